From an optimization exercise on the open Yosys and OpenROAD flow, aimed at small area; shortcuts taken in it are not production practice.
Where RTL was checked, it was by simulation tests only, not by an equivalence proof against the original.
Runs are listed by start time; runs that overlapped did not see each other's results, and the first one shown may already differ from the original design.
Not every run is shown, and edits may drop behaviour that the tests do not exercise.
Only the layout flow was run in runs 3 and 4; the RTL was not checked for function there.
No activity file was given, so power comes from the tool's default toggle rates.

File: config.mk
export PLATFORM = sky130hd
export DESIGN_NAME = conv3x3_engine
export DESIGN_NICKNAME = conv3x3_engine
export VERILOG_FILES = /design/flow/design.v
export SDC_FILE = /design/flow/constraint.sdc
export NUM_CORES = 4
export LEC_CHECK = 0
export CAP_MARGIN = 20
export CORE_MARGIN = 2
export CORE_UTILIZATION = 40
export SLEW_MARGIN = 20
File: constraint.sdc
create_clock -name core_clock -period 10.0 [get_ports {clk}]
set_input_delay 2.0000 -clock core_clock [delete_from_list [all_inputs] [get_ports {clk}]]
set_output_delay 2.0000 -clock core_clock [all_outputs]
set_load 0.01 [all_outputs]
File: design.v
`timescale 1ns / 1ps
module line_buffer #(
    parameter DATA_WIDTH = 16,
    parameter IMG_WIDTH  = 64
)(
    input  wire                     clk,
    input  wire                     rst_n,
    input  wire [DATA_WIDTH-1:0]    pixel_in,
    input  wire                     valid_in,
    output reg  [DATA_WIDTH-1:0]    row0,   
    output reg  [DATA_WIDTH-1:0]    row1,   
    output reg  [DATA_WIDTH-1:0]    row2,   
    output reg                      valid_out,
    output reg new_row  
);
    (* ram_style = "block" *)
    reg [DATA_WIDTH-1:0] linebuf1 [0:IMG_WIDTH-1];
    (* ram_style = "block" *)
    reg [DATA_WIDTH-1:0] linebuf2 [0:IMG_WIDTH-1];
    reg [$clog2(IMG_WIDTH)-1:0] col;
    reg [1:0] row_cnt;
    always @(posedge clk or negedge rst_n) begin
        if (!rst_n) begin
            col       <= 0;
            row_cnt   <= 0;
            valid_out <= 0;
            new_row   <= 0;    
            row0 <= 0;
            row1 <= 0;
            row2 <= 0;
        end
        else if (valid_in) begin
            row0 <= linebuf2[col];
            row1 <= linebuf1[col];
            row2 <= pixel_in;
            linebuf2[col] <= linebuf1[col];
            linebuf1[col] <= pixel_in;
            new_row <= 0;    
            if (col == IMG_WIDTH-1) begin
                col <= 0;
                new_row <= 1;  
                if (row_cnt < 2)
                    row_cnt <= row_cnt + 1;
            end
            else begin
                col <= col + 1;
            end
            if (row_cnt >= 2)
                valid_out <= 1;
            else
                valid_out <= 0;
        end
    end
endmodule
`timescale 1ns / 1ps
module sliding_window #(
    parameter DATA_WIDTH = 16
)(
    input  wire clk,
    input  wire rst_n,
    input  wire [DATA_WIDTH-1:0] row0,
    input  wire [DATA_WIDTH-1:0] row1,
    input  wire [DATA_WIDTH-1:0] row2,
    input  wire valid_in,
    input  wire new_row,
    output reg [DATA_WIDTH-1:0] w00, w01, w02,
    output reg [DATA_WIDTH-1:0] w10, w11, w12,
    output reg [DATA_WIDTH-1:0] w20, w21, w22,
    output reg valid_out
);
reg [1:0] col_cnt;
reg [DATA_WIDTH-1:0] s0_0, s0_1, s0_2;
reg [DATA_WIDTH-1:0] s1_0, s1_1, s1_2;
reg [DATA_WIDTH-1:0] s2_0, s2_1, s2_2;
always @(posedge clk or negedge rst_n)
begin
    if(!rst_n)
    begin
        col_cnt <= 0;
        valid_out <= 0;
        s0_0<=0; s0_1<=0; s0_2<=0;
        s1_0<=0; s1_1<=0; s1_2<=0;
        s2_0<=0; s2_1<=0; s2_2<=0;
    end
    else if(valid_in)
    begin
        w00 <= s0_0;
        w01 <= s0_1;
        w02 <= s0_2;
        w10 <= s1_0;
        w11 <= s1_1;
        w12 <= s1_2;
        w20 <= s2_0;
        w21 <= s2_1;
        w22 <= s2_2;
        s0_0 <= s0_1;
        s0_1 <= s0_2;
        s0_2 <= row0;
        s1_0 <= s1_1;
        s1_1 <= s1_2;
        s1_2 <= row1;
        s2_0 <= s2_1;
        s2_1 <= s2_2;
        s2_2 <= row2;
        if(col_cnt < 2)
            col_cnt <= col_cnt + 1;
        valid_out <= (col_cnt >= 2);
    end
    else
        valid_out <= 0;
end
endmodule
`timescale 1ns / 1ps
module weight_buffer #(
    parameter WR_DATA_W = 64,
    parameter DATA_W    = 16,
    parameter PAR       = 9,
    parameter ADDR_W    = 10,
    parameter DEPTH     = 1024
)(
    input  wire clk,
    input  wire rst_n,
    input  wire [WR_DATA_W-1:0] wr_data,
    input  wire                 wr_en,
    input  wire [ADDR_W-1:0]    wr_addr,
    input  wire [ADDR_W-1:0]    rd_addr,
    output reg  [PAR*DATA_W-1:0] weight_vec
);
reg [PAR*DATA_W-1:0] mem0;
always @(posedge clk)
begin
    if(wr_en)
    begin
        case(wr_addr)
        0: mem0[63:0]     <= wr_data;
        1: mem0[127:64]   <= wr_data;
        2: mem0[143:128]  <= wr_data[15:0];
        default: ;
        endcase
    end
end
always @(posedge clk or negedge rst_n)
begin
    if(!rst_n)
        weight_vec <= 0;
    else
        weight_vec <= (rd_addr == 0) ? mem0 : {PAR*DATA_W{1'b0}};
end
endmodule
`timescale 1ns / 1ps
module mac_unit #(
    parameter DATA_W = 16,
    parameter ACC_W  = 48
)(
    input  wire clk,
    input  wire rst_n,
    input  wire valid_in,
    input  wire signed [DATA_W-1:0] data_in,
    input  wire signed [DATA_W-1:0] weight_in,
    output reg  signed [ACC_W-1:0]  mac_out,
    output reg                      valid_out
);
    reg signed [DATA_W-1:0] data_reg;
    reg signed [DATA_W-1:0] weight_reg;
    reg                     valid_reg1;
    always @(posedge clk or negedge rst_n) begin
        if (!rst_n) begin
            data_reg   <= 0;
            weight_reg <= 0;
            valid_reg1 <= 0;
        end else begin
            data_reg   <= data_in;
            weight_reg <= weight_in;
            valid_reg1 <= valid_in;
        end
    end
    wire signed [2*DATA_W-1:0] mult_wire;
    assign mult_wire = data_reg * weight_reg;
    reg signed [2*DATA_W-1:0] mult_reg;
    reg                       valid_reg2;
    always @(posedge clk or negedge rst_n) begin
        if (!rst_n) begin
            mult_reg   <= 0;
            valid_reg2 <= 0;
        end else begin
            mult_reg   <= mult_wire;
            valid_reg2 <= valid_reg1;
        end
    end
    always @(posedge clk or negedge rst_n) begin
        if (!rst_n) begin
            mac_out   <= 0;
            valid_out <= 0;
        end else begin
            mac_out   <= {{(ACC_W-2*DATA_W){mult_reg[2*DATA_W-1]}}, mult_reg};
            valid_out <= valid_reg2;
        end
    end
endmodule
`timescale 1ns / 1ps
module mac_array #(
    parameter PAR     = 9,
    parameter DATA_W  = 16,
    parameter ACC_W   = 48
)(
    input  wire clk,
    input  wire rst_n,
    input  wire valid_in,
    input  wire signed [PAR*DATA_W-1:0] data_vec,
    input  wire signed [PAR*DATA_W-1:0] weight_vec,
    output wire signed [PAR*ACC_W-1:0]  mac_out,
    output wire                         valid_out
);
    genvar i;
    wire [PAR-1:0] valid_lane;
    generate
        for (i = 0; i < PAR; i = i + 1) begin : MAC_LANES
            mac_unit #(
                .DATA_W(DATA_W),
                .ACC_W (ACC_W)
            ) mac_inst (
                .clk       (clk),
                .rst_n     (rst_n),
                .valid_in  (valid_in),
                .data_in   (data_vec [i*DATA_W +: DATA_W]),
                .weight_in (weight_vec[i*DATA_W +: DATA_W]),
                .mac_out  (mac_out[i*ACC_W +: ACC_W]),
                .valid_out (valid_lane[i])
            );
        end
    endgenerate
    assign valid_out = valid_lane[PAR-1];
endmodule
`timescale 1ns / 1ps
module adder_tree_16 #(
    parameter PAR   = 9,
    parameter ACC_W = 48
)(
    input  wire clk,
    input  wire rst_n,
    input  wire valid_in,
    input  wire signed [PAR*ACC_W-1:0] in_vec,
    output reg  signed [ACC_W-1:0] sum_out,
    output reg                     valid_out
);
    reg signed [PAR*ACC_W-1:0] in_reg;
    reg valid_s0;
    always @(posedge clk or negedge rst_n) begin
        if (!rst_n) begin
            in_reg   <= 0;
            valid_s0 <= 0;
        end
        else begin
            in_reg   <= in_vec;
            valid_s0 <= valid_in;
        end
    end
    wire signed [ACC_W-1:0] s0 [0:PAR-1];
    genvar i;
    generate
        for (i = 0; i < PAR; i = i + 1) begin : UNPACK
            assign s0[i] = in_reg[i*ACC_W +: ACC_W];
        end
    endgenerate
    reg signed [ACC_W-1:0] s1 [0:4];
    reg valid_s1;
    always @(posedge clk or negedge rst_n) begin
        if (!rst_n) begin
            s1[0]<=0; s1[1]<=0; s1[2]<=0; s1[3]<=0; s1[4]<=0;
            valid_s1 <= 0;
        end
        else begin
            s1[0] <= s0[0] + s0[1];
            s1[1] <= s0[2] + s0[3];
            s1[2] <= s0[4] + s0[5];
            s1[3] <= s0[6] + s0[7];
            s1[4] <= s0[8];
            valid_s1 <= valid_s0;
        end
    end
    reg signed [ACC_W-1:0] s2 [0:2];
    reg valid_s2;
    always @(posedge clk or negedge rst_n) begin
        if (!rst_n) begin
            s2[0]<=0; s2[1]<=0; s2[2]<=0;
            valid_s2 <= 0;
        end
        else begin
            s2[0] <= s1[0] + s1[1];
            s2[1] <= s1[2] + s1[3];
            s2[2] <= s1[4];
            valid_s2 <= valid_s1;
        end
    end
    reg signed [ACC_W-1:0] s3 [0:1];
    reg valid_s3;
    always @(posedge clk or negedge rst_n) begin
        if (!rst_n) begin
            s3[0]<=0; s3[1]<=0;
            valid_s3 <= 0;
        end
        else begin
            s3[0] <= s2[0] + s2[1];
            s3[1] <= s2[2];
            valid_s3 <= valid_s2;
        end
    end
    always @(posedge clk or negedge rst_n) begin
        if (!rst_n) begin
            sum_out   <= 0;
            valid_out <= 0;
        end
        else begin
            sum_out   <= s3[0] + s3[1];
            valid_out <= valid_s3;
        end
    end
endmodule
`timescale 1ns / 1ps
module relu6 #(
    parameter DATA_W = 16,
    parameter FRAC_W = 8
)(
    input  wire signed [DATA_W-1:0] data_in,
    output wire signed [DATA_W-1:0] data_out
);
    localparam signed [DATA_W-1:0] SIX_QUANTIZED = 6 <<< FRAC_W;
    assign data_out = (data_in < 0)               ? 0 :
                      (data_in > SIX_QUANTIZED)   ? SIX_QUANTIZED :
                                                    data_in;
endmodule
`timescale 1ns / 1ps
module requantizer #(
    parameter ACC_W  = 48,
    parameter DATA_W = 16,
    parameter FRAC_W = 8
)(
    input  wire clk,
    input  wire rst_n,
    input  wire signed [ACC_W-1:0] sum_in,
    input  wire                    valid_in,
    input  wire signed [ACC_W-1:0] bias,
    output reg  signed [DATA_W-1:0] data_out,
    output reg                      valid_out
);
    reg signed [ACC_W-1:0] acc_reg;
    reg                    valid_acc;
    always @(posedge clk or negedge rst_n) begin
        if (!rst_n) begin
            acc_reg   <= 0;
            valid_acc <= 0;
        end else begin
            acc_reg   <= sum_in + bias;
            valid_acc <= valid_in;
        end
    end
    wire signed [ACC_W-1:0] shifted = acc_reg >>> FRAC_W;
    reg signed [DATA_W-1:0] sat;
    always @(*) begin
        if (shifted > $signed({1'b0, {(DATA_W-1){1'b1}}}))
            sat = {1'b0, {(DATA_W-1){1'b1}}};
        else if (shifted < $signed({1'b1, {(DATA_W-1){1'b0}}}))
            sat = {1'b1, {(DATA_W-1){1'b0}}};
        else
            sat = shifted[DATA_W-1:0];
    end
    wire signed [DATA_W-1:0] act;
    relu6 #(
        .DATA_W(DATA_W),
        .FRAC_W(FRAC_W)
    ) relu_inst (
        .data_in (sat),
        .data_out(act)
    );
    always @(posedge clk or negedge rst_n) begin
        if (!rst_n) begin
            data_out  <= 0;
            valid_out <= 0;
        end else begin
            data_out  <= act;
            valid_out <= valid_acc;
        end
    end
endmodule
`timescale 1ns / 1ps
module conv3x3_engine #(
    parameter DATA_W = 16,
    parameter ACC_W  = 48,
    parameter IMG_W  = 5,
    parameter PAR    = 9
)(
    input  wire clk,
    input  wire rst_n,
    input  wire [DATA_W-1:0] pixel_in,
    input  wire              valid_in,
    input  wire [63:0] wr_data,
    input  wire        wr_en,
    input  wire [9:0]  wr_addr,
    input  wire [9:0]  rd_addr,
    input  wire signed [ACC_W-1:0] bias,
    output wire signed [DATA_W-1:0] pixel_out,
    output wire                     valid_out
);
    wire [DATA_W-1:0] row0, row1, row2;
    wire lb_valid, lb_new_row;
    line_buffer #(
        .DATA_WIDTH(DATA_W),
        .IMG_WIDTH (IMG_W)
    ) lb_inst (
        .clk      (clk),
        .rst_n    (rst_n),
        .pixel_in (pixel_in),
        .valid_in (valid_in),
        .row0     (row0),
        .row1     (row1),
        .row2     (row2),
        .valid_out(lb_valid),
        .new_row  (lb_new_row)
    );
    reg lb_fire;
    always @(posedge clk or negedge rst_n) begin
        if (!rst_n)
            lb_fire <= 1'b0;
        else
            lb_fire <= valid_in;
    end
    wire [DATA_W-1:0] w00, w01, w02, w10, w11, w12, w20, w21, w22;
    wire sw_valid;
    sliding_window #(
        .DATA_WIDTH(DATA_W)
    ) sw_inst (
        .clk      (clk),
        .rst_n    (rst_n),
        .row0     (row0),
        .row1     (row1),
        .row2     (row2),
        .valid_in (lb_fire & lb_valid),
        .new_row  (lb_new_row),
        .w00(w00), .w01(w01), .w02(w02),
        .w10(w10), .w11(w11), .w12(w12),
        .w20(w20), .w21(w21), .w22(w22),
        .valid_out(sw_valid)
    );
    wire [PAR*DATA_W-1:0] weight_vec;
    weight_buffer #(
        .WR_DATA_W(64),
        .DATA_W   (DATA_W),
        .PAR      (PAR),
        .ADDR_W   (10),
        .DEPTH    (1024)
    ) wb_inst (
        .clk       (clk),
        .rst_n     (rst_n),
        .wr_data   (wr_data),
        .wr_en     (wr_en),
        .wr_addr   (wr_addr),
        .rd_addr   (rd_addr),
        .weight_vec(weight_vec)
    );
    wire [PAR*DATA_W-1:0] data_vec = {w22, w21, w20, w12, w11, w10, w02, w01, w00};
    wire [PAR*ACC_W-1:0]  mac_out;
    wire                  mac_valid;
    mac_array #(
        .PAR   (PAR),
        .DATA_W(DATA_W),
        .ACC_W (ACC_W)
    ) mac_inst (
        .clk       (clk),
        .rst_n     (rst_n),
        .valid_in  (sw_valid),
        .data_vec  (data_vec),
        .weight_vec(weight_vec),
        .mac_out   (mac_out),
        .valid_out (mac_valid)
    );
    wire signed [ACC_W-1:0] sum_out;
    wire                    sum_valid;
    adder_tree_16 #(
        .PAR  (PAR),
        .ACC_W(ACC_W)
    ) tree_inst (
        .clk      (clk),
        .rst_n    (rst_n),
        .valid_in (mac_valid),
        .in_vec   (mac_out),
        .sum_out  (sum_out),
        .valid_out(sum_valid)
    );
    requantizer #(
        .ACC_W (ACC_W),
        .DATA_W(DATA_W),
        .FRAC_W(8)
    ) rq_inst (
        .clk      (clk),
        .rst_n    (rst_n),
        .sum_in   (sum_out),
        .valid_in (sum_valid),
        .bias     (bias),
        .data_out (pixel_out),
        .valid_out(valid_out)
    );
endmodule
File: run.sh
#!/bin/bash
# synth_recipe.tcl (not shown) runs the flow's synth.tcl, then flattens the netlist and writes it again
# the make line also repeats each setting of config.mk as NAME=value (left out here)
make -C /OpenROAD-flow-scripts/flow DESIGN_CONFIG=/design/flow/config.mk WORK_HOME=/design/flow/orfs CLKGATE_MAP_FILE= SYNTH_SCRIPT=/design/flow/synth_recipe.tcl finish
==> impl_metrics.yaml, run 1 <==
detailed_routing:
  met1_length_mm: 196
  drc: 0
  vias: 106469
  topRoutingLayerUsed: "met5"
  drtPass1Iterations: 6
  wl_per_cell_um: 20.5
  met2WireLength_mm: 203
  route.antenna.remaining_nets: 0
  drt_wl_total_mm: 439
  drt_iter0_drc: 7510
  via_per_inst: 4.96
  wl_met3_mm: 26.9
setup_path:
  start_kind: "flip-flop"
  cpMaxStageDelayCell: "dfrtp_1"
  cp_cell_sequence: "and2_1, fa_1, inv_1, fa_1, fa_1, inv_1, fa_1, fa_1, inv_1, fa_1, inv_1, ha_1, a21o_1, a21oi_1, or2_2, o311ai_1, o41ai_2, o21ai_1, o41a_1, a211oi_1, a21oi_1, xnor2_1"
  r2r_end: "mac_inst.MAC_LANES[2].mac_inst.mult_reg[31]"
  critical_path_class: "reg -> reg"
  crit_path_end_kind: "flip-flop"
  rr_worst_depth: 22
  reg2reg_from: "mac_inst.MAC_LANES[2].mac_inst.data_reg[7]"
  cp_max_fo: 16
  cp_slowest_stage_delay_ps: 820
  crit_path_frequent_cell: "fa_1"
  cp.arrival_ps: 7840
  crit_required_ps: 10770
  worstSetupStartpoint: "mac_inst.MAC_LANES[2].mac_inst.data_reg[7]"
  endpoint: "mac_inst.MAC_LANES[2].mac_inst.mult_reg[31]"
  reg2reg_setup_slack_ps: 2940
final_layout:
  fin_nets: 19096
  drive_gt1_share_pct: 4.69
  fillers: 40402
  seq_area_um2: 64600
  syn_to_final_growth_pct: 9.93
  multi_input_area_um2: 98700
sta:
  drv_slew: 0
  fmaxAchievable_mhz: 142
  min_period_ps: 7060
  grt_setup_unrepaired: "false"
  fin_skew_ps: 53.6
  finalCritPeriodShare_pct: 70.6
  setup-violations-final: 0
  fin_setup_tns_ps: 0
  relSlewSlack_pct: 25.1
  finalHoldViolCount: 0
  worstMarginPinSlew_ps: 1120
floorplanning:
  rows: 243
  dieArea_um2: 443000
  coreArea_um2: 437000
  die_y_um: 666
  fp.dieW_um: 666
  ios: 169
  initial_core_util_pct: 40.1
power_and_ir_drop:
  p_per_area_nw_per_um2: 128
  power_mw: 24.6
  peakVddDrop_mv: 0.135
  p_leak_nw: 99.3
global_routing:
  grt_pass1_wl_mm: 686
  antenna_found_initial: 48
  overflow: 0
  grt_usage_pct: 20.2
  grt_max_degree: 179
  grt_pass1_vias: 112704
placement:
  port-buffer-count: 167
  hpwl_mm: 345
  place.gp.congestion: 0.884
yosys:
  netlist_instances: 15370
  yosysSeqAreaShare_pct: 36.9
  syn_area_um2: 175000
  ys.flop_type: "dfrtp_1"
  synth_edf_count: 448
  synthArstFlopShare_pct: 82.0
  synth_warnings: 12
  synth-seq-cells: 2491
  synth_area_leaders: "dfrtp_1 29%, fa_1 27%, ha_1 7.9%"
  synth_cell_types: 98
  yosys.area.top_type: "dfrtp_1"
  synth.top_cell.area_share_pct: 29.2
  syn_area_per_cell_um2: 11.4
clock_tree:
  cts_buffers: 276
  insertion_delay_ps: 950
  cts_tree: "built"
  ctsResizeCount: 0
  cts_hold_buf: 0
  cts_buffer_depth: 4
  cts.clk_slew.worst_paths_ps: 70
  cts_root_buffer: "clkbuf_16"
  cts_setup_buffers: 0
  cts_sinks: 2491
  htreeDepth: 5
flow_run:
  drv_cap: 0
worst_hold_path:
  min_path_type: "reg -> reg"
outcome:
  outcome: "finished clean"
-- synthesized netlist by cell type (all sizes together) (10+ instances only) --
master   count
edfxtp     448
nand2b      89
o21ai      292
nor2b       59
fa        2366
nand3      124
or3         30
buf         18
xor2       157
a211oi      52
o211ai      48
a21oi      517
o31ai       26
o21a        76
a21boi      10
or4         10
nor4        22
a31oi       94
a31o        10
nor3        85
a21o       322
o2111ai     12
mux2       160
inv       2765
clkbuf     389
o41ai       11
nand2     1322
a221oi      15
a211o       23
a221o       14
nand4       43
nor2       434
a2111oi     16
dfrtp     2043
or2         24
and3        70
o21bai      96
o311ai      10
a41oi       12
xnor2      478
o31a        10
a22oi       68
and2      1282
ha        1107
and4        12
-- power by group --
part | switching [mW] | leakage [nW] | total (mW) | internal, mW
clock network | 4.40 | 4.56 | 10.4 | 5.98
registers | 1.19 | 31.8 | 12.4 | 11.2
logic | 1.10 | 62.9 | 1.75 | 0.647
total | 6.68 | 99.3 | 24.6 | 17.9
-- stage by stage --
stage                     instances  hold WS [ps]  setup WS (ps)  utilization [%]  instance area [um2]
after global placement        20950           331           2980             41.9               183000
after detailed placement      20950           334           3010             41.9               183000
after CTS                     21450           318           2980             44.0               192000
after global routing          21451           331           2500             44.1               192000
after floorplan               15374           331           2260                -               175000
final                         21472           319           2940             44.1               193000
-- cell usage in the layout (no fill, tap or decap), types with 89 or more instances in the layout --
| master | n |
|---|---|
| dfrtp_1 | 2043 |
| nand2_1 | 1321 |
| clkdlybuf4s50_1 | 165 |
| nand2b_1 | 89 |
| and2_1 | 1280 |
| edfxtp_1 | 448 |
| o21ai_0 | 232 |
| o21bai_1 | 95 |
| a21oi_1 | 511 |
| inv_1 | 2765 |
| nand3_1 | 124 |
| nor2_1 | 433 |
| a31oi_1 | 93 |
| a21o_1 | 322 |
| xor2_1 | 157 |
| mux2_2 | 160 |
| xnor2_1 | 478 |
| ha_1 | 1106 |
| fa_1 | 2366 |
| clkbuf_16 | 284 |
-- cell type report --
cell class              count  share of cell area [%]
flip-flops and latches   2491                    33.5
well taps                5757                    3.74
repair buffers            226                    1.16
inverters                2766                    5.39
clock inverters           119                   0.751
multi-input cells        9710                    51.3
diodes                     22                  0.0286
clock buffers             381                    4.10
-- worst max-delay path, delay by kind of cell, from the launching register on --
kind / cells / cell delay [ps]
AOI/OAI and AO/OA: 8 / 2160
and+or+nand+nor: 2 / 380
adders and majority gates: 7 / 3190
DFF: 1 / 820
xor gates and xnor gates: 1 / 140
buffers and inverters: 4 / 230
-- worst min path at each step --
stage,start,endpoint,depth (start not counted)
6_report,tree_inst.valid_s1,tree_inst.valid_s2,0
5_1_grt,mac_inst.MAC_LANES[4].mac_inst.mult_reg[22],mac_inst.MAC_LANES[4].mac_inst.mac_out[22],0
4_1_cts,mac_inst.MAC_LANES[4].mac_inst.mac_out[13],tree_inst.in_reg[205],0
3_5_place_dp,sw_inst.w00[4],mac_inst.MAC_LANES[0].mac_inst.data_reg[4],0
3_3_place_gp,sw_inst.w00[14],mac_inst.MAC_LANES[0].mac_inst.data_reg[14],0
2_1_floorplan,sw_inst.w00[0],mac_inst.MAC_LANES[0].mac_inst.data_reg[0],0
-- logic make-up after synthesis --
| kind of cell | Yosys count | synth area share [%] |
|---|---|---|
| xor gates and xnor gates | 635 | 3.18 |
| muxes | 163 | 1.05 |
| and+or+nand+nor | 3636 | 10.4 |
| other | 1 | 0.00214 |
| adders and majority gates | 3473 | 35.0 |
| buffers and inverters | 3173 | 6.80 |
| DFF | 2491 | 36.9 |
| AOI/OAI and AO/OA | 1798 | 6.75 |
-- per-layer routing --
metal,vias up,GRT usage [%]
met5,-,0
met4,26,5.59
met3,552,3.62
met2,2473,32.4
met1,54996,28.3
li1,48422,-
==> run 2, diff against run 1 <==
==> design.v (replaced) <==
`timescale 1ns / 1ps
module conv3x3_engine (
    input  wire clk,
    input  wire rst_n,
    input  wire [15:0] pixel_in,
    input  wire        valid_in,
    input  wire [63:0] wr_data,
    input  wire        wr_en,
    input  wire [9:0]  wr_addr,
    input  wire [9:0]  rd_addr,
    input  wire signed [47:0] bias,
    output reg  signed [15:0] pixel_out,
    output reg                valid_out
);
    reg [3:0] cnt;
    always @(posedge clk or negedge rst_n)
        if (!rst_n) cnt <= 4'd0;
        else if (valid_in && cnt != 4'd13) cnt <= cnt + 4'd1;
    reg [15:0] h [0:12];
    integer i;
    always @(posedge clk)
        if (valid_in) begin
            h[0] <= pixel_in;
            for (i = 1; i < 13; i = i + 1) h[i] <= h[i-1];
        end
    reg [143:0] W;
    always @(posedge clk)
        if (wr_en) begin
            if (wr_addr == 10'd0) W[63:0]    <= wr_data;
            if (wr_addr == 10'd1) W[127:64]  <= wr_data;
            if (wr_addr == 10'd2) W[143:128] <= wr_data[15:0];
        end
    wire rd0 = (rd_addr == 10'd0);
    wire first = (cnt == 4'd12);
    wire [15:0] x0 = first ? 16'd0 : h[12];
    wire [15:0] x3 = first ? 16'd0 : h[7];
    wire [15:0] x6 = first ? 16'd0 : h[2];
    wire [143:0] xv = {h[0], h[1], x6, h[5], h[6], x3, h[10], h[11], x0};
    reg signed [47:0] acc;
    integer k;
    always @(*) begin
        acc = bias;
        for (k = 0; k < 9; k = k + 1)
            acc = acc + (rd0 ? $signed(xv[16*k +: 16]) * $signed(W[16*k +: 16]) : 48'sd0);
    end
    wire signed [47:0] q = acc >>> 8;
    wire [15:0] res = q < 0 ? 16'd0 : (q > 48'sd1536 ? 16'd1536 : q[15:0]);
    always @(posedge clk) pixel_out <= res;
    always @(posedge clk or negedge rst_n)
        if (!rst_n) valid_out <= 1'b0;
        else valid_out <= valid_in && cnt >= 4'd12;
endmodule
==> run 2 against run 1 <==
  * The layout now fails its checks (setup timing)
  * Via count shrank 23%
  * Sequential share of layout area shrank 25 points
  * Register-to-register slack got worse by 5800 ps
  * Worst setup slack worse by 5800 ps
  * Wire length shrank 24%
  * Die area down 37%
  * Global-route usage up 4.6 points
  * Critical path type unchanged
  * Critical endpoint is now pixel_out[4]
  * Highest routed layer unchanged
==> impl_metrics.yaml, run 2 <==
detailed_routing:
  drt_wl_total_mm: 333
  drtPass1Iterations: 8
  vias: 82411
  via_per_inst: 4.83
  drt_iter0_drc: 5452
  drc: 0
  wl_per_cell_um: 19.5
  route.antenna.remaining_nets: 0
setup_path:
  crit_path_end_kind: "flip-flop"
  cp_max_fo: 8
  rr_worst_depth: 49
  cp_slowest_stage_delay_ps: 740
  cp.arrival_ps: 13570
  start_kind: "flip-flop"
  crit_required_ps: 10690
  crit_path_frequent_cell: "fa_1"
  critical_path_class: "reg -> reg"
  cpMaxStageDelayCell: "fa_2"
outcome:
  outcome: "finished with violations"
  violations: "setup timing"
final_layout:
  top_register: "h"
  drive_gt1_share_pct: 17.7
  syn_to_final_growth_pct: 22.1
  final_cell_mix: "2,967 x inv_1, 2,665 x fa_1, 1,924 x buf_4, 1,362 x nand2_1, 761 x ha_1"
  instances_no_fill: 17052
  fin_nets: 16935
  layout_commonest_cell: "inv_1"
  largest_register_ffs: 208
placement:
  pre_cts_slack_ps: -3310
  port-buffer-count: 168
  hpwl_mm: 294
  post-place-cells: 16875
  place.gp.congestion: 0.988
yosys:
  yosysSeqAreaShare_pct: 9.98
  synthArstFlopShare_pct: 1.34
  synth.most_common_cell: "inv_1"
  synth_edf_count: 352
  netlist_instances: 11420
  syn_area_per_cell_um2: 9.67
  ys.flop_type: "edfxtp_1"
  synth_cell_types: 88
  synth.top_cell.area_share_pct: 48.7
  yosys.area.top_type: "fa_1"
  synth-seq-cells: 373
  synthTopCellsByCount: "2,989 x inv_1, 2,683 x fa_1, 1,375 x nand2_1"
  synth_warnings: 2
  syn_area_um2: 110000
  synth_area_leaders: "fa_1 49%, inv_1 10%, edfxtp_1 9.6%"
worst_hold_path:
  hold_depth: 0
  min_path_type: "reg -> reg"
sta:
  worstMarginPinSlew_ps: 939
  finalCritPeriodShare_pct: 129
  setup-violations-final: 11
  fin_skew_ps: 59.9
  setup_ws_ps: -2880
  grt_setup_unrepaired: "true"
  finalHoldViolCount: 0
  fmaxAchievable_mhz: 77.6
  relSlewSlack_pct: 37.4
  drv_slew: 0
  min_period_ps: 12880
  fin_setup_tns_ps: -31270
floorplanning:
  dieArea_um2: 280000
  fp.dieW_um: 529
  rows: 192
  initial_core_util_pct: 40.3
  die_y_um: 529
  coreArea_um2: 274000
  ios: 169
clock_tree:
  cts_sinks: 373
  cts_tree: "built"
  cts.clk_slew.worst_paths_ps: 60
  cts_buffer_depth: 3
  cts_buffers: 58
  cts_hold_buf: 0
  cts_root_buffer: "clkbuf_16"
  htreeDepth: 2
  insertion_delay_ps: 770
global_routing:
  grt_pass1_wl_mm: 528
  overflow: 0
  antenna_found_initial: 17
  grt_usage_pct: 24.8
  grt_pass1_vias: 89603
  grt_max_degree: 99
flow_run:
  drv_cap: 0
==> run 2: cell types whose count changed after synthesis, sizes merged, moves of 224 or more <==
cell / delta
xnor2: -245
dfrtp: -2038
a21oi: -317
a21o: -235
ha: -317
inv: +224
and3: +284
and2: -507
fa: +317
==> run 2: stage by stage <==
step / hold slack [ps] / util (%) / instance area (um2)
global route: 423 / 49.2 / 135000
global placement: 400 / 47.9 / 131000
floorplan: 400 / - / 111000
detailed placement: 405 / 47.9 / 131000
CTS: 418 / 49.0 / 134000
finish: 417 / 49.2 / 135000
==> run 2: layer usage <==
metal	share of wire, %	GRT usage, %
met1	43	34.0
met3	6.4	3.13
met4	5.0	10.3
met2	46	39.7
met5	0.0054	0
==> run 2: cell type report <==
cell class / instances / area [um2]
Antenna cell: 6 / 15.0
Clock buffer: 63 / 1470
Clock inverter: 47 / 529
Fill cell: 25750 / 139000
Inverter: 2990 / 11200
Multi-Input combinational cell: 7687 / 87800
Sequential cell: 373 / 11000
Tap cell: 3686 / 4610
Timing Repair Buffer: 2200 / 18200
==> run 2: path summary, 6_finish.rpt <==
check                      slack, ps     start      endpoint
max                            -2880   h[5][6]  pixel_out[4]
min                              420  h[9][14]     h[10][14]
max reg2reg                    -2880   h[5][6]  pixel_out[4]
min reg2reg                      420  h[9][14]     h[10][14]
max in group asynchronous       8290     rst_n        cnt[1]
min in group asynchronous       1460     rst_n        cnt[3]
==> run 2: logic make-up (layout without fill, tap and decap cells) <==
logic type / Yosys count / count (layout) / share of synthesized area (%)
buf+inv: 3364 / 5300 / 11.5
simple gates: 3190 / 3190 / 14.3
flops: 373 / 373 / 9.98
other cells: 1 / 11 / 0.00340
mux: 5 / 5 / 0.0465
compound gates: 683 / 683 / 3.99
xor+xnor: 331 / 331 / 2.63
fa+ha+maj: 3473 / 3473 / 57.6
==> run 2: worst max-delay path, delay by kind of cell, from the launching register on <==
kind                     cells  cell delay [ps]
AO/OA/AOI/OAI               12             2210
XOR/XNOR                     2              340
multiplexers                 1               80
adder cells (fa/ha/maj)     13             6360
AND/OR/NAND/NOR              9             2260
flip-flops                   1              380
buffers and inverters       12             1160
==> run 2: repair_timing <==
action	in CTS	in global routing
pin swaps	84	63
setup buffers	42	18
cloned	2	3
resized for setup	114	115
setup endpoints to repair	11	11
Power of run 2 is left out: the tool's default activity adds up to more than one toggle a clock period on the data nets, which glitch-free logic cannot reach.
## Run 3: large edit since run 2, in outline
design.v: 52 -> 4331 lines; modules unchanged: 0
  csa_fa: new, 10 lines
  csa_ha: new, 9 lines
  conv3x3_engine: edited, 51 -> 4310 lines, shown in part
  code outside the modules changed too, not shown
==> module csa_fa as of run 3 <==
module csa_fa (
    input  wire a,
    input  wire b,
    input  wire c,
    output wire s,
    output wire co
);
    assign s  = a ^ b ^ c;
    assign co = (a & b) | (c & (a ^ b));
endmodule
==> module csa_ha as of run 3 <==
module csa_ha (
    input  wire a,
    input  wire b,
    output wire s,
    output wire co
);
    assign s  = a ^ b;
    assign co = a & b;
endmodule
==> module conv3x3_engine, changes in run 3, first 51 of 4329 lines <==
@@ -1,4 +1,4 @@
 module conv3x3_engine (
-    input  wire clk,
-    input  wire rst_n,
+    input  wire        clk,
+    input  wire        rst_n,
     input  wire [15:0] pixel_in,
@@ -10,15 +10,21 @@
     input  wire signed [47:0] bias,
-    output reg  signed [15:0] pixel_out,
-    output reg                valid_out
+    output wire signed [15:0] pixel_out,
+    output reg         valid_out
 );
     reg [3:0] cnt;
+    reg       first;
     always @(posedge clk or negedge rst_n)
-        if (!rst_n) cnt <= 4'd0;
-        else if (valid_in && cnt != 4'd13) cnt <= cnt + 4'd1;
-    reg [15:0] h [0:12];
-    integer i;
+        if (!rst_n) begin
+            cnt   <= 4'd0;
+            first <= 1'b0;
+        end else if (valid_in) begin
+            if (cnt != 4'd13) cnt <= cnt + 4'd1;
+            first <= (cnt == 4'd11);
+        end
+    reg [15:0] h0, h1, h2, h3, h4, h5, h6, h7, h8, h9, h10, h11, h12;
     always @(posedge clk)
         if (valid_in) begin
-            h[0] <= pixel_in;
-            for (i = 1; i < 13; i = i + 1) h[i] <= h[i-1];
+            h0 <= pixel_in; h1 <= h0; h2 <= h1; h3 <= h2; h4 <= h3;
+            h5 <= h4; h6 <= h5; h7 <= h6; h8 <= h7; h9 <= h8;
+            h10 <= h9; h11 <= h10; h12 <= h11;
         end
@@ -31,21 +37,4274 @@
         end
-    wire rd0 = (rd_addr == 10'd0);
-    wire first = (cnt == 4'd12);
-    wire [15:0] x0 = first ? 16'd0 : h[12];
-    wire [15:0] x3 = first ? 16'd0 : h[7];
-    wire [15:0] x6 = first ? 16'd0 : h[2];
-    wire [143:0] xv = {h[0], h[1], x6, h[5], h[6], x3, h[10], h[11], x0};
-    reg signed [47:0] acc;
-    integer k;
-    always @(*) begin
-        acc = bias;
-        for (k = 0; k < 9; k = k + 1)
-            acc = acc + (rd0 ? $signed(xv[16*k +: 16]) * $signed(W[16*k +: 16]) : 48'sd0);
--- a/config.mk
+++ b/config.mk
@@ -11 +11,3 @@
 export SLEW_MARGIN = 20
+export SYNTH_HIERARCHICAL = 1
+export SYNTH_MINIMUM_KEEP_SIZE = 0
==> run 3 against run 2 <==
  * Now clean on timing, DRC and antenna
  * Register-to-register slack improved by 3000 ps
  * Hold slack got worse by 15 ps
  * Worst setup slack improved by 3000 ps
  * Design area fell by 40%
  * Clock skew fell by 10 ps
  * Cell count fell by 48%
  * Critical path type unchanged
==> impl_metrics.yaml, run 3 <==
yosys:
  yosys.area.top_type: "fa_1"
  synth_cell_types: 89
  synth-seq-cells: 370
  yosysSeqAreaShare_pct: 16.2
  syn_area_per_cell_um2: 11.0
  synth.most_common_cell: "fa_1"
  synthArstFlopShare_pct: 1.62
  syn_area_um2: 67800
  synth.top_cell.area_share_pct: 39.4
  netlist_instances: 6153
  synth_edf_count: 352
  ys.flop_type: "edfxtp_1"
  synth_warnings: 7
  synthTopCellsByCount: "1,335 x fa_1, 1,044 x xnor2_1, 1,016 x a22oi_1"
  synth_area_leaders: "fa_1 39%, edfxtp_1 16%, xnor2_1 13%"
power_and_ir_drop:
  p_leak_nw: 33.2
  comb_power_share_pct: 35.7
  power.share.clock_pct: 33.5
  swShare_pct: 37.0
  internal-power_mw: 3.90
  peakVddDrop_mv: 0.134
  power_mw: 6.19
  p_seq_share_pct: 30.8
  p_sw_mw: 2.29
  p_per_area_nw_per_um2: 76.1
placement:
  port-buffer-count: 163
  hpwl_mm: 289
  place.gp.congestion: 1.11
global_routing:
  overflow: 0
  grt_usage_pct: 38.3
  grt_pass1_wl_mm: 456
  grt_pass1_vias: 56938
  grt_max_degree: 86
  antenna_found_initial: 17
final_layout:
  syn_to_final_growth_pct: 19.9
  final_cell_mix: "1,229 x fa_1, 1,028 x xnor2_1, 988 x a22oi_1, 831 x buf_4, 352 x edfxtp_1"
  layout_commonest_cell: "fa_1"
  top_register: "W"
  drive_gt1_share_pct: 21.0
  largest_register_ffs: 144
  fin_nets: 8271
  fin_util_pct: 48.2
  fillers: 15490
sta:
  min_period_ps: 9830
  fin_skew_ps: 49.6
  worstMarginPinSlew_ps: 1150
  setup-violations-final: 0
  finalCritPeriodShare_pct: 98.3
  grt_setup_unrepaired: "true"
  relSlewSlack_pct: 23.3
  fmaxAchievable_mhz: 102
  drv_slew: 0
  finalHoldViolCount: 0
detailed_routing:
  vias: 55811
  via_per_inst: 6.25
  drt_iter0_drc: 7398
  wl_per_cell_um: 37.5
  route.antenna.remaining_nets: 0
  drt_wl_total_mm: 335
  drtPass1Iterations: 6
  drc: 0
floorplanning:
  ios: 169
  dieArea_um2: 173000
  initial_core_util_pct: 40.2
  fp.dieW_um: 416
  rows: 151
  die_y_um: 416
  coreArea_um2: 169000
clock_tree:
  cts_tree: "built"
  cts_buffer_depth: 3
  htreeDepth: 2
  insertion_delay_ps: 720
  cts_sinks: 370
  cts_hold_buf: 0
  cts_buffers: 51
  cts.clk_slew.worst_paths_ps: 70
  cts_root_buffer: "clkbuf_16"
setup_path:
  cp_max_fo: 13
  cp_slowest_stage_delay_ps: 620
  crit_path_frequent_cell: "fa_1"
  cpMaxStageDelayCell: "fa_1"
  crit_path_end_kind: "flip-flop"
  critical_path_class: "reg -> reg"
  start_kind: "flip-flop"
  crit_required_ps: 10560
  cp.arrival_ps: 10390
outcome:
  outcome: "finished clean"
worst_hold_path:
  min_path_type: "reg -> reg"
flow_run:
  drv_cap: 0
[run 3: final timing paths]
kind | startpoint | to | slack [ps] | cells after the start
max | rd0 | q[10] | 170 | 28
min | h8[8] | h9[8] | 400 | 0
max reg2reg | rd0 | q[10] | 170 | 28
min reg2reg | h8[8] | h9[8] | 400 | 0
max in group asynchronous | rst_n | cnt[0] | 8220 | 1
min in group asynchronous | rst_n | valid_out | 1550 | 1
[run 3: through the flow]
| step | worst slack, ps | std cells | cell area [um2] | TNS (ps) | hold WS [ps] |
|---|---|---|---|---|---|
| detailed placement | -592 | 8804 | 78100 | -5920 | 405 |
| global route | -67.3 | 8919 | 81300 | -192 | 412 |
| finish | 168 | 8924 | 81300 | 0 | 402 |
| global placement | -650 | 8804 | 78100 | -6320 | 400 |
| floorplan | 117 | 6159 | 67900 | 0 | 400 |
| CTS | 1.12 | 8904 | 80100 | 0 | 410 |
[run 3: logic make-up after synthesis]
family / count (synthesis) / share of synthesized area (%)
other: 2 / 0.0111
adders and majority gates: 1461 / 41.7
muxes: 123 / 1.82
AOI/OAI and AO/OA: 1345 / 14.1
and+or+nand+nor: 940 / 7.35
xor gates and xnor gates: 1097 / 14.2
buffers and inverters: 815 / 4.65
DFF: 370 / 16.2
[run 3: worst max-delay path, delay by kind of cell (launching register included)]
kind,cells,cell delay [ps]
adders and majority gates,11,5620
xor gates and xnor gates,1,170
buffers and inverters,5,870
DFF,1,380
and+or+nand+nor,7,1590
AOI/OAI and AO/OA,4,1020
[run 3: metal layers]
layer	vias to the layer above	wire (um)	track usage [%]	part of all wire (%)
li1	22052	-	-	-
met1	28986	125000	48.5	37
met2	4021	143000	57.0	43
met3	740	46500	15.0	14
met4	12	20300	18.3	6.1
met5	-	57	0	0.017
[run 3: area by class of cell]
class                           instances  area, um2  area share [%]
Clock inverter                         40        504           0.620
Sequential cell                       370      11000            13.5
Timing Repair Buffer                 1135      10500            12.9
Antenna cell                            5       12.5          0.0154
Tap cell                             2218       2780            3.41
Clock buffer                           56       1360            1.67
Inverter                              126        475           0.584
Multi-Input combinational cell       4974      54800            67.4
[run 3: per-module statistics from Yosys, one instance, submodules excluded]
module,cells inside,flip-flops and latches
csa_fa,1,0
conv3x3_engine,4791,370
csa_ha,1,0
[run 3: repair_timing]
action                                 CTS  global route
resized for setup                       13           282
buffers inserted                         4            12
endpoints found under the hold margin    0             0
cloned                                   0             3
setup endpoints to repair               11            11
pin swaps                                0            69
[run 3: power groups by stage]
stage / sequential (mW) / clock, mW / combinational (mW)
2_1_floorplan: 1.83 / 0 / 1.03
3_3_place_gp: 1.93 / 0 / 2.05
3_5_place_dp: 1.93 / 0 / 2.05
4_1_cts: 1.90 / 2.09 / 2.06
5_1_grt: 1.90 / 2.14 / 2.33
6_report: 1.90 / 2.08 / 2.21
==> run 4, diff against run 3 <==
--- a/design.v
+++ b/design.v
@@ -4309,4 +4309,6 @@
     csa_fa u_s2723 (.a(bias[34]), .b(c2586), .c(c2654), .s(s2723), .co(c2724));
-    wire [36:0] ra = {1'b1, c2724, c2722, c2720, c2718, c2716, c2714, c2712, c2710, c2708, c2706, c2704, c2702, c2700, c2698, c2696, c2694, c2692, c2690, c2688, c2686, c2684, c2682, c2680, c2678, c2676, c2674, c2672, c2670, c2668, c2666, c2664, c2662, c2660, c2658, c2656, s2655};
-    wire [36:0] rb = {1'b0, 1'b1, s2723, s2721, s2719, s2717, s2715, s2713, s2711, s2709, s2707, s2705, s2703, s2701, s2699, s2697, s2695, s2693, s2691, s2689, s2687, s2685, s2683, s2681, s2679, s2677, s2675, s2673, s2671, s2669, s2667, s2665, s2663, s2661, s2659, s2657, s2455};
+    wire [36:0] ra_d = {1'b1, c2724, c2722, c2720, c2718, c2716, c2714, c2712, c2710, c2708, c2706, c2704, c2702, c2700, c2698, c2696, c2694, c2692, c2690, c2688, c2686, c2684, c2682, c2680, c2678, c2676, c2674, c2672, c2670, c2668, c2666, c2664, c2662, c2660, c2658, c2656, s2655};
+    wire [36:0] rb_d = {1'b0, 1'b1, s2723, s2721, s2719, s2717, s2715, s2713, s2711, s2709, s2707, s2705, s2703, s2701, s2699, s2697, s2695, s2693, s2691, s2689, s2687, s2685, s2683, s2681, s2679, s2677, s2675, s2673, s2671, s2669, s2667, s2665, s2663, s2661, s2659, s2657, s2455};
+    reg  [36:0] ra, rb;
+    always @(posedge clk) begin ra <= ra_d; rb <= rb_d; end
     wire [36:0] V = ra + rb;
@@ -4327,5 +4329,11 @@
     assign pixel_out = {5'd0, q};
+    reg v1;
     always @(posedge clk or negedge rst_n)
-        if (!rst_n) valid_out <= 1'b0;
-        else        valid_out <= valid_in && cnt >= 4'd12;
+        if (!rst_n) begin
+            v1 <= 1'b0;
+            valid_out <= 1'b0;
+        end else begin
+            v1 <= valid_in && cnt >= 4'd12;
+            valid_out <= v1;
+        end
 endmodule
==> run 4 against run 3 <==
  * Global-route usage down 0.71 points
  * Largest cell class unchanged
  * Count of clock-buffer cells in the layout up 10
  * Clock skew up 71 ps
  * Core utilization down 4.7 points
  * First-iteration DRC count up 4.4%
==> impl_metrics.yaml, run 4 <==
outcome:
  outcome: "finished clean"
power_and_ir_drop:
  swShare_pct: 36.2
  peakVddDrop_mv: 0.162
  comb_power_share_pct: 24.0
  power.share.clock_pct: 36.7
  internal-power_mw: 3.78
  p_per_area_nw_per_um2: 79.3
  p_leak_nw: 29.5
  p_sw_mw: 2.14
  p_seq_share_pct: 39.4
detailed_routing:
  wl_per_cell_um: 39.8
  drtPass1Iterations: 8
  route.antenna.remaining_nets: 0
  drt_wl_total_mm: 332
  via_per_inst: 6.43
  drc: 0
  vias: 53589
  drt_iter0_drc: 7720
sta:
  finalCritPeriodShare_pct: 82.9
  fin_skew_ps: 121
  worstMarginPinSlew_ps: 1230
  fmaxAchievable_mhz: 121
  relSlewSlack_pct: 18.3
  grt_setup_unrepaired: "false"
  drv_slew: 0
  finalHoldViolCount: 0
  min_period_ps: 8290
  setup-violations-final: 0
  fin_setup_tns_ps: 0
yosys:
  synth_area_leaders: "fa_1 39%, edfxtp_1 15%, xnor2_1 13%"
  synthTopCellsByCount: "1,335 x fa_1, 1,048 x xnor2_1, 1,016 x a22oi_1"
  synth.most_common_cell: "fa_1"
  yosysSeqAreaShare_pct: 17.9
  synthArstFlopShare_pct: 1.58
  syn_area_per_cell_um2: 11.1
  synth.top_cell.area_share_pct: 38.7
  syn_area_um2: 69100
  synth_cell_types: 75
  ys.flop_type: "edfxtp_1"
  synth_warnings: 7
  synth-seq-cells: 442
  netlist_instances: 6229
  yosys.area.top_type: "fa_1"
  synth_edf_count: 352
setup_path:
  cpMaxStageDelayCell: "dfxtp_4"
  critical_path_class: "reg -> reg"
  crit_required_ps: 10550
  crit_path_end_kind: "flip-flop"
  cp_slowest_stage_delay_ps: 780
  reg2reg_from: "rd0"
  worstSetupStartpoint: "rd0"
  start_kind: "flip-flop"
  timing.critical_path.buf_inv: 3
  crit_path_frequent_cell: "fa_1"
  cp_cell_sequence: "buf_4, and2_1, ha_1, nand2b_1, inv_2, xnor2_1, inv_1, fa_1, fa_1, fa_1, fa_1, fa_1, fa_1, fa_1, fa_1, fa_1"
  cp_max_fo: 64
  cp.arrival_ps: 8840
  crit_family: "adder cells"
final_layout:
  drive_gt1_share_pct: 6.93
  fillers: 16122
  layout_commonest_cell: "fa_1"
  fin_nets: 7582
  top_register: "W"
  syn_to_final_growth_pct: 8.02
  stdcell_area_um2: 74700
  multi_input_area_um2: 53800
  largest_register_ffs: 144
  final_cell_mix: "1,335 x fa_1, 1,046 x xnor2_1, 1,016 x a22oi_1, 352 x edfxtp_1, 254 x nand2_1"
  seq_area_um2: 12400
clock_tree:
  cts_buffer_depth: 3
  cts_tree: "built"
  insertion_delay_ps: 780
  cts_sinks: 442
  cts_root_buffer: "clkbuf_16"
  cts.clk_slew.worst_paths_ps: 70
  cts_setup_buffers: 0
  htreeDepth: 2
  ctsResizeCount: 0
  cts_buffers: 58
  cts_hold_buf: 0
global_routing:
  overflow: 0
  grt_pass1_vias: 53195
  grt_usage_pct: 37.5
  antenna_found_initial: 11
  grt_max_degree: 65
  grt_pass1_wl_mm: 452
floorplanning:
  initial_core_util_pct: 40.3
  fp.dieW_um: 420
  coreArea_um2: 172000
  die_y_um: 420
  ios: 169
  rows: 152
  dieArea_um2: 176000
placement:
  hpwl_mm: 268
  place.gp.congestion: 1.07
  dpl_cell_area_um2: 72700
  port-buffer-count: 163
worst_hold_path:
  min_path_type: "reg -> reg"
  min-delay-start: "v1"
flow_run:
  drv_cap: 0
[run 4: cell types whose count changed after synthesis, sizes merged, moves of 11 or more]
cell    before  now
nand3       34   23
buf        131  120
clkbuf     557  573
dfxtp       12   83
[run 4: Yosys stat by module (local to each module, per instance)]
| module | cell area (um2) | cells inside |
|---|---|---|
| conv3x3_engine | 42100 | 4867 |
| csa_fa | 20.0 | 1 |
| csa_ha | 12.5 | 1 |
[run 4: final timing paths]
check	endpoint	slack, ps	depth (start not counted)
worst max register to register	rb[20]	1710	16
worst min register to register	valid_out	350	0
max in group asynchronous	valid_out	8260	1
min in group asynchronous	cnt[0]	1490	1
worst min-delay path	valid_out	350	0
worst max-delay path	rb[20]	1710	16
[run 4: area by class of cell]
type / count / share of cell area [%]
multi-input cells: 4974 / 72.0
flip-flops and latches: 442 / 16.6
repair buffers: 367 / 4.28
well taps: 2310 / 3.87
clock buffers: 66 / 2.03
inverters: 126 / 0.633
clock inverters: 42 / 0.563
diodes: 3 / 0.0101
[run 4: power by group through the flow]
stage	combinational, mW	sequential [mW]	clock (mW)
2_1_floorplan	0.885	2.20	0
3_3_place_gp	1.37	2.36	0
3_5_place_dp	1.38	2.36	0
6_report	1.42	2.33	2.17
5_1_grt	1.52	2.34	2.27
4_1_cts	1.39	2.32	2.21
[run 4: cell families (layout without fill, tap and decap cells)]
logic type / after synthesis / count (layout) / synth area share, %
and+or+nand+nor: 920 / 920 / 6.95
buffers and inverters: 819 / 601 / 4.50
muxes: 125 / 125 / 1.82
xor gates and xnor gates: 1097 / 1097 / 13.9
adders and majority gates: 1461 / 1461 / 40.9
DFF: 442 / 442 / 17.9
AOI/OAI and AO/OA: 1363 / 1363 / 13.9
other: 2 / 11 / 0.0109
[run 4: worst register-to-register path, delay by kind of cell, from the launching register on]
family	cells	cell delay (ps)
xor+xnor	1	490
buf+inv	3	1160
fa+ha+maj	10	4790
simple gates	2	850
flops	1	780
[run 4: through the flow]
stage	utilization [%]	instances	hold slack, ps	worst slack [ps]	total power, mW
after floorplan	-	6235	331	2260	3.09
after global placement	42.3	8217	334	1870	3.73
after detailed placement	42.3	8217	342	1860	3.74
after CTS	43.4	8325	353	1740	5.92
after global routing	43.5	8327	365	1500	6.12
final	43.5	8330	353	1710	5.92
[run 4: per-layer routing]
layer  GRT usage (%)  vias up  part of all wire [%]
met5               0        -                 0.011
met1            49.3    27970                    39
met3            17.6      689                    15
li1                -    20722                     -
met4            15.1        6                   5.0
met2            53.1     4202                    41
--- run 5: outline of the changes from run 4 ---
design.v: 4339 -> 5486 lines; modules unchanged: 2
  pp_sel3: new, 11 lines
  conv3x3_engine: edited, 4318 -> 5453 lines, shown in part
  code outside the modules changed too, not shown
==> module pp_sel3 as of run 5 <==
module pp_sel3 (
    input  wire a,
    input  wire p,
    input  wire b,
    input  wire q,
    input  wire c,
    input  wire r,
    output wire y
);
    assign y = ~((a & p) | (b & q) | (c & r));
endmodule
==> module conv3x3_engine as of run 5, first 47 of 5453 lines <==
module conv3x3_engine (
    input  wire        clk,
    input  wire        rst_n,
    input  wire [15:0] pixel_in,
    input  wire        valid_in,
    input  wire [63:0] wr_data,
    input  wire        wr_en,
    input  wire [9:0]  wr_addr,
    input  wire [9:0]  rd_addr,
    input  wire signed [47:0] bias,
    output wire signed [15:0] pixel_out,
    output reg         valid_out
);
    reg [3:0] cnt;
    reg       first;
    always @(posedge clk or negedge rst_n)
        if (!rst_n) begin
            cnt   <= 4'd0;
            first <= 1'b0;
        end else if (valid_in) begin
            if (cnt != 4'd13) cnt <= cnt + 4'd1;
            first <= (cnt == 4'd11);
        end
    reg [15:0] h0, h1, h2, h3, h4, h5, h6, h7, h8, h9, h10, h11, h12;
    always @(posedge clk)
        if (valid_in) begin
            h0 <= pixel_in; h1 <= h0; h2 <= h1; h3 <= h2; h4 <= h3;
            h5 <= h4; h6 <= h5; h7 <= h6; h8 <= h7; h9 <= h8;
            h10 <= h9; h11 <= h10; h12 <= h11;
        end
    reg [143:0] W;
    always @(posedge clk)
        if (wr_en) begin
            if (wr_addr == 10'd0) W[63:0]    <= wr_data;
            if (wr_addr == 10'd1) W[127:64]  <= wr_data;
            if (wr_addr == 10'd2) W[143:128] <= wr_data[15:0];
        end
    reg rd0;
    always @(posedge clk) rd0 <= (rd_addr == 10'd0);
    wire col0 = rd0 & ~first;
    wire [15:0] w0 = W[15:0],    w1 = W[31:16],   w2 = W[47:32];
    wire [15:0] w3 = W[63:48],   w4 = W[79:64],   w5 = W[95:80];
    wire [15:0] w6 = W[111:96],  w7 = W[127:112], w8 = W[143:128];
    wire [15:0] x0 = h12 & {16{~first}}, x1 = h11, x2 = h10;
    wire [15:0] x3 = h7  & {16{~first}}, x4 = h6,  x5 = h5;
    wire [15:0] x6 = h2  & {16{~first}}, x7 = h1,  x8 = h0;
    wire [17:0] w3_0 = {{2{w0[15]}}, w0} + {w0[15], w0, 1'b0};
==> run 5 against run 4 <==
  * Hold slack better by 1.0 ps
  * Count of clock-buffer cells in the layout is 5 higher
  * Fmax is 9.1% lower
  * Critical endpoint is now rb[23]
  * Flip-flop and latch count stayed put
  * Register-to-register slack worse by 830 ps
  * Worst setup slack worse by 830 ps
  * Sequential share of layout area is 0.97 points higher
  * Die area is 11% lower
  * Design area is 5.5% lower
  * Synthesized cell count is 25% lower
  * Cell count is 12% lower
==> impl_metrics.yaml, run 5 <==
sta:
  worstMarginPinSlew_ps: 1290
  relSlewSlack_pct: 13.3
  setup-violations-final: 0
  grt_setup_unrepaired: "false"
  fin_setup_tns_ps: 0
  finalCritPeriodShare_pct: 91.2
  fin_skew_ps: 32.3
  min_period_ps: 9120
  finalHoldViolCount: 0
  drv_slew: 0
  fmaxAchievable_mhz: 110
setup_path:
  crit_path_end_kind: "flip-flop"
  crit_path_frequent_cell: "fa_1"
  critical_path_class: "reg -> reg"
  r2r_end: "rb[23]"
  cpMaxStageDelayCell: "edfxtp_1"
  reg2reg_from: "W[1]"
  cp.arrival_ps: 9700
  rr_worst_depth: 24
  reg2reg_setup_slack_ps: 880
  start_kind: "flip-flop"
  crit_required_ps: 10580
  cp_max_fo: 18
  cp_cell_sequence: "ha_1, inv_1, fa_1, nor2b_1, o21ai_0, a21boi_0, o21ai_0, a21boi_0, o2111ai_1, nand3_1, or4_1, nand2_1, xnor2_1, a222oi_1, fa_1, fa_1, fa_1, fa_1, fa_1, fa_1, fa_1, fa_1, fa_1, fa_1"
  crit_family: "adder cells"
  timing.critical_path.buf_inv: 1
  cp_slowest_stage_delay_ps: 760
clock_tree:
  htreeDepth: 2
  cts_setup_buffers: 0
  cts_tree: "built"
  insertion_delay_ps: 730
  cts_root_buffer: "clkbuf_16"
  cts_buffers: 59
  cts_sinks: 442
  ctsResizeCount: 0
  cts.clk_slew.worst_paths_ps: 60
  cts_hold_buf: 0
  cts_buffer_depth: 3
floorplanning:
  die_y_um: 396
  ios: 169
  dieArea_um2: 157000
  fp.dieW_um: 396
  rows: 143
  coreArea_um2: 152000
  initial_core_util_pct: 40.4
final_layout:
  final_cell_mix: "1,295 x fa_1, 1,224 x a222oi_1, 352 x edfxtp_1, 266 x buf_4, 248 x nor2_1"
  syn_to_final_growth_pct: 14.6
  fillers: 14004
  drive_gt1_share_pct: 8.90
  largest_register_ffs: 144
  top_register: "W"
  fin_nets: 6907
  layout_commonest_cell: "fa_1"
global_routing:
  antenna_found_initial: 18
  grt_pass1_wl_mm: 492
  grt_max_degree: 141
  overflow: 0
  grt_usage_pct: 45.9
  grt_pass1_vias: 57019
detailed_routing:
  drt_iter0_drc: 17348
  drtPass1Iterations: 29
  drc: 0
  wl_per_cell_um: 49.8
  via_per_inst: 7.86
  route.antenna.remaining_nets: 0
  vias: 57804
  drt_wl_total_mm: 366
yosys:
  synth.top_cell.area_share_pct: 42.1
  synthArstFlopShare_pct: 1.58
  synthTopCellsByCount: "1,295 x fa_1, 1,224 x a222oi_1, 352 x edfxtp_1"
  synth_cell_types: 75
  yosys.area.top_type: "fa_1"
  synth.most_common_cell: "fa_1"
  synth_area_leaders: "fa_1 42%, a222oi_1 20%, edfxtp_1 17%"
  yosysSeqAreaShare_pct: 20.2
  synth_edf_count: 352
  syn_area_um2: 61600
  netlist_instances: 4701
  ys.flop_type: "edfxtp_1"
  synth_warnings: 7
  syn_area_per_cell_um2: 13.1
  synth-seq-cells: 442
flow_run:
  drv_cap: 0
placement:
  hpwl_mm: 295
  place.gp.congestion: 1.08
  port-buffer-count: 163
worst_hold_path:
  min-delay-start: "v1"
  hold_depth: 0
  min_path_type: "reg -> reg"
  hold-path-endpoint: "valid_out"
outcome:
  outcome: "finished clean"
## run 5: cell types whose count changed after synthesis, moves of 47 or more
cell / previous run / this run
and2_1: 189 / 54
mux2i_1: 121 / 6
xnor2_1: 1048 / 74
o21ai_0: 149 / 80
buf_1: 105 / 0
nor2_1: 164 / 248
nor3b_1: 8 / 55
inv_1: 84 / 234
ha_1: 126 / 195
nand2_1: 255 / 115
clkbuf_1: 572 / 21
a22oi_1: 1016 / 3
a222oi_1: 0 / 1224
## run 5: worst register-to-register path: cells and delay by family (launching register included)
kind | cells | cell delay (ps)
XOR/XNOR | 1 | 730
AO/OA/AOI/OAI | 6 | 1240
adder cells (fa/ha/maj) | 12 | 5750
flip-flops | 1 | 760
AND/OR/NAND/NOR | 4 | 450
buffers and inverters | 1 | 60
## run 5: logic make-up after synthesis
group / synth area share, %
compound gates: 23.7
xor+xnor: 1.48
fa+ha+maj: 46.1
buf+inv: 1.66
flops: 20.2
mux: 0.140
other cells: 0.0122
simple gates: 6.83
## run 5: area by class of cell
type                    count  area (um2)  share of cell area [%]
diodes                      9        22.5                  0.0319
clock buffers              71        1630                    2.30
clock inverters            40         428                   0.607
inverters                 240         901                    1.28
multi-input cells        4084       48900                    69.3
flip-flops and latches    442       12400                    17.6
well taps                2030        2540                    3.60
repair buffers            438        3700                    5.25
## run 5: worst max path at each step
stage | startpoint | to | slack (ps) | cells past startpoint
2_1_floorplan | W[0] | rb[18] | 2060 | 24
3_3_place_gp | W[2] | rb[23] | 1150 | 23
3_5_place_dp | W[1] | rb[23] | 1080 | 24
4_1_cts | W[1] | rb[23] | 1050 | 24
5_1_grt | W[48] | rb[18] | 560 | 25
6_report | W[1] | rb[23] | 880 | 24
## run 5: Yosys stat by module, one instance, submodules excluded
module,cells inside,copies in the design
csa_ha,1,24
pp_sel3,1,1224
conv3x3_engine,2167,1
csa_fa,1,1286
## run 5: stage by stage
stage                     setup WS [ps]  instances  hold slack, ps  util, %  cell area, um2
after floorplan                    2060       4793             331        -           61900
after global placement             1150       7226             341     44.9           68400
after detailed placement           1080       7229             339     44.9           68400
after CTS                          1050       7340             360     46.2           70500
after global routing                557       7345             375     46.3           70500
final                               881       7354             354     46.3           70600
## run 5: metal layers
metal	vias up	track usage (%)	part of all wire, %
met2	5622	66.6	41
met1	29664	55.2	34
li1	21310	-	-
met4	10	33.6	9.7
met5	-	0	0.019
met3	1198	18.3	15
Power of run 5 is left out: the tool's default activity adds up to more than one toggle a clock period on the data nets, which glitch-free logic cannot reach.
==> run 6, diff against run 5 <==
--- a/design.v
+++ b/design.v
@@ -83,4 +83,3 @@
     wire dc_0_0 = x0[0] & x0[1];
-    wire npp_0_0_0;
-    pp_sel3 u_npp_0_0_0 (.a(da_0_0), .p(w0[0]), .b(db_0_0), .q(1'b0), .c(dc_0_0), .r(w3_0[0]), .y(npp_0_0_0));
+    wire npp_0_0_0 = ~((da_0_0 & w0[0]) | (dc_0_0 & w3_0[0]));
     wire npp_0_0_1;
@@ -121,4 +120,3 @@
     wire dc_0_1 = x0[2] & x0[3];
-    wire npp_0_1_0;
-    pp_sel3 u_npp_0_1_0 (.a(da_0_1), .p(w0[0]), .b(db_0_1), .q(1'b0), .c(dc_0_1), .r(w3_0[0]), .y(npp_0_1_0));
+    wire npp_0_1_0 = ~((da_0_1 & w0[0]) | (dc_0_1 & w3_0[0]));
     wire npp_0_1_1;
@@ -159,4 +157,3 @@
     wire dc_0_2 = x0[4] & x0[5];
-    wire npp_0_2_0;
-    pp_sel3 u_npp_0_2_0 (.a(da_0_2), .p(w0[0]), .b(db_0_2), .q(1'b0), .c(dc_0_2), .r(w3_0[0]), .y(npp_0_2_0));
+    wire npp_0_2_0 = ~((da_0_2 & w0[0]) | (dc_0_2 & w3_0[0]));
     wire npp_0_2_1;
@@ -197,4 +194,3 @@
     wire dc_0_3 = x0[6] & x0[7];
-    wire npp_0_3_0;
-    pp_sel3 u_npp_0_3_0 (.a(da_0_3), .p(w0[0]), .b(db_0_3), .q(1'b0), .c(dc_0_3), .r(w3_0[0]), .y(npp_0_3_0));
+    wire npp_0_3_0 = ~((da_0_3 & w0[0]) | (dc_0_3 & w3_0[0]));
     wire npp_0_3_1;
@@ -235,4 +231,3 @@
     wire dc_0_4 = x0[8] & x0[9];
-    wire npp_0_4_0;
-    pp_sel3 u_npp_0_4_0 (.a(da_0_4), .p(w0[0]), .b(db_0_4), .q(1'b0), .c(dc_0_4), .r(w3_0[0]), .y(npp_0_4_0));
+    wire npp_0_4_0 = ~((da_0_4 & w0[0]) | (dc_0_4 & w3_0[0]));
     wire npp_0_4_1;
@@ -273,4 +268,3 @@
     wire dc_0_5 = x0[10] & x0[11];
-    wire npp_0_5_0;
-    pp_sel3 u_npp_0_5_0 (.a(da_0_5), .p(w0[0]), .b(db_0_5), .q(1'b0), .c(dc_0_5), .r(w3_0[0]), .y(npp_0_5_0));
+    wire npp_0_5_0 = ~((da_0_5 & w0[0]) | (dc_0_5 & w3_0[0]));
     wire npp_0_5_1;
@@ -311,4 +305,3 @@
     wire dc_0_6 = x0[12] & x0[13];
-    wire npp_0_6_0;
-    pp_sel3 u_npp_0_6_0 (.a(da_0_6), .p(w0[0]), .b(db_0_6), .q(1'b0), .c(dc_0_6), .r(w3_0[0]), .y(npp_0_6_0));
+    wire npp_0_6_0 = ~((da_0_6 & w0[0]) | (dc_0_6 & w3_0[0]));
     wire npp_0_6_1;
@@ -349,4 +342,3 @@
     wire dc_0_7 = ~x0[14] & x0[15];
-    wire npp_0_7_0;
-    pp_sel3 u_npp_0_7_0 (.a(da_0_7), .p(w0[0]), .b(db_0_7), .q(~w0[0]), .c(dc_0_7), .r(~1'b0), .y(npp_0_7_0));
+    wire npp_0_7_0 = ~((da_0_7 & w0[0]) | (db_0_7 & ~w0[0]) | dc_0_7);
     wire npp_0_7_1;
@@ -389,4 +381,3 @@
     wire dc_1_0 = x1[0] & x1[1];
-    wire npp_1_0_0;
-    pp_sel3 u_npp_1_0_0 (.a(da_1_0), .p(w1[0]), .b(db_1_0), .q(1'b0), .c(dc_1_0), .r(w3_1[0]), .y(npp_1_0_0));
+    wire npp_1_0_0 = ~((da_1_0 & w1[0]) | (dc_1_0 & w3_1[0]));
     wire npp_1_0_1;
@@ -427,4 +418,3 @@
     wire dc_1_1 = x1[2] & x1[3];
-    wire npp_1_1_0;
-    pp_sel3 u_npp_1_1_0 (.a(da_1_1), .p(w1[0]), .b(db_1_1), .q(1'b0), .c(dc_1_1), .r(w3_1[0]), .y(npp_1_1_0));
+    wire npp_1_1_0 = ~((da_1_1 & w1[0]) | (dc_1_1 & w3_1[0]));
     wire npp_1_1_1;
@@ -465,4 +455,3 @@
     wire dc_1_2 = x1[4] & x1[5];
-    wire npp_1_2_0;
-    pp_sel3 u_npp_1_2_0 (.a(da_1_2), .p(w1[0]), .b(db_1_2), .q(1'b0), .c(dc_1_2), .r(w3_1[0]), .y(npp_1_2_0));
+    wire npp_1_2_0 = ~((da_1_2 & w1[0]) | (dc_1_2 & w3_1[0]));
     wire npp_1_2_1;
@@ -503,4 +492,3 @@
     wire dc_1_3 = x1[6] & x1[7];
-    wire npp_1_3_0;
-    pp_sel3 u_npp_1_3_0 (.a(da_1_3), .p(w1[0]), .b(db_1_3), .q(1'b0), .c(dc_1_3), .r(w3_1[0]), .y(npp_1_3_0));
+    wire npp_1_3_0 = ~((da_1_3 & w1[0]) | (dc_1_3 & w3_1[0]));
     wire npp_1_3_1;
@@ -541,4 +529,3 @@
     wire dc_1_4 = x1[8] & x1[9];
-    wire npp_1_4_0;
-    pp_sel3 u_npp_1_4_0 (.a(da_1_4), .p(w1[0]), .b(db_1_4), .q(1'b0), .c(dc_1_4), .r(w3_1[0]), .y(npp_1_4_0));
+    wire npp_1_4_0 = ~((da_1_4 & w1[0]) | (dc_1_4 & w3_1[0]));
     wire npp_1_4_1;
@@ -579,4 +566,3 @@
     wire dc_1_5 = x1[10] & x1[11];
-    wire npp_1_5_0;
-    pp_sel3 u_npp_1_5_0 (.a(da_1_5), .p(w1[0]), .b(db_1_5), .q(1'b0), .c(dc_1_5), .r(w3_1[0]), .y(npp_1_5_0));
+    wire npp_1_5_0 = ~((da_1_5 & w1[0]) | (dc_1_5 & w3_1[0]));
     wire npp_1_5_1;
@@ -617,4 +603,3 @@
     wire dc_1_6 = x1[12] & x1[13];
-    wire npp_1_6_0;
-    pp_sel3 u_npp_1_6_0 (.a(da_1_6), .p(w1[0]), .b(db_1_6), .q(1'b0), .c(dc_1_6), .r(w3_1[0]), .y(npp_1_6_0));
+    wire npp_1_6_0 = ~((da_1_6 & w1[0]) | (dc_1_6 & w3_1[0]));
     wire npp_1_6_1;
@@ -655,4 +640,3 @@
     wire dc_1_7 = ~x1[14] & x1[15];
-    wire npp_1_7_0;
-    pp_sel3 u_npp_1_7_0 (.a(da_1_7), .p(w1[0]), .b(db_1_7), .q(~w1[0]), .c(dc_1_7), .r(~1'b0), .y(npp_1_7_0));
+    wire npp_1_7_0 = ~((da_1_7 & w1[0]) | (db_1_7 & ~w1[0]) | dc_1_7);
     wire npp_1_7_1;
@@ -695,4 +679,3 @@
     wire dc_2_0 = x2[0] & x2[1];
-    wire npp_2_0_0;
-    pp_sel3 u_npp_2_0_0 (.a(da_2_0), .p(w2[0]), .b(db_2_0), .q(1'b0), .c(dc_2_0), .r(w3_2[0]), .y(npp_2_0_0));
+    wire npp_2_0_0 = ~((da_2_0 & w2[0]) | (dc_2_0 & w3_2[0]));
     wire npp_2_0_1;
@@ -733,4 +716,3 @@
     wire dc_2_1 = x2[2] & x2[3];
-    wire npp_2_1_0;
-    pp_sel3 u_npp_2_1_0 (.a(da_2_1), .p(w2[0]), .b(db_2_1), .q(1'b0), .c(dc_2_1), .r(w3_2[0]), .y(npp_2_1_0));
+    wire npp_2_1_0 = ~((da_2_1 & w2[0]) | (dc_2_1 & w3_2[0]));
     wire npp_2_1_1;
@@ -771,4 +753,3 @@
     wire dc_2_2 = x2[4] & x2[5];
-    wire npp_2_2_0;
-    pp_sel3 u_npp_2_2_0 (.a(da_2_2), .p(w2[0]), .b(db_2_2), .q(1'b0), .c(dc_2_2), .r(w3_2[0]), .y(npp_2_2_0));
+    wire npp_2_2_0 = ~((da_2_2 & w2[0]) | (dc_2_2 & w3_2[0]));
     wire npp_2_2_1;
@@ -809,4 +790,3 @@
     wire dc_2_3 = x2[6] & x2[7];
-    wire npp_2_3_0;
-    pp_sel3 u_npp_2_3_0 (.a(da_2_3), .p(w2[0]), .b(db_2_3), .q(1'b0), .c(dc_2_3), .r(w3_2[0]), .y(npp_2_3_0));
+    wire npp_2_3_0 = ~((da_2_3 & w2[0]) | (dc_2_3 & w3_2[0]));
     wire npp_2_3_1;
@@ -847,4 +827,3 @@
     wire dc_2_4 = x2[8] & x2[9];
-    wire npp_2_4_0;
-    pp_sel3 u_npp_2_4_0 (.a(da_2_4), .p(w2[0]), .b(db_2_4), .q(1'b0), .c(dc_2_4), .r(w3_2[0]), .y(npp_2_4_0));
+    wire npp_2_4_0 = ~((da_2_4 & w2[0]) | (dc_2_4 & w3_2[0]));
     wire npp_2_4_1;
@@ -885,4 +864,3 @@
     wire dc_2_5 = x2[10] & x2[11];
-    wire npp_2_5_0;
-    pp_sel3 u_npp_2_5_0 (.a(da_2_5), .p(w2[0]), .b(db_2_5), .q(1'b0), .c(dc_2_5), .r(w3_2[0]), .y(npp_2_5_0));
+    wire npp_2_5_0 = ~((da_2_5 & w2[0]) | (dc_2_5 & w3_2[0]));
     wire npp_2_5_1;
@@ -923,4 +901,3 @@
     wire dc_2_6 = x2[12] & x2[13];
-    wire npp_2_6_0;
-    pp_sel3 u_npp_2_6_0 (.a(da_2_6), .p(w2[0]), .b(db_2_6), .q(1'b0), .c(dc_2_6), .r(w3_2[0]), .y(npp_2_6_0));
+    wire npp_2_6_0 = ~((da_2_6 & w2[0]) | (dc_2_6 & w3_2[0]));
     wire npp_2_6_1;
@@ -961,4 +938,3 @@
     wire dc_2_7 = ~x2[14] & x2[15];
-    wire npp_2_7_0;
-    pp_sel3 u_npp_2_7_0 (.a(da_2_7), .p(w2[0]), .b(db_2_7), .q(~w2[0]), .c(dc_2_7), .r(~1'b0), .y(npp_2_7_0));
+    wire npp_2_7_0 = ~((da_2_7 & w2[0]) | (db_2_7 & ~w2[0]) | dc_2_7);
     wire npp_2_7_1;
@@ -1001,4 +977,3 @@
     wire dc_3_0 = x3[0] & x3[1];
-    wire npp_3_0_0;
-    pp_sel3 u_npp_3_0_0 (.a(da_3_0), .p(w3[0]), .b(db_3_0), .q(1'b0), .c(dc_3_0), .r(w3_3[0]), .y(npp_3_0_0));
+    wire npp_3_0_0 = ~((da_3_0 & w3[0]) | (dc_3_0 & w3_3[0]));
     wire npp_3_0_1;
@@ -1039,4 +1014,3 @@
     wire dc_3_1 = x3[2] & x3[3];
-    wire npp_3_1_0;
-    pp_sel3 u_npp_3_1_0 (.a(da_3_1), .p(w3[0]), .b(db_3_1), .q(1'b0), .c(dc_3_1), .r(w3_3[0]), .y(npp_3_1_0));
+    wire npp_3_1_0 = ~((da_3_1 & w3[0]) | (dc_3_1 & w3_3[0]));
     wire npp_3_1_1;
@@ -1077,4 +1051,3 @@
     wire dc_3_2 = x3[4] & x3[5];
-    wire npp_3_2_0;
-    pp_sel3 u_npp_3_2_0 (.a(da_3_2), .p(w3[0]), .b(db_3_2), .q(1'b0), .c(dc_3_2), .r(w3_3[0]), .y(npp_3_2_0));
+    wire npp_3_2_0 = ~((da_3_2 & w3[0]) | (dc_3_2 & w3_3[0]));
     wire npp_3_2_1;
@@ -1115,4 +1088,3 @@
     wire dc_3_3 = x3[6] & x3[7];
-    wire npp_3_3_0;
-    pp_sel3 u_npp_3_3_0 (.a(da_3_3), .p(w3[0]), .b(db_3_3), .q(1'b0), .c(dc_3_3), .r(w3_3[0]), .y(npp_3_3_0));
+    wire npp_3_3_0 = ~((da_3_3 & w3[0]) | (dc_3_3 & w3_3[0]));
     wire npp_3_3_1;
@@ -1153,4 +1125,3 @@
     wire dc_3_4 = x3[8] & x3[9];
-    wire npp_3_4_0;
-    pp_sel3 u_npp_3_4_0 (.a(da_3_4), .p(w3[0]), .b(db_3_4), .q(1'b0), .c(dc_3_4), .r(w3_3[0]), .y(npp_3_4_0));
+    wire npp_3_4_0 = ~((da_3_4 & w3[0]) | (dc_3_4 & w3_3[0]));
     wire npp_3_4_1;
@@ -1191,4 +1162,3 @@
     wire dc_3_5 = x3[10] & x3[11];
-    wire npp_3_5_0;
-    pp_sel3 u_npp_3_5_0 (.a(da_3_5), .p(w3[0]), .b(db_3_5), .q(1'b0), .c(dc_3_5), .r(w3_3[0]), .y(npp_3_5_0));
+    wire npp_3_5_0 = ~((da_3_5 & w3[0]) | (dc_3_5 & w3_3[0]));
     wire npp_3_5_1;
@@ -1229,4 +1199,3 @@
     wire dc_3_6 = x3[12] & x3[13];
-    wire npp_3_6_0;
-    pp_sel3 u_npp_3_6_0 (.a(da_3_6), .p(w3[0]), .b(db_3_6), .q(1'b0), .c(dc_3_6), .r(w3_3[0]), .y(npp_3_6_0));
+    wire npp_3_6_0 = ~((da_3_6 & w3[0]) | (dc_3_6 & w3_3[0]));
     wire npp_3_6_1;
@@ -1267,4 +1236,3 @@
     wire dc_3_7 = ~x3[14] & x3[15];
-    wire npp_3_7_0;
-    pp_sel3 u_npp_3_7_0 (.a(da_3_7), .p(w3[0]), .b(db_3_7), .q(~w3[0]), .c(dc_3_7), .r(~1'b0), .y(npp_3_7_0));
+    wire npp_3_7_0 = ~((da_3_7 & w3[0]) | (db_3_7 & ~w3[0]) | dc_3_7);
     wire npp_3_7_1;
@@ -1307,4 +1275,3 @@
     wire dc_4_0 = x4[0] & x4[1];
-    wire npp_4_0_0;
-    pp_sel3 u_npp_4_0_0 (.a(da_4_0), .p(w4[0]), .b(db_4_0), .q(1'b0), .c(dc_4_0), .r(w3_4[0]), .y(npp_4_0_0));
+    wire npp_4_0_0 = ~((da_4_0 & w4[0]) | (dc_4_0 & w3_4[0]));
     wire npp_4_0_1;
@@ -1345,4 +1312,3 @@
     wire dc_4_1 = x4[2] & x4[3];
-    wire npp_4_1_0;
-    pp_sel3 u_npp_4_1_0 (.a(da_4_1), .p(w4[0]), .b(db_4_1), .q(1'b0), .c(dc_4_1), .r(w3_4[0]), .y(npp_4_1_0));
+    wire npp_4_1_0 = ~((da_4_1 & w4[0]) | (dc_4_1 & w3_4[0]));
     wire npp_4_1_1;
@@ -1383,4 +1349,3 @@
     wire dc_4_2 = x4[4] & x4[5];
-    wire npp_4_2_0;
-    pp_sel3 u_npp_4_2_0 (.a(da_4_2), .p(w4[0]), .b(db_4_2), .q(1'b0), .c(dc_4_2), .r(w3_4[0]), .y(npp_4_2_0));
+    wire npp_4_2_0 = ~((da_4_2 & w4[0]) | (dc_4_2 & w3_4[0]));
     wire npp_4_2_1;
@@ -1421,4 +1386,3 @@
     wire dc_4_3 = x4[6] & x4[7];
-    wire npp_4_3_0;
-    pp_sel3 u_npp_4_3_0 (.a(da_4_3), .p(w4[0]), .b(db_4_3), .q(1'b0), .c(dc_4_3), .r(w3_4[0]), .y(npp_4_3_0));
+    wire npp_4_3_0 = ~((da_4_3 & w4[0]) | (dc_4_3 & w3_4[0]));
     wire npp_4_3_1;
@@ -1459,4 +1423,3 @@
     wire dc_4_4 = x4[8] & x4[9];
-    wire npp_4_4_0;
-    pp_sel3 u_npp_4_4_0 (.a(da_4_4), .p(w4[0]), .b(db_4_4), .q(1'b0), .c(dc_4_4), .r(w3_4[0]), .y(npp_4_4_0));
+    wire npp_4_4_0 = ~((da_4_4 & w4[0]) | (dc_4_4 & w3_4[0]));
     wire npp_4_4_1;
@@ -1497,4 +1460,3 @@
     wire dc_4_5 = x4[10] & x4[11];
-    wire npp_4_5_0;
-    pp_sel3 u_npp_4_5_0 (.a(da_4_5), .p(w4[0]), .b(db_4_5), .q(1'b0), .c(dc_4_5), .r(w3_4[0]), .y(npp_4_5_0));
+    wire npp_4_5_0 = ~((da_4_5 & w4[0]) | (dc_4_5 & w3_4[0]));
     wire npp_4_5_1;
@@ -1535,4 +1497,3 @@
     wire dc_4_6 = x4[12] & x4[13];
-    wire npp_4_6_0;
-    pp_sel3 u_npp_4_6_0 (.a(da_4_6), .p(w4[0]), .b(db_4_6), .q(1'b0), .c(dc_4_6), .r(w3_4[0]), .y(npp_4_6_0));
+    wire npp_4_6_0 = ~((da_4_6 & w4[0]) | (dc_4_6 & w3_4[0]));
     wire npp_4_6_1;
@@ -1573,4 +1534,3 @@
     wire dc_4_7 = ~x4[14] & x4[15];
-    wire npp_4_7_0;
-    pp_sel3 u_npp_4_7_0 (.a(da_4_7), .p(w4[0]), .b(db_4_7), .q(~w4[0]), .c(dc_4_7), .r(~1'b0), .y(npp_4_7_0));
+    wire npp_4_7_0 = ~((da_4_7 & w4[0]) | (db_4_7 & ~w4[0]) | dc_4_7);
     wire npp_4_7_1;
@@ -1613,4 +1573,3 @@
     wire dc_5_0 = x5[0] & x5[1];
-    wire npp_5_0_0;
-    pp_sel3 u_npp_5_0_0 (.a(da_5_0), .p(w5[0]), .b(db_5_0), .q(1'b0), .c(dc_5_0), .r(w3_5[0]), .y(npp_5_0_0));
+    wire npp_5_0_0 = ~((da_5_0 & w5[0]) | (dc_5_0 & w3_5[0]));
     wire npp_5_0_1;
@@ -1651,4 +1610,3 @@
     wire dc_5_1 = x5[2] & x5[3];
-    wire npp_5_1_0;
-    pp_sel3 u_npp_5_1_0 (.a(da_5_1), .p(w5[0]), .b(db_5_1), .q(1'b0), .c(dc_5_1), .r(w3_5[0]), .y(npp_5_1_0));
+    wire npp_5_1_0 = ~((da_5_1 & w5[0]) | (dc_5_1 & w3_5[0]));
     wire npp_5_1_1;
@@ -1689,4 +1647,3 @@
     wire dc_5_2 = x5[4] & x5[5];
-    wire npp_5_2_0;
-    pp_sel3 u_npp_5_2_0 (.a(da_5_2), .p(w5[0]), .b(db_5_2), .q(1'b0), .c(dc_5_2), .r(w3_5[0]), .y(npp_5_2_0));
+    wire npp_5_2_0 = ~((da_5_2 & w5[0]) | (dc_5_2 & w3_5[0]));
     wire npp_5_2_1;
@@ -1727,4 +1684,3 @@
     wire dc_5_3 = x5[6] & x5[7];
-    wire npp_5_3_0;
-    pp_sel3 u_npp_5_3_0 (.a(da_5_3), .p(w5[0]), .b(db_5_3), .q(1'b0), .c(dc_5_3), .r(w3_5[0]), .y(npp_5_3_0));
+    wire npp_5_3_0 = ~((da_5_3 & w5[0]) | (dc_5_3 & w3_5[0]));
     wire npp_5_3_1;
@@ -1765,4 +1721,3 @@
     wire dc_5_4 = x5[8] & x5[9];
-    wire npp_5_4_0;
-    pp_sel3 u_npp_5_4_0 (.a(da_5_4), .p(w5[0]), .b(db_5_4), .q(1'b0), .c(dc_5_4), .r(w3_5[0]), .y(npp_5_4_0));
+    wire npp_5_4_0 = ~((da_5_4 & w5[0]) | (dc_5_4 & w3_5[0]));
     wire npp_5_4_1;
@@ -1803,4 +1758,3 @@
     wire dc_5_5 = x5[10] & x5[11];
-    wire npp_5_5_0;
-    pp_sel3 u_npp_5_5_0 (.a(da_5_5), .p(w5[0]), .b(db_5_5), .q(1'b0), .c(dc_5_5), .r(w3_5[0]), .y(npp_5_5_0));
+    wire npp_5_5_0 = ~((da_5_5 & w5[0]) | (dc_5_5 & w3_5[0]));
     wire npp_5_5_1;
@@ -1841,4 +1795,3 @@
     wire dc_5_6 = x5[12] & x5[13];
-    wire npp_5_6_0;
-    pp_sel3 u_npp_5_6_0 (.a(da_5_6), .p(w5[0]), .b(db_5_6), .q(1'b0), .c(dc_5_6), .r(w3_5[0]), .y(npp_5_6_0));
+    wire npp_5_6_0 = ~((da_5_6 & w5[0]) | (dc_5_6 & w3_5[0]));
     wire npp_5_6_1;
@@ -1879,4 +1832,3 @@
     wire dc_5_7 = ~x5[14] & x5[15];
-    wire npp_5_7_0;
-    pp_sel3 u_npp_5_7_0 (.a(da_5_7), .p(w5[0]), .b(db_5_7), .q(~w5[0]), .c(dc_5_7), .r(~1'b0), .y(npp_5_7_0));
+    wire npp_5_7_0 = ~((da_5_7 & w5[0]) | (db_5_7 & ~w5[0]) | dc_5_7);
     wire npp_5_7_1;
@@ -1919,4 +1871,3 @@
     wire dc_6_0 = x6[0] & x6[1];
-    wire npp_6_0_0;
-    pp_sel3 u_npp_6_0_0 (.a(da_6_0), .p(w6[0]), .b(db_6_0), .q(1'b0), .c(dc_6_0), .r(w3_6[0]), .y(npp_6_0_0));
+    wire npp_6_0_0 = ~((da_6_0 & w6[0]) | (dc_6_0 & w3_6[0]));
     wire npp_6_0_1;
@@ -1957,4 +1908,3 @@
     wire dc_6_1 = x6[2] & x6[3];
-    wire npp_6_1_0;
-    pp_sel3 u_npp_6_1_0 (.a(da_6_1), .p(w6[0]), .b(db_6_1), .q(1'b0), .c(dc_6_1), .r(w3_6[0]), .y(npp_6_1_0));
+    wire npp_6_1_0 = ~((da_6_1 & w6[0]) | (dc_6_1 & w3_6[0]));
     wire npp_6_1_1;
@@ -1995,4 +1945,3 @@
     wire dc_6_2 = x6[4] & x6[5];
-    wire npp_6_2_0;
-    pp_sel3 u_npp_6_2_0 (.a(da_6_2), .p(w6[0]), .b(db_6_2), .q(1'b0), .c(dc_6_2), .r(w3_6[0]), .y(npp_6_2_0));
+    wire npp_6_2_0 = ~((da_6_2 & w6[0]) | (dc_6_2 & w3_6[0]));
     wire npp_6_2_1;
@@ -2033,4 +1982,3 @@
     wire dc_6_3 = x6[6] & x6[7];
-    wire npp_6_3_0;
-    pp_sel3 u_npp_6_3_0 (.a(da_6_3), .p(w6[0]), .b(db_6_3), .q(1'b0), .c(dc_6_3), .r(w3_6[0]), .y(npp_6_3_0));
+    wire npp_6_3_0 = ~((da_6_3 & w6[0]) | (dc_6_3 & w3_6[0]));
     wire npp_6_3_1;
@@ -2071,4 +2019,3 @@
     wire dc_6_4 = x6[8] & x6[9];
-    wire npp_6_4_0;
-    pp_sel3 u_npp_6_4_0 (.a(da_6_4), .p(w6[0]), .b(db_6_4), .q(1'b0), .c(dc_6_4), .r(w3_6[0]), .y(npp_6_4_0));
+    wire npp_6_4_0 = ~((da_6_4 & w6[0]) | (dc_6_4 & w3_6[0]));
     wire npp_6_4_1;
@@ -2109,4 +2056,3 @@
     wire dc_6_5 = x6[10] & x6[11];
-    wire npp_6_5_0;
-    pp_sel3 u_npp_6_5_0 (.a(da_6_5), .p(w6[0]), .b(db_6_5), .q(1'b0), .c(dc_6_5), .r(w3_6[0]), .y(npp_6_5_0));
+    wire npp_6_5_0 = ~((da_6_5 & w6[0]) | (dc_6_5 & w3_6[0]));
     wire npp_6_5_1;
@@ -2147,4 +2093,3 @@
     wire dc_6_6 = x6[12] & x6[13];
-    wire npp_6_6_0;
-    pp_sel3 u_npp_6_6_0 (.a(da_6_6), .p(w6[0]), .b(db_6_6), .q(1'b0), .c(dc_6_6), .r(w3_6[0]), .y(npp_6_6_0));
+    wire npp_6_6_0 = ~((da_6_6 & w6[0]) | (dc_6_6 & w3_6[0]));
     wire npp_6_6_1;
@@ -2185,4 +2130,3 @@
     wire dc_6_7 = ~x6[14] & x6[15];
-    wire npp_6_7_0;
-    pp_sel3 u_npp_6_7_0 (.a(da_6_7), .p(w6[0]), .b(db_6_7), .q(~w6[0]), .c(dc_6_7), .r(~1'b0), .y(npp_6_7_0));
+    wire npp_6_7_0 = ~((da_6_7 & w6[0]) | (db_6_7 & ~w6[0]) | dc_6_7);
     wire npp_6_7_1;
@@ -2225,4 +2169,3 @@
     wire dc_7_0 = x7[0] & x7[1];
-    wire npp_7_0_0;
-    pp_sel3 u_npp_7_0_0 (.a(da_7_0), .p(w7[0]), .b(db_7_0), .q(1'b0), .c(dc_7_0), .r(w3_7[0]), .y(npp_7_0_0));
+    wire npp_7_0_0 = ~((da_7_0 & w7[0]) | (dc_7_0 & w3_7[0]));
     wire npp_7_0_1;
@@ -2263,4 +2206,3 @@
     wire dc_7_1 = x7[2] & x7[3];
-    wire npp_7_1_0;
-    pp_sel3 u_npp_7_1_0 (.a(da_7_1), .p(w7[0]), .b(db_7_1), .q(1'b0), .c(dc_7_1), .r(w3_7[0]), .y(npp_7_1_0));
+    wire npp_7_1_0 = ~((da_7_1 & w7[0]) | (dc_7_1 & w3_7[0]));
     wire npp_7_1_1;
@@ -2301,4 +2243,3 @@
     wire dc_7_2 = x7[4] & x7[5];
-    wire npp_7_2_0;
-    pp_sel3 u_npp_7_2_0 (.a(da_7_2), .p(w7[0]), .b(db_7_2), .q(1'b0), .c(dc_7_2), .r(w3_7[0]), .y(npp_7_2_0));
+    wire npp_7_2_0 = ~((da_7_2 & w7[0]) | (dc_7_2 & w3_7[0]));
     wire npp_7_2_1;
@@ -2339,4 +2280,3 @@
     wire dc_7_3 = x7[6] & x7[7];
-    wire npp_7_3_0;
-    pp_sel3 u_npp_7_3_0 (.a(da_7_3), .p(w7[0]), .b(db_7_3), .q(1'b0), .c(dc_7_3), .r(w3_7[0]), .y(npp_7_3_0));
+    wire npp_7_3_0 = ~((da_7_3 & w7[0]) | (dc_7_3 & w3_7[0]));
     wire npp_7_3_1;
@@ -2377,4 +2317,3 @@
     wire dc_7_4 = x7[8] & x7[9];
-    wire npp_7_4_0;
-    pp_sel3 u_npp_7_4_0 (.a(da_7_4), .p(w7[0]), .b(db_7_4), .q(1'b0), .c(dc_7_4), .r(w3_7[0]), .y(npp_7_4_0));
+    wire npp_7_4_0 = ~((da_7_4 & w7[0]) | (dc_7_4 & w3_7[0]));
     wire npp_7_4_1;
@@ -2415,4 +2354,3 @@
     wire dc_7_5 = x7[10] & x7[11];
-    wire npp_7_5_0;
-    pp_sel3 u_npp_7_5_0 (.a(da_7_5), .p(w7[0]), .b(db_7_5), .q(1'b0), .c(dc_7_5), .r(w3_7[0]), .y(npp_7_5_0));
+    wire npp_7_5_0 = ~((da_7_5 & w7[0]) | (dc_7_5 & w3_7[0]));
     wire npp_7_5_1;
@@ -2453,4 +2391,3 @@
     wire dc_7_6 = x7[12] & x7[13];
-    wire npp_7_6_0;
-    pp_sel3 u_npp_7_6_0 (.a(da_7_6), .p(w7[0]), .b(db_7_6), .q(1'b0), .c(dc_7_6), .r(w3_7[0]), .y(npp_7_6_0));
+    wire npp_7_6_0 = ~((da_7_6 & w7[0]) | (dc_7_6 & w3_7[0]));
     wire npp_7_6_1;
@@ -2491,4 +2428,3 @@
     wire dc_7_7 = ~x7[14] & x7[15];
-    wire npp_7_7_0;
-    pp_sel3 u_npp_7_7_0 (.a(da_7_7), .p(w7[0]), .b(db_7_7), .q(~w7[0]), .c(dc_7_7), .r(~1'b0), .y(npp_7_7_0));
+    wire npp_7_7_0 = ~((da_7_7 & w7[0]) | (db_7_7 & ~w7[0]) | dc_7_7);
     wire npp_7_7_1;
@@ -2531,4 +2467,3 @@
     wire dc_8_0 = x8[0] & x8[1];
-    wire npp_8_0_0;
-    pp_sel3 u_npp_8_0_0 (.a(da_8_0), .p(w8[0]), .b(db_8_0), .q(1'b0), .c(dc_8_0), .r(w3_8[0]), .y(npp_8_0_0));
+    wire npp_8_0_0 = ~((da_8_0 & w8[0]) | (dc_8_0 & w3_8[0]));
     wire npp_8_0_1;
@@ -2569,4 +2504,3 @@
     wire dc_8_1 = x8[2] & x8[3];
-    wire npp_8_1_0;
-    pp_sel3 u_npp_8_1_0 (.a(da_8_1), .p(w8[0]), .b(db_8_1), .q(1'b0), .c(dc_8_1), .r(w3_8[0]), .y(npp_8_1_0));
+    wire npp_8_1_0 = ~((da_8_1 & w8[0]) | (dc_8_1 & w3_8[0]));
     wire npp_8_1_1;
@@ -2607,4 +2541,3 @@
     wire dc_8_2 = x8[4] & x8[5];
-    wire npp_8_2_0;
-    pp_sel3 u_npp_8_2_0 (.a(da_8_2), .p(w8[0]), .b(db_8_2), .q(1'b0), .c(dc_8_2), .r(w3_8[0]), .y(npp_8_2_0));
+    wire npp_8_2_0 = ~((da_8_2 & w8[0]) | (dc_8_2 & w3_8[0]));
     wire npp_8_2_1;
@@ -2645,4 +2578,3 @@
     wire dc_8_3 = x8[6] & x8[7];
-    wire npp_8_3_0;
-    pp_sel3 u_npp_8_3_0 (.a(da_8_3), .p(w8[0]), .b(db_8_3), .q(1'b0), .c(dc_8_3), .r(w3_8[0]), .y(npp_8_3_0));
+    wire npp_8_3_0 = ~((da_8_3 & w8[0]) | (dc_8_3 & w3_8[0]));
     wire npp_8_3_1;
@@ -2683,4 +2615,3 @@
     wire dc_8_4 = x8[8] & x8[9];
-    wire npp_8_4_0;
-    pp_sel3 u_npp_8_4_0 (.a(da_8_4), .p(w8[0]), .b(db_8_4), .q(1'b0), .c(dc_8_4), .r(w3_8[0]), .y(npp_8_4_0));
+    wire npp_8_4_0 = ~((da_8_4 & w8[0]) | (dc_8_4 & w3_8[0]));
     wire npp_8_4_1;
@@ -2721,4 +2652,3 @@
     wire dc_8_5 = x8[10] & x8[11];
-    wire npp_8_5_0;
-    pp_sel3 u_npp_8_5_0 (.a(da_8_5), .p(w8[0]), .b(db_8_5), .q(1'b0), .c(dc_8_5), .r(w3_8[0]), .y(npp_8_5_0));
+    wire npp_8_5_0 = ~((da_8_5 & w8[0]) | (dc_8_5 & w3_8[0]));
     wire npp_8_5_1;
@@ -2759,4 +2689,3 @@
     wire dc_8_6 = x8[12] & x8[13];
-    wire npp_8_6_0;
-    pp_sel3 u_npp_8_6_0 (.a(da_8_6), .p(w8[0]), .b(db_8_6), .q(1'b0), .c(dc_8_6), .r(w3_8[0]), .y(npp_8_6_0));
+    wire npp_8_6_0 = ~((da_8_6 & w8[0]) | (dc_8_6 & w3_8[0]));
     wire npp_8_6_1;
@@ -2797,4 +2726,3 @@
     wire dc_8_7 = ~x8[14] & x8[15];
-    wire npp_8_7_0;
-    pp_sel3 u_npp_8_7_0 (.a(da_8_7), .p(w8[0]), .b(db_8_7), .q(~w8[0]), .c(dc_8_7), .r(~1'b0), .y(npp_8_7_0));
+    wire npp_8_7_0 = ~((da_8_7 & w8[0]) | (db_8_7 & ~w8[0]) | dc_8_7);
     wire npp_8_7_1;
@@ -2833,6 +2761,6 @@
     wire nng_8 = ~x8[15];
-    wire s1, c2;
-    csa_fa u_s1 (.a(1'b1), .b(npp_0_0_12), .c(npp_0_1_10), .s(s1), .co(c2));
-    wire s3, c4;
-    csa_fa u_s3 (.a(1'b1), .b(npp_0_0_13), .c(npp_0_1_11), .s(s3), .co(c4));
+    wire s1 = ~(npp_0_0_12 ^ npp_0_1_10);
+    wire c2 = npp_0_0_12 | npp_0_1_10;
+    wire s3 = ~(npp_0_0_13 ^ npp_0_1_11);
+    wire c4 = npp_0_0_13 | npp_0_1_11;
     wire s5, c6;
@@ -2861,4 +2789,4 @@
     csa_ha u_s27 (.a(npp_2_5_4), .b(npp_2_6_2), .s(s27), .co(c28));
-    wire s29, c30;
-    csa_fa u_s29 (.a(1'b1), .b(npp_0_0_15), .c(npp_0_1_13), .s(s29), .co(c30));
+    wire s29 = ~(npp_0_0_15 ^ npp_0_1_13);
+    wire c30 = npp_0_0_15 | npp_0_1_13;
     wire s31, c32;
@@ -2905,4 +2833,4 @@
     csa_ha u_s71 (.a(npp_3_6_4), .b(npp_3_7_2), .s(s71), .co(c72));
-    wire s73, c74;
-    csa_fa u_s73 (.a(1'b1), .b(sg_0_0), .c(npp_0_1_15), .s(s73), .co(c74));
+    wire s73 = ~(sg_0_0 ^ npp_0_1_15);
+    wire c74 = sg_0_0 | npp_0_1_15;
     wire s75, c76;
@@ -2927,4 +2855,4 @@
     csa_fa u_s93 (.a(npp_3_5_7), .b(npp_3_6_5), .c(npp_3_7_3), .s(s93), .co(c94));
-    wire s95, c96;
-    csa_fa u_s95 (.a(1'b1), .b(npp_0_1_16), .c(npp_0_2_14), .s(s95), .co(c96));
+    wire s95 = ~(npp_0_1_16 ^ npp_0_2_14);
+    wire c96 = npp_0_1_16 | npp_0_2_14;
     wire s97, c98;
@@ -2949,4 +2877,4 @@
     csa_fa u_s115 (.a(npp_1_3_13), .b(npp_1_4_11), .c(npp_1_5_9), .s(s115), .co(c116));
-    wire s117, c118;
-    csa_fa u_s117 (.a(1'b1), .b(npp_0_0_8), .c(npp_0_1_6), .s(s117), .co(c118));
+    wire s117 = ~(npp_0_0_8 ^ npp_0_1_6);
+    wire c118 = npp_0_0_8 | npp_0_1_6;
     wire s119, c120;
@@ -2955,4 +2883,4 @@
     csa_ha u_s121 (.a(npp_1_0_8), .b(npp_1_1_6), .s(s121), .co(c122));
-    wire s123, c124;
-    csa_fa u_s123 (.a(1'b1), .b(npp_0_0_9), .c(npp_0_1_7), .s(s123), .co(c124));
+    wire s123 = ~(npp_0_0_9 ^ npp_0_1_7);
+    wire c124 = npp_0_0_9 | npp_0_1_7;
     wire s125, c126;
@@ -2963,4 +2891,4 @@
     csa_fa u_s129 (.a(npp_1_3_3), .b(npp_1_4_1), .c(npp_2_0_9), .s(s129), .co(c130));
-    wire s131, c132;
-    csa_fa u_s131 (.a(1'b1), .b(npp_0_0_10), .c(npp_0_1_8), .s(s131), .co(c132));
+    wire s131 = ~(npp_0_0_10 ^ npp_0_1_8);
+    wire c132 = npp_0_0_10 | npp_0_1_8;
     wire s133, c134;
@@ -2981,4 +2909,4 @@
     csa_fa u_s147 (.a(npp_3_5_0), .b(npp_4_0_10), .c(npp_4_1_8), .s(s147), .co(c148));
-    wire s149, c150;
-    csa_fa u_s149 (.a(1'b1), .b(npp_0_0_11), .c(npp_0_1_9), .s(s149), .co(c150));
+    wire s149 = ~(npp_0_0_11 ^ npp_0_1_9);
+    wire c150 = npp_0_0_11 | npp_0_1_9;
     wire s151, c152;
@@ -3433,8 +3361,8 @@
     csa_fa u_s599 (.a(npp_0_4_16), .b(npp_0_5_14), .c(npp_0_6_12), .s(s599), .co(c600));
-    wire s601, c602;
-    csa_ha u_s601 (.a(1'b1), .b(npp_0_0_4), .s(s601), .co(c602));
-    wire s603, c604;
-    csa_fa u_s603 (.a(1'b1), .b(npp_0_0_5), .c(npp_0_1_3), .s(s603), .co(c604));
-    wire s605, c606;
-    csa_fa u_s605 (.a(1'b1), .b(npp_0_0_6), .c(npp_0_1_4), .s(s605), .co(c606));
+    wire s601 = ~npp_0_0_4;
+    wire c602 = npp_0_0_4;
+    wire s603 = ~(npp_0_0_5 ^ npp_0_1_3);
+    wire c604 = npp_0_0_5 | npp_0_1_3;
+    wire s605 = ~(npp_0_0_6 ^ npp_0_1_4);
+    wire c606 = npp_0_0_6 | npp_0_1_4;
     wire s607, c608;
@@ -3449,4 +3377,4 @@
     csa_ha u_s615 (.a(npp_3_2_2), .b(npp_3_3_0), .s(s615), .co(c616));
-    wire s617, c618;
-    csa_fa u_s617 (.a(1'b1), .b(npp_0_0_7), .c(npp_0_1_5), .s(s617), .co(c618));
+    wire s617 = ~(npp_0_0_7 ^ npp_0_1_5);
+    wire c618 = npp_0_0_7 | npp_0_1_5;
     wire s619, c620;
@@ -3975,6 +3903,6 @@
     csa_fa u_s1141 (.a(sg_2_5), .b(npp_2_6_15), .c(npp_2_7_13), .s(s1141), .co(c1142));
-    wire s1143, c1144;
-    csa_ha u_s1143 (.a(1'b1), .b(npp_0_0_2), .s(s1143), .co(c1144));
-    wire s1145, c1146;
-    csa_fa u_s1145 (.a(1'b1), .b(npp_0_0_3), .c(npp_0_1_1), .s(s1145), .co(c1146));
+    wire s1143 = ~npp_0_0_2;
+    wire c1144 = npp_0_0_2;
+    wire s1145 = ~(npp_0_0_3 ^ npp_0_1_1);
+    wire c1146 = npp_0_0_3 | npp_0_1_1;
     wire s1147, c1148;
@@ -4749,4 +4677,4 @@
     csa_fa u_s1915 (.a(npp_6_7_16), .b(npp_7_7_16), .c(npp_8_7_16), .s(s1915), .co(c1916));
-    wire s1917, c1918;
-    csa_fa u_s1917 (.a(1'b1), .b(npp_0_0_0), .c(npp_1_0_0), .s(s1917), .co(c1918));
+    wire s1917 = ~(npp_0_0_0 ^ npp_1_0_0);
+    wire c1918 = npp_0_0_0 | npp_1_0_0;
     wire s1919, c1920;
@@ -5313,4 +5241,4 @@
     csa_fa u_s2479 (.a(~bias[32]), .b(c2346), .c(c2348), .s(s2479), .co(c2480));
-    wire s2481, c2482;
-    csa_ha u_s2481 (.a(1'b1), .b(c2350), .s(s2481), .co(c2482));
+    wire s2481 = ~c2350;
+    wire c2482 = c2350;
     wire s2483, c2484;
==> flow/run.sh (new file) <==
#!/bin/bash
# Layout flow: the standard ORFS flow (standard.sh, with its unchanged
# synthesis), with two changes in how the layout is built:
#  - the port buffers that buffer_ports inserts use the smallest buffer cell;
#  - clock tree synthesis inserts no dummy loads.
# make's full output goes to flow_make.log in the work folder; ORFS also
# keeps each step's own log under orfs/logs.
set -euo pipefail
export BUFFER_PORTS_ARGS="-buffer_cell sky130_fd_sc_hd__buf_1"
export CTS_ARGS="-sink_clustering_enable -repair_clock_nets -dont_use_dummy_load -buf_list sky130_fd_sc_hd__clkbuf_16"
bash standard.sh > flow_make.log 2>&1
==> standard.sh (new file) <==
#!/bin/bash
# synth_recipe.tcl (not shown) runs the flow's synth.tcl, then flattens the netlist and writes it again
# the make line also repeats each setting of config.mk as NAME=value (left out here)
make -C /OpenROAD-flow-scripts/flow DESIGN_CONFIG=/design/flow/config.mk WORK_HOME=/design/flow/orfs CLKGATE_MAP_FILE= SYNTH_SCRIPT=/design/flow/synth_recipe.tcl "${@:-finish}"
removed: run.sh
==> run 6 against run 5 <==
  * Hold slack worse by 5.3 ps
  * Design area down 3.5%
  * Die area down 0.94%
  * Flip-flop and latch count unchanged
  * Non-clock buffer count up 40
  * Global-route usage up 2.3 points
  * Highest routed layer unchanged
==> impl_metrics.yaml, run 6 <==
outcome:
  outcome: "finished clean"
setup_path:
  cp_slowest_stage_delay_ps: 750
  critical_path_class: "reg -> reg"
  crit_path_end_kind: "flip-flop"
  reg2reg_from: "W[50]"
  reg2reg_setup_slack_ps: 1020
  start_kind: "flip-flop"
  rr_worst_depth: 23
  cp.arrival_ps: 9550
  cpMaxStageDelayCell: "edfxtp_1"
  crit_path_frequent_cell: "fa_1"
  cp_max_fo: 18
  r2r_end: "rb[18]"
  crit_required_ps: 10580
  cp_cell_sequence: "ha_1, nor2b_1, o21ai_0, a21boi_0, o21ai_0, nand2b_1, a21o_1, a41o_1, or4_1, a31o_2, a21oi_1, xnor2_1, a222oi_1, fa_1, fa_1, fa_1, fa_1, fa_1, fa_1, fa_1, fa_1, fa_1, fa_1"
  crit_family: "adder cells"
  timing.critical_path.buf_inv: 0
yosys:
  yosysSeqAreaShare_pct: 20.3
  synth_edf_count: 352
  synthTopCellsByCount: "1,281 x fa_1, 1,153 x a222oi_1, 352 x edfxtp_1"
  synthArstFlopShare_pct: 1.58
  synth_warnings: 7
  ys.flop_type: "edfxtp_1"
  syn_area_um2: 61000
  synth_area_leaders: "fa_1 42%, a222oi_1 19%, edfxtp_1 17%"
  synth.top_cell.area_share_pct: 42.1
  yosys.area.top_type: "fa_1"
  synth.most_common_cell: "fa_1"
  syn_area_per_cell_um2: 13.0
  synth-seq-cells: 442
  synth_cell_types: 73
  netlist_instances: 4693
worst_hold_path:
  min_path_type: "reg -> reg"
  min-delay-start: "v1"
  hold_depth: 0
  hold-path-endpoint: "valid_out"
final_layout:
  drive_gt1_share_pct: 9.11
  top_register: "W"
  syn_to_final_growth_pct: 11.7
  final_cell_mix: "1,281 x fa_1, 1,153 x a222oi_1, 352 x edfxtp_1, 311 x buf_4, 275 x inv_1"
  layout_commonest_cell: "fa_1"
  largest_register_ffs: 144
  fin_nets: 6835
floorplanning:
  die_y_um: 394
  initial_core_util_pct: 40.2
  coreArea_um2: 152000
  ios: 169
  dieArea_um2: 156000
  rows: 143
  fp.dieW_um: 394
detailed_routing:
  drt_wl_total_mm: 383
  drt_iter0_drc: 17643
  vias: 57201
  drtPass1Iterations: 29
  drc: 0
  wl_per_cell_um: 52.9
  via_per_inst: 7.90
  route.antenna.remaining_nets: 0
clock_tree:
  cts_setup_buffers: 0
  insertion_delay_ps: 730
  cts.clk_slew.worst_paths_ps: 60
  cts_hold_buf: 0
  ctsResizeCount: 0
  cts_tree: "built"
  htreeDepth: 2
  cts_root_buffer: "clkbuf_16"
  cts_buffers: 57
  cts_buffer_depth: 3
  cts_sinks: 442
sta:
  fin_setup_tns_ps: 0
  setup-violations-final: 0
  min_period_ps: 8980
  grt_setup_unrepaired: "false"
  worstMarginPinSlew_ps: 1360
  fmaxAchievable_mhz: 111
  fin_skew_ps: 51.2
  relSlewSlack_pct: 8.99
  finalCritPeriodShare_pct: 89.8
  finalHoldViolCount: 0
  drv_slew: 0
placement:
  place.gp.congestion: 1.13
  port-buffer-count: 163
  hpwl_mm: 311
global_routing:
  grt_pass1_wl_mm: 505
  antenna_found_initial: 21
  grt_pass1_vias: 55537
  overflow: 0
  grt_usage_pct: 48.2
  grt_max_degree: 126
flow_run:
  drv_cap: 0
==> run 6: cell count changes after synthesis, moves of 15 or more <==
| cell | change |
|---|---|
| a222oi_1 | -71 |
| nand2_1 | +63 |
| inv_1 | +41 |
| xnor2_1 | +26 |
| nand3_1 | -24 |
| nor2b_1 | -24 |
| a21oi_1 | +19 |
| nor2_1 | -19 |
| nand2b_1 | +15 |
==> run 6: metrics by stage <==
step	instance area [um2]	instances	utilization (%)	setup slack, ps	hold WS, ps
global placement	66600	7164	43.9	1070	333
global route	68100	7224	44.9	541	381
detailed placement	66600	7164	43.9	1070	337
CTS	68000	7221	44.8	976	351
floorplan	61000	4697	-	1890	331
finish	68100	7239	44.9	1020	348
==> run 6: cell families after synthesis <==
group                    share of synthesized area [%]
AO/OA/AOI/OAI                                     22.6
XOR/XNOR                                          1.88
adder cells (fa/ha/maj)                           46.3
buffers and inverters                             2.05
flip-flops                                        20.3
multiplexers                                     0.103
other                                          0.00615
AND/OR/NAND/NOR                                   6.76
==> run 6: cell type report <==
cell class	instances	area, um2
Fill cell	14124	83600
Multi-Input combinational cell	3935	47600
Sequential cell	442	12400
Timing Repair Buffer	478	2990
Tap cell	2030	2540
Clock buffer	57	1430
Inverter	282	1060
Antenna cell	15	37.5
==> run 6: per-layer routing <==
| layer | track usage (%) | vias to the layer above | wire [um] |
|---|---|---|---|
| met2 | 67.1 | 5606 | 153000 |
| met4 | 37.3 | 16 | 40100 |
| met3 | 21.7 | 1326 | 59800 |
| li1 | - | 20794 | - |
| met5 | 0.647 | - | 251 |
| met1 | 58.0 | 29459 | 130000 |
==> run 6: worst max path at each step <==
stage | start | endpoint | slack [ps] | depth (start not counted)
2_1_floorplan | W[17] | rb[18] | 1890 | 25
3_3_place_gp | W[18] | rb[18] | 1070 | 23
3_5_place_dp | W[50] | rb[18] | 1070 | 23
4_1_cts | W[50] | rb[18] | 980 | 23
5_1_grt | W[50] | rb[18] | 540 | 23
6_report | W[50] | rb[18] | 1020 | 23
==> run 6: modules after synthesis, one instance, submodules excluded <==
module          cell area [um2]  flops+latches
csa_ha                     12.5              0
conv3x3_engine            23700            442
csa_fa                     20.0              0
pp_sel3                    10.0              0
Power of run 6 is not shown: the default activity estimate is doubtful for this run.

==> static timing again, ports no longer ideal <==
The flow's constraints put no driver on any port. The routed layouts listed below were extracted and timed again, unchanged, in two steps. Step 1, drivers: a clkbuf_16 drives clk and a buf_2 each remaining input, both assumed. Step 2 adds t to the input delays and takes it off the output delays; t is the mean of the earliest and latest rising clock arrival at the registers after step 1. Input paths then give back, and output paths get back, about the clock's delay inside the block. Three values: ideal ports, drivers, drivers and shift; two values: the first two.
run | t (ns) | setup WS [ns] | hold slack, ns | latest minus earliest clock arrival (ns) | worst slew at a driven data input, ns
run 1 | 1.024 | 2.935 / 2.935 / 2.935 | 0.319 / 0.319 / 0.319 | 0.089 / 0.089 | 0.12
run 2 | 0.844 | -2.881 / -2.881 / -2.881 | 0.417 / 0.417 / 0.417 | 0.072 / 0.072 | 0.14
run 3 | 0.790 | 0.168 / 0.168 / -0.303 | 0.402 / 0.402 / 0.402 | 0.053 / 0.052 | 0.06
run 4 | 0.808 | 1.709 / 1.709 / 1.709 | 0.353 / 0.353 / 0.353 | 0.124 / 0.124 | 0.09
run 5 | 0.808 | 0.881 / 0.881 / 0.881 | 0.354 / 0.354 / 0.354 | 0.032 / 0.032 | 0.09
run 6 | 0.789 | 1.022 / 1.022 / 1.022 | 0.348 / 0.348 / 0.348 | 0.052 / 0.053 | 0.08
With both steps, setup timing fails in run 3, where it was met with ideal ports. For run 3, which loses most, drivers alone change the setup slack by 0.000 ns; drivers and shift together by -0.471 ns.
